This design comes from an exercise in tuning for small area on the open sky130 flow, not from production work. In this exercise RTL edits were held to simulation tests only and were not proved equivalent to the original. The runs stand in the order in which they began. Some may have run side by side, so a run need not build on the results above it, and the first need not be the original design. The series may have gaps, and a smaller design here may also do less where the tests do not look. Power figures rest on the tool's default switching activity, not on a simulated workload.

**flow/design.v**
```verilog
`timescale 1ns / 1ps
module rvsteel_core #(
  parameter     [31:0]  BOOT_ADDRESS = 32'h00000000
  ) (
  input  wire           clock,
  input  wire           reset,
  input  wire           halt,
  output wire   [31:0]  rw_address,
  input  wire   [31:0]  read_data,
  output wire           read_request,
  input  wire           read_response,
  output wire   [31:0]  write_data,
  output wire   [3:0 ]  write_strobe,
  output wire           write_request,
  input  wire           write_response,
  input  wire           irq_external,
  output wire           irq_external_response,
  input  wire           irq_timer,
  output wire           irq_timer_response,
  input  wire           irq_software,
  output wire           irq_software_response,
  input  wire   [15:0]  irq_fast,
  output wire   [15:0]  irq_fast_response,
  input  wire   [63:0]  real_time_clock
  );
  localparam MARCHID              = 12'hF12;
  localparam MIMPID               = 12'hF13;
  localparam CYCLE                = 12'hC00;
  localparam TIME                 = 12'hC01;
  localparam INSTRET              = 12'hC02;
  localparam CYCLEH               = 12'hC80;
  localparam TIMEH                = 12'hC81;
  localparam INSTRETH             = 12'hC82;
  localparam MSTATUS              = 12'h300;
  localparam MSTATUSH             = 12'h310;
  localparam MISA                 = 12'h301;
  localparam MIE                  = 12'h304;
  localparam MTVEC                = 12'h305;
  localparam MSCRATCH             = 12'h340;
  localparam MEPC                 = 12'h341;
  localparam MCAUSE               = 12'h342;
  localparam MTVAL                = 12'h343;
  localparam MIP                  = 12'h344;
  localparam MCYCLE               = 12'hB00;
  localparam MINSTRET             = 12'hB02;
  localparam MCYCLEH              = 12'hB80;
  localparam MINSTRETH            = 12'hB82;
  localparam WB_ALU               = 3'b000;
  localparam WB_LOAD_UNIT         = 3'b001;
  localparam WB_UPPER_IMM         = 3'b010;
  localparam WB_TARGET_ADDER      = 3'b011;
  localparam WB_CSR               = 3'b100;
  localparam WB_PC_PLUS_4         = 3'b101;
  localparam I_TYPE_IMMEDIATE     = 3'b001;
  localparam S_TYPE_IMMEDIATE     = 3'b010;
  localparam B_TYPE_IMMEDIATE     = 3'b011;
  localparam U_TYPE_IMMEDIATE     = 3'b100;
  localparam J_TYPE_IMMEDIATE     = 3'b101;
  localparam CSR_TYPE_IMMEDIATE   = 3'b110;
  localparam PC_BOOT              = 2'b00;
  localparam PC_EPC               = 2'b01;
  localparam PC_TRAP              = 2'b10;
  localparam PC_NEXT              = 2'b11;
  localparam LOAD_SIZE_BYTE       = 2'b00;
  localparam LOAD_SIZE_HALF       = 2'b01;
  localparam LOAD_SIZE_WORD       = 2'b10;
  localparam CSR_RWX              = 2'b01;
  localparam CSR_RSX              = 2'b10;
  localparam CSR_RCX              = 2'b11;
  localparam STATE_RESET          = 4'b0001;
  localparam STATE_OPERATING      = 4'b0010;
  localparam STATE_TRAP_TAKEN     = 4'b0100;
  localparam STATE_TRAP_RETURN    = 4'b1000;
  localparam NOP_INSTRUCTION      = 32'h00000013;
  localparam OPCODE_OP            = 7'b0110011;
  localparam OPCODE_OP_IMM        = 7'b0010011;
  localparam OPCODE_LOAD          = 7'b0000011;
  localparam OPCODE_STORE         = 7'b0100011;
  localparam OPCODE_BRANCH        = 7'b1100011;
  localparam OPCODE_JAL           = 7'b1101111;
  localparam OPCODE_JALR          = 7'b1100111;
  localparam OPCODE_LUI           = 7'b0110111;
  localparam OPCODE_AUIPC         = 7'b0010111;
  localparam OPCODE_MISC_MEM      = 7'b0001111;
  localparam OPCODE_SYSTEM        = 7'b1110011;
  localparam FUNCT3_ADD           = 3'b000;
  localparam FUNCT3_SUB           = 3'b000;
  localparam FUNCT3_SLT           = 3'b010;
  localparam FUNCT3_SLTU          = 3'b011;
  localparam FUNCT3_AND           = 3'b111;
  localparam FUNCT3_OR            = 3'b110;
  localparam FUNCT3_XOR           = 3'b100;
  localparam FUNCT3_SLL           = 3'b001;
  localparam FUNCT3_SRL           = 3'b101;
  localparam FUNCT3_SRA           = 3'b101;
  localparam FUNCT3_ADDI          = 3'b000;
  localparam FUNCT3_SLTI          = 3'b010;
  localparam FUNCT3_SLTIU         = 3'b011;
  localparam FUNCT3_ANDI          = 3'b111;
  localparam FUNCT3_ORI           = 3'b110;
  localparam FUNCT3_XORI          = 3'b100;
  localparam FUNCT3_SLLI          = 3'b001;
  localparam FUNCT3_SRLI          = 3'b101;
  localparam FUNCT3_SRAI          = 3'b101;
  localparam FUNCT3_BEQ           = 3'b000;
  localparam FUNCT3_BNE           = 3'b001;
  localparam FUNCT3_BLT           = 3'b100;
  localparam FUNCT3_BGE           = 3'b101;
  localparam FUNCT3_BLTU          = 3'b110;
  localparam FUNCT3_BGEU          = 3'b111;
  localparam FUNCT3_SB            = 3'b000;
  localparam FUNCT3_SH            = 3'b001;
  localparam FUNCT3_SW            = 3'b010;
  localparam FUNCT3_ECALL         = 3'b000;
  localparam FUNCT3_EBREAK        = 3'b000;
  localparam FUNCT3_MRET          = 3'b000;
  localparam FUNCT7_SUB           = 7'b0100000;
  localparam FUNCT7_SRA           = 7'b0100000;
  localparam FUNCT7_ADD           = 7'b0000000;
  localparam FUNCT7_SLT           = 7'b0000000;
  localparam FUNCT7_SLTU          = 7'b0000000;
  localparam FUNCT7_AND           = 7'b0000000;
  localparam FUNCT7_OR            = 7'b0000000;
  localparam FUNCT7_XOR           = 7'b0000000;
  localparam FUNCT7_SLL           = 7'b0000000;
  localparam FUNCT7_SRL           = 7'b0000000;
  localparam FUNCT7_SRAI          = 7'b0100000;
  localparam FUNCT7_SLLI          = 7'b0000000;
  localparam FUNCT7_SRLI          = 7'b0000000;
  localparam FUNCT7_ECALL         = 7'b0000000;
  localparam FUNCT7_EBREAK        = 7'b0000000;
  localparam FUNCT7_MRET          = 7'b0011000;
  localparam RS1_ECALL            = 5'b00000;
  localparam RS1_EBREAK           = 5'b00000;
  localparam RS1_MRET             = 5'b00000;
  localparam RS2_ECALL            = 5'b00000;
  localparam RS2_EBREAK           = 5'b00001;
  localparam RS2_MRET             = 5'b00010;
  localparam RD_ECALL             = 5'b00000;
  localparam RD_EBREAK            = 5'b00000;
  localparam RD_MRET              = 5'b00000;
  wire  [31:0]  alu_2nd_operand;
  wire          alu_2nd_operand_source;
  wire  [31:0]  alu_adder_2nd_operand_mux;
  wire  [31:0]  alu_minus_2nd_operand;
  wire  [3:0 ]  alu_operation_code;
  reg   [31:0]  alu_output;
  wire  [31:0]  alu_shift_right_mux;
  wire          alu_slt_result;
  wire          alu_sltu_result;
  wire  [31:0]  alu_sra_result;
  wire  [31:0]  alu_srl_result;
  reg           branch_condition_satisfied;
  wire  [31:0]  branch_target_address;
  wire          clock_enable;
  wire  [31:0]  csr_data_mask;
  reg   [31:0]  csr_data_out;
  wire          csr_file_write_enable;
  wire          csr_file_write_request;
  reg   [31:0]  csr_mcause;
  reg   [4:0 ]  csr_mcause_code;
  reg           csr_mcause_interrupt_flag;
  reg   [63:0]  csr_mcycle;
  reg   [31:0]  csr_mepc;
  wire  [31:0]  csr_mie;
  reg   [15:0]  csr_mie_mfie;
  reg           csr_mie_meie;
  reg           csr_mie_msie;
  reg           csr_mie_mtie;
  wire  [31:0]  csr_mip;
  reg   [15:0]  csr_mip_mfip;
  reg           csr_mip_meip;
  reg           csr_mip_mtip;
  reg           csr_mip_msip;
  reg   [63:0]  csr_minstret;
  reg   [31:0]  csr_mscratch;
  wire  [31:0]  csr_mstatus;
  reg           csr_mstatus_mie;
  reg           csr_mstatus_mpie;
  reg   [31:0]  csr_mtvec;
  reg   [31:0]  csr_mtval;
  wire  [2:0 ]  csr_operation;
  reg   [63:0]  csr_utime;
  reg   [31:0]  csr_write_data;
  reg   [3:0 ]  current_state;
  wire          ebreak;
  wire          ecall;
  wire          flush;
  wire          illegal_instruction;
  reg   [31:0]  immediate;
  wire  [31:0]  immediate_b_type;
  wire  [31:0]  immediate_csr_type;
  wire  [31:0]  immediate_i_type;
  wire  [31:0]  immediate_j_type;
  wire  [31:0]  immediate_s_type;
  wire  [19:0]  immediate_sign_extension;
  reg   [2:0 ]  immediate_type;
  wire  [31:0]  immediate_u_type;
  reg   [31:0]  integer_file [31:1];
  wire          integer_file_write_enable;
  wire          integer_file_write_request;
  wire  [31:0]  instruction;
  wire  [31:0]  instruction_address;
  wire  [2:0 ]  instruction_funct3;
  wire  [6:0 ]  instruction_funct7;
  wire  [6:0 ]  instruction_opcode;
  wire  [11:0]  instruction_csr_address;
  wire  [4:0 ]  instruction_rd_address;
  wire  [4:0 ]  instruction_rs1_address;
  wire  [4:0 ]  instruction_rs2_address;
  wire  [31:0]  interrupt_address_offset;
  wire          load;
  reg   [7:0 ]  load_byte_data;
  wire  [23:0]  load_byte_upper_bits;
  wire          load_commit_cycle;
  reg   [31:0]  load_data;
  reg   [15:0]  load_half_data;
  wire  [15:0]  load_half_upper_bits;
  wire          load_pending;
  wire          load_request;
  wire  [1:0 ]  load_size;
  wire          load_unsigned;
  wire          misaligned_address_exception;
  wire          misaligned_instruction_address;
  wire          misaligned_load;
  wire          misaligned_store;
  wire          mret;
  wire  [31:0]  next_address;
  reg   [31:0]  next_program_counter;
  reg   [3:0 ]  next_state;
  reg   [31:0]  prev_instruction;
  reg   [31:0]  prev_instruction_address;
  reg           prev_load_request;
  reg           prev_read_request;
  reg   [31:0]  prev_rw_address;
  reg   [31:0]  prev_write_data;
  reg           prev_write_request;
  reg   [3:0 ]  prev_write_strobe;
  reg   [31:0]  program_counter;
  wire  [31:0]  program_counter_plus_4;
  reg   [1:0 ]  program_counter_source;
  wire          reset_internal;
  reg           reset_reg;
  wire  [31:0]  rs1_data;
  wire  [31:0]  rs2_data;
  wire  [31:0]  rw_address_internal;
  wire          store;
  reg   [31:0]  store_byte_data;
  wire          store_commit_cycle;
  reg   [31:0]  store_half_data;
  wire          store_pending;
  wire          store_request;
  wire          take_branch;
  wire          take_trap;
  wire  [31:0]  target_address_adder;
  wire          target_address_source;
  wire  [31:0]  trap_address;
  reg   [31:0]  write_data_internal;
  reg   [3:0 ]  write_strobe_for_byte;
  reg   [3:0 ]  write_strobe_for_half;
  reg   [3:0 ]  write_strobe_internal;
  reg   [2:0 ]  writeback_mux_selector;
  reg   [31:0]  writeback_multiplexer_output;
  wire          branch_type;
  wire          jal_type;
  wire          jalr_type;
  wire          auipc_type;
  wire          lui_type;
  wire          load_type;
  wire          store_type;
  wire          system_type;
  wire          op_type;
  wire          op_imm_type;
  wire          misc_mem_type;
  wire          addi;
  wire          slti;
  wire          sltiu;
  wire          andi;
  wire          ori;
  wire          xori;
  wire          slli;
  wire          srli;
  wire          srai;
  wire          add;
  wire          sub;
  wire          slt;
  wire          sltu;
  wire          is_and;
  wire          is_or;
  wire          is_xor;
  wire          sll;
  wire          srl;
  wire          sra;
  wire          csrxxx;
  wire          illegal_store;
  wire          illegal_load;
  wire          illegal_jalr;
  wire          illegal_branch;
  wire          illegal_op;
  wire          illegal_op_imm;
  wire          illegal_system;
  wire          unknown_type;
  wire          misaligned_word;
  wire          misaligned_half;
  wire          misaligned;
  wire          is_branch;
  wire          is_jump;
  wire          is_equal;
  wire          is_not_equal;
  wire          is_less_than_unsigned;
  wire          is_less_than;
  wire          is_greater_or_equal_than;
  wire          is_greater_or_equal_than_unsigned;
  wire          interrupt_pending;
  wire          exception_pending;
  always @(posedge clock)
    reset_reg <= reset;
  assign reset_internal = reset | reset_reg;
  assign clock_enable = !( halt                |
    (prev_read_request   & !read_response    ) |
    (prev_write_request  & !write_response   ) );
  always @(posedge clock) begin
    if (reset_internal) begin
      prev_instruction_address  <= BOOT_ADDRESS;
      prev_load_request         <= 1'b0;
      prev_rw_address           <= 32'h00000000;
      prev_read_request         <= 1'b0;
      prev_write_data           <= 32'h00000000;
      prev_write_request        <= 1'b0;
      prev_write_strobe         <= 4'b0000;
    end
    else if(clock_enable) begin
      prev_instruction_address  <= instruction_address;
      prev_load_request         <= load_request;
      prev_rw_address           <= rw_address;
      prev_read_request         <= read_request;
      prev_write_data           <= write_data;
      prev_write_request        <= write_request;
      prev_write_strobe         <= write_strobe;
    end
  end
  assign instruction_address =
    reset ?
    BOOT_ADDRESS :
    (clock_enable ?
      next_program_counter :
      prev_instruction_address);
    always @(posedge clock)
    if (reset_internal)
      prev_instruction <= NOP_INSTRUCTION;
    else
      prev_instruction <= instruction;
  always @* begin : next_program_counter_mux
    case (program_counter_source)
      PC_BOOT: next_program_counter = BOOT_ADDRESS;
      PC_EPC:  next_program_counter = csr_mepc;
      PC_TRAP: next_program_counter = trap_address;
      PC_NEXT: next_program_counter = next_address;
    endcase
  end
  assign program_counter_plus_4 =
    program_counter + 32'h00000004;
  assign target_address_adder =
    target_address_source == 1'b1 ?
    rs1_data + immediate :
    program_counter + immediate;
  assign branch_target_address =
    {target_address_adder[31:1], 1'b0};
  assign next_address =
   take_branch ?
   branch_target_address :
   program_counter_plus_4;
  always @(posedge clock) begin : program_counter_reg_implementation
    if (reset_internal)
      program_counter <= BOOT_ADDRESS;
    else if (clock_enable & !load_pending & !store_pending)
      program_counter <= next_program_counter;
  end
  assign instruction =
    flush ?
    NOP_INSTRUCTION :
    (!clock_enable | load_commit_cycle | store_commit_cycle) ?
      prev_instruction :
      read_data;
  assign instruction_opcode =
    instruction[6:0];
  assign instruction_funct3 =
    instruction[14:12];
  assign instruction_funct7 =
    instruction[31:25];
  assign instruction_rs1_address =
    instruction[19:15];
  assign instruction_rs2_address =
    instruction[24:20];
  assign instruction_rd_address =
    instruction[11:7];
  assign instruction_csr_address =
    instruction[31:20];
  assign read_request =
    reset_internal ?
    1'b0 :
    (clock_enable ?
      ~store_request :
      prev_read_request);
  assign rw_address =
    reset_internal ?
    32'h00000000 :
    (clock_enable ?
      rw_address_internal :
      prev_rw_address);
  assign write_request =
    reset_internal ?
    1'b0 :
    (clock_enable ?
      store_request :
      prev_write_request);
  assign write_data =
    reset_internal ?
    32'h00000000 :
    (clock_enable ?
      write_data_internal :
      prev_write_data);
  assign write_strobe =
    reset_internal ?
    4'b0 :
    (clock_enable ?
      write_strobe_internal :
      prev_write_strobe);
  assign load_commit_cycle =
    prev_load_request & read_response;
  assign store_commit_cycle =
    prev_write_request & write_response;
  assign load_pending =
    load  & !load_commit_cycle;
  assign store_pending =
    store & !store_commit_cycle;
  assign load_request =
    load  & ~misaligned_load  & ~take_trap & ~load_commit_cycle;
  assign store_request =
    store & ~misaligned_store & ~take_trap & ~store_commit_cycle;
  assign rw_address_internal =
    load_request | store_request ?
    {target_address_adder[31:2], 2'b00} :
    instruction_address;
  always @* begin
    case(instruction_funct3)
      FUNCT3_SB: begin
        write_strobe_internal = write_strobe_for_byte;
        write_data_internal   = store_byte_data;
      end
      FUNCT3_SH: begin
        write_strobe_internal = write_strobe_for_half;
        write_data_internal   = store_half_data;
      end
      FUNCT3_SW: begin
        write_strobe_internal = {4{write_request}};
        write_data_internal   = rs2_data;
      end
      default: begin
        write_strobe_internal = {4{write_request}};
        write_data_internal   = rs2_data;
      end
    endcase
  end
  always @* begin
    case(target_address_adder[1:0])
      2'b00: begin
        store_byte_data       = {24'b0, rs2_data[7:0]};
        write_strobe_for_byte = {3'b0, write_request};
      end
      2'b01: begin
        store_byte_data       = {16'b0, rs2_data[7:0], 8'b0};
        write_strobe_for_byte = {2'b0, write_request, 1'b0};
      end
      2'b10: begin
        store_byte_data       = {8'b0, rs2_data[7:0], 16'b0};
        write_strobe_for_byte = {1'b0, write_request, 2'b0};
      end
      2'b11: begin
        store_byte_data       = {rs2_data[7:0], 24'b0};
        write_strobe_for_byte = {write_request, 3'b0};
      end
    endcase
  end
  always @* begin
    case(target_address_adder[1])
      1'b0: begin
        store_half_data       = {16'b0, rs2_data[15:0]};
        write_strobe_for_half = {2'b0, {2{write_request}}};
      end
      1'b1: begin
        store_half_data       = {rs2_data[15:0], 16'b0};
        write_strobe_for_half = {{2{write_request}}, 2'b0};
      end
    endcase
  end
  assign branch_type =
    instruction_opcode == OPCODE_BRANCH;
  assign jal_type =
    instruction_opcode == OPCODE_JAL;
  assign jalr_type =
    instruction_opcode == OPCODE_JALR;
  assign auipc_type =
    instruction_opcode == OPCODE_AUIPC;
  assign lui_type =
    instruction_opcode == OPCODE_LUI;
  assign load_type =
    instruction_opcode == OPCODE_LOAD;
  assign store_type =
    instruction_opcode == OPCODE_STORE;
  assign system_type =
    instruction_opcode == OPCODE_SYSTEM;
  assign op_type =
    instruction_opcode == OPCODE_OP;
  assign op_imm_type =
    instruction_opcode == OPCODE_OP_IMM;
  assign misc_mem_type =
    instruction_opcode == OPCODE_MISC_MEM;
  assign addi =
    op_imm_type &
    instruction_funct3 == FUNCT3_ADDI;
  assign slti =
    op_imm_type &
    instruction_funct3 == FUNCT3_SLTI;
  assign sltiu =
    op_imm_type &
    instruction_funct3 == FUNCT3_SLTIU;
  assign andi =
    op_imm_type &
    instruction_funct3 == FUNCT3_ANDI;
  assign ori =
    op_imm_type &
    instruction_funct3 == FUNCT3_ORI;
  assign xori =
    op_imm_type &
    instruction_funct3 == FUNCT3_XORI;
  assign slli =
    op_imm_type &
    instruction_funct3 == FUNCT3_SLLI &
    instruction_funct7 == FUNCT7_SLLI;
  assign srli =
    op_imm_type &
    instruction_funct3 == FUNCT3_SRLI &
    instruction_funct7 == FUNCT7_SRLI;
  assign srai =
    op_imm_type &
    instruction_funct3 == FUNCT3_SRAI &
    instruction_funct7 == FUNCT7_SRAI;
  assign add =
    op_type &
    instruction_funct3 == FUNCT3_ADD &
    instruction_funct7 == FUNCT7_ADD;
  assign sub =
    op_type &
    instruction_funct3 == FUNCT3_SUB &
    instruction_funct7 == FUNCT7_SUB;
  assign slt =
    op_type &
    instruction_funct3 == FUNCT3_SLT &
    instruction_funct7 == FUNCT7_SLT;
  assign sltu =
    op_type &
    instruction_funct3 == FUNCT3_SLTU &
    instruction_funct7 == FUNCT7_SLTU;
  assign is_and =
    op_type &
    instruction_funct3 == FUNCT3_AND &
    instruction_funct7 == FUNCT7_AND;
  assign is_or =
    op_type &
    instruction_funct3 == FUNCT3_OR &
    instruction_funct7 == FUNCT7_OR;
  assign is_xor =
    op_type &
    instruction_funct3 == FUNCT3_XOR &
    instruction_funct7 == FUNCT7_XOR;
  assign sll =
    op_type &
    instruction_funct3 == FUNCT3_SLL &
    instruction_funct7 == FUNCT7_SLL;
  assign srl =
    op_type &
    instruction_funct3 == FUNCT3_SRL &
    instruction_funct7 == FUNCT7_SRL;
  assign sra =
    op_type &
    instruction_funct3 == FUNCT3_SRA &
    instruction_funct7 == FUNCT7_SRA;
  assign csrxxx =
    system_type &
    instruction_funct3 != 3'b000 &
    instruction_funct3 != 3'b100;
  assign ecall =
    system_type &
    instruction_funct3 == FUNCT3_ECALL &
    instruction_funct7 == FUNCT7_ECALL &
    instruction_rs1_address == RS1_ECALL &
    instruction_rs2_address == RS2_ECALL &
    instruction_rd_address  == RD_ECALL;
  assign ebreak =
    system_type &
    instruction_funct3 == FUNCT3_EBREAK &
    instruction_funct7 == FUNCT7_EBREAK &
    instruction_rs1_address == RS1_EBREAK &
    instruction_rs2_address == RS2_EBREAK &
    instruction_rd_address  == RD_EBREAK;
  assign mret =
    system_type &
    instruction_funct3 == FUNCT3_MRET &
    instruction_funct7 == FUNCT7_MRET &
    instruction_rs1_address == RS1_MRET &
    instruction_rs2_address == RS2_MRET &
    instruction_rd_address  == RD_MRET;
  assign illegal_store =
    store_type &
    (instruction_funct3[2] == 1'b1 ||
    instruction_funct3[1:0] == 2'b11);
  assign illegal_load =
    load_type &
    (instruction_funct3 == 3'b011 ||
     instruction_funct3 == 3'b110 ||
     instruction_funct3 == 3'b111);
  assign illegal_jalr =
    jalr_type &
    instruction_funct3 != 3'b000;
  assign illegal_branch =
    branch_type &
    (instruction_funct3 == 3'b010 ||
    instruction_funct3 == 3'b011);
  assign illegal_op =
    op_type &
    ~(add | sub | slt | sltu | is_and | is_or | is_xor | sll | srl | sra);
  assign illegal_op_imm =
    op_imm_type &
    ~(addi | slti | sltiu | andi | ori | xori | slli | srli | srai);
  assign illegal_system =
    system_type &
    ~(csrxxx | ecall | ebreak | mret);
  assign unknown_type =
    ~(branch_type | jal_type | jalr_type | auipc_type | lui_type | load_type | store_type
    | system_type | op_type | op_imm_type | misc_mem_type);
  assign illegal_instruction =
    unknown_type | illegal_store | illegal_load | illegal_jalr | illegal_branch | illegal_op
    | illegal_op_imm | illegal_system;
  assign misaligned_word =
    instruction_funct3[1:0] == 2'b10 &
    (target_address_adder[1] | target_address_adder[0]);
  assign misaligned_half =
    instruction_funct3[1:0] == 2'b01 &
    target_address_adder[0];
  assign misaligned =
    misaligned_word | misaligned_half;
  assign misaligned_store =
    store & misaligned;
  assign misaligned_load =
    load & misaligned;
  assign alu_operation_code[2:0] =
    instruction_funct3;
  assign alu_operation_code[3] =
    instruction_funct7[5] &
    ~(addi | slti | sltiu | andi | ori | xori);
  assign load =
    load_type &
    ~illegal_load;
  assign store =
    store_type &
    ~illegal_store;
  assign load_size =
    instruction_funct3[1:0];
  assign load_unsigned =
    instruction_funct3[2];
  assign alu_2nd_operand_source =
    instruction_opcode[5];
  assign target_address_source =
    load_type | store_type | jalr_type;
  assign integer_file_write_request =
    lui_type | auipc_type | jalr_type | jal_type | op_type | op_imm_type | load_type | csrxxx;
  assign csr_file_write_request =
    csrxxx;
  assign csr_operation = instruction_funct3;
  always @* begin : writeback_selector_decoding
    if (op_type == 1'b1 || op_imm_type == 1'b1)
      writeback_mux_selector = WB_ALU;
    else if (load_type == 1'b1)
      writeback_mux_selector = WB_LOAD_UNIT;
    else if (jal_type == 1'b1 || jalr_type == 1'b1)
      writeback_mux_selector = WB_PC_PLUS_4;
    else if (lui_type == 1'b1)
      writeback_mux_selector = WB_UPPER_IMM;
    else if (auipc_type == 1'b1)
      writeback_mux_selector = WB_TARGET_ADDER;
    else if (csrxxx == 1'b1)
      writeback_mux_selector = WB_CSR;
    else
      writeback_mux_selector = WB_ALU;
  end
  always @* begin : immediate_type_decoding
    if (op_imm_type == 1'b1 || load_type == 1'b1 || jalr_type == 1'b1)
      immediate_type = I_TYPE_IMMEDIATE;
    else if (store_type == 1'b1)
      immediate_type = S_TYPE_IMMEDIATE;
    else if (branch_type == 1'b1)
      immediate_type = B_TYPE_IMMEDIATE;
    else if (jal_type == 1'b1)
      immediate_type = J_TYPE_IMMEDIATE;
    else if (lui_type == 1'b1 || auipc_type == 1'b1)
      immediate_type = U_TYPE_IMMEDIATE;
    else if (csrxxx == 1'b1)
      immediate_type = CSR_TYPE_IMMEDIATE;
    else
      immediate_type = I_TYPE_IMMEDIATE;
  end
  assign immediate_sign_extension = {
    20 {instruction[31]}
  };
  assign immediate_i_type = {
    immediate_sign_extension,
    instruction[31:20]
  };
  assign immediate_s_type = {
    immediate_sign_extension,
    instruction[31:25],
    instruction[11:7 ]
  };
  assign immediate_b_type = {
    immediate_sign_extension,
    instruction[7],
    instruction[30:25],
    instruction[11:8],
    1'b0
  };
  assign immediate_u_type = {
    instruction[31:12],
    12'h000
  };
  assign immediate_j_type = {
    immediate_sign_extension[11:0],
    instruction[19:12],
    instruction[20],
    instruction[30:21],
    1'b0
  };
  assign immediate_csr_type = {
    27'b0,
    instruction[19:15]
  };
  always @(*) begin : immediate_mux
    case (immediate_type)
      I_TYPE_IMMEDIATE:
        immediate = immediate_i_type;
      S_TYPE_IMMEDIATE:
        immediate = immediate_s_type;
      B_TYPE_IMMEDIATE:
        immediate = immediate_b_type;
      U_TYPE_IMMEDIATE:
        immediate = immediate_u_type;
      J_TYPE_IMMEDIATE:
        immediate = immediate_j_type;
      CSR_TYPE_IMMEDIATE:
        immediate = immediate_csr_type;
      default:
        immediate = immediate_i_type;
    endcase
  end
  assign is_branch =
    branch_type & !illegal_branch;
  assign is_jump =
    jal_type | (jalr_type & !illegal_jalr);
  assign is_equal =
    rs1_data == rs2_data;
  assign is_not_equal =
    !is_equal;
  assign is_less_than_unsigned =
    rs1_data < rs2_data;
  assign is_less_than =
    rs1_data[31] ^ rs2_data[31] ?
    rs1_data[31] :
    is_less_than_unsigned;
  assign is_greater_or_equal_than =
    !is_less_than;
  assign is_greater_or_equal_than_unsigned =
    !is_less_than_unsigned;
  always @* begin : branch_condition_satisfied_mux
    case (instruction_funct3)
      FUNCT3_BEQ:
        branch_condition_satisfied =
          is_equal;
      FUNCT3_BNE:
        branch_condition_satisfied =
          is_not_equal;
      FUNCT3_BLT:
        branch_condition_satisfied =
          is_less_than;
      FUNCT3_BGE:
        branch_condition_satisfied =
          is_greater_or_equal_than;
      FUNCT3_BLTU:
        branch_condition_satisfied =
          is_less_than_unsigned;
      FUNCT3_BGEU:
        branch_condition_satisfied =
          is_greater_or_equal_than_unsigned;
      default:
        branch_condition_satisfied =
          1'b0;
      endcase
  end
  assign take_branch =
    (is_jump == 1'b1) ?
    1'b1 :
      (is_branch == 1'b1) ?
      branch_condition_satisfied :
      1'b0;
  assign integer_file_write_enable =
    integer_file_write_request & !flush & !load_pending;
  integer i;
  always @(posedge clock) begin
    if (reset_internal)
      for (i = 1; i < 32; i = i + 1) integer_file[i] <= 32'h00000000;
    else if (clock_enable & integer_file_write_enable)
      integer_file[instruction_rd_address] <= writeback_multiplexer_output;
  end
  assign rs1_data =
    instruction_rs1_address == 5'b00000 ?
    32'h00000000 :
    integer_file[instruction_rs1_address];
  assign rs2_data =
    instruction_rs2_address == 5'b00000 ?
    32'h00000000 :
    integer_file[instruction_rs2_address];
  assign flush =
    current_state != STATE_OPERATING;
  assign interrupt_pending =
    (csr_mie_meie & csr_mip_meip) |
    (csr_mie_mtie & csr_mip_mtip) |
    (csr_mie_msie & csr_mip_msip) |
    (|(csr_mie_mfie & csr_mip_mfip));
  assign exception_pending =
    illegal_instruction |
    misaligned_load |
    misaligned_store |
    misaligned_instruction_address;
  assign take_trap =
    (csr_mstatus_mie & interrupt_pending) |
    exception_pending |
    ecall |
    ebreak;
  always @* begin : m_mode_fsm_next_state_logic
    case (current_state)
      STATE_RESET:
        next_state = STATE_OPERATING;
      STATE_OPERATING:
        if(take_trap)
          next_state = STATE_TRAP_TAKEN;
        else if(mret)
          next_state = STATE_TRAP_RETURN;
        else
          next_state = STATE_OPERATING;
      STATE_TRAP_TAKEN:
        next_state = STATE_OPERATING;
      STATE_TRAP_RETURN:
        next_state = STATE_OPERATING;
      default:
        next_state = STATE_OPERATING;
    endcase
  end
  always @(posedge clock) begin : m_mode_fsm_current_state_register
    if(reset_internal)
      current_state <= STATE_RESET;
    else if (clock_enable | interrupt_pending)
      current_state <= next_state;
  end
  always @* begin : program_counter_source_mux
    case (current_state)
      STATE_RESET:
        program_counter_source = PC_BOOT;
      STATE_OPERATING:
        program_counter_source = PC_NEXT;
      STATE_TRAP_TAKEN:
        program_counter_source = PC_TRAP;
      STATE_TRAP_RETURN:
        program_counter_source = PC_EPC;
      default:
        program_counter_source = PC_NEXT;
    endcase
  end
  assign irq_external_response =
    (current_state    == STATE_TRAP_TAKEN) &&
    (csr_mcause_code  == 5'b1011);
  assign irq_timer_response =
    (current_state    == STATE_TRAP_TAKEN) &&
    (csr_mcause_code  == 5'b0111);
  assign irq_software_response =
    (current_state    == STATE_TRAP_TAKEN) &&
    (csr_mcause_code  == 5'b0011);
  generate
    genvar ifast;
    for (ifast = 0; ifast < 16; ifast = ifast + 1) begin
        assign irq_fast_response[ifast] =
        (current_state    == STATE_TRAP_TAKEN) &&
        (csr_mcause_code  == ifast+16);
    end
  endgenerate
  assign csr_data_mask =
    csr_operation[2] == 1'b1 ?
    {27'b0, immediate[4:0]} :
    rs1_data;
  always @* begin : csr_write_data_mux
    case (csr_operation[1:0])
      CSR_RWX:
        csr_write_data = csr_data_mask;
      CSR_RSX:
        csr_write_data = csr_data_out |  csr_data_mask;
      CSR_RCX:
        csr_write_data = csr_data_out & ~csr_data_mask;
      default:
        csr_write_data = csr_data_out;
    endcase
  end
  always @* begin : csr_data_out_mux
    case (instruction_csr_address)
      MARCHID:       csr_data_out = 32'h00000018;  
      MIMPID:        csr_data_out = 32'h00000006;  
      CYCLE:         csr_data_out = csr_mcycle    [31:0 ];
      CYCLEH:        csr_data_out = csr_mcycle    [63:32];
      TIME:          csr_data_out = csr_utime     [31:0 ];
      TIMEH:         csr_data_out = csr_utime     [63:32];
      INSTRET:       csr_data_out = csr_minstret  [31:0 ];
      INSTRETH:      csr_data_out = csr_minstret  [63:32];
      MSTATUS:       csr_data_out = csr_mstatus;
      MSTATUSH:      csr_data_out = 32'h00000000;
      MISA:          csr_data_out = 32'h40000100;  
      MIE:           csr_data_out = csr_mie;
      MTVEC:         csr_data_out = csr_mtvec;
      MSCRATCH:      csr_data_out = csr_mscratch;
      MEPC:          csr_data_out = csr_mepc;
      MCAUSE:        csr_data_out = csr_mcause;
      MTVAL:         csr_data_out = csr_mtval;
      MIP:           csr_data_out = csr_mip;
      MCYCLE:        csr_data_out = csr_mcycle    [31:0 ];
      MCYCLEH:       csr_data_out = csr_mcycle    [63:32];
      MINSTRET:      csr_data_out = csr_minstret  [31:0 ];
      MINSTRETH:     csr_data_out = csr_minstret  [63:32];
      default:       csr_data_out = 32'h00000000;
    endcase
  end
  assign csr_file_write_enable =
    csr_file_write_request & !flush;
  assign misaligned_instruction_address =
    take_branch & next_address[1];
  assign csr_mstatus = {
    19'b0000000000000000000,
    2'b11,               
    3'b000,
    csr_mstatus_mpie,    
    3'b000,
    csr_mstatus_mie,     
    3'b000
  };
  always @(posedge clock) begin : mstatus_csr_fields_update
    if(reset_internal) begin
      csr_mstatus_mie   <= 1'b0;
      csr_mstatus_mpie  <= 1'b1;
    end
    else if (clock_enable) begin
      if(current_state == STATE_TRAP_RETURN) begin
        csr_mstatus_mie   <= csr_mstatus_mpie;
        csr_mstatus_mpie  <= 1'b1;
      end
      else if(current_state == STATE_TRAP_TAKEN) begin
        csr_mstatus_mpie  <= csr_mstatus_mie;
        csr_mstatus_mie   <= 1'b0;
      end
      else if(current_state == STATE_OPERATING && instruction_csr_address == MSTATUS && csr_file_write_enable) begin
        csr_mstatus_mie   <= csr_write_data[3];
        csr_mstatus_mpie  <= csr_write_data[7];
      end
    end
  end
  assign csr_mie = {
    csr_mie_mfie,    
    4'b0,
    csr_mie_meie,    
    3'b0,
    csr_mie_mtie,    
    3'b0,
    csr_mie_msie,    
    3'b0
  };
  always @(posedge clock) begin : mie_csr_fields_implementation
    if(reset_internal) begin
      csr_mie_mfie <= 16'b0;
      csr_mie_meie <= 1'b0;
      csr_mie_mtie <= 1'b0;
      csr_mie_msie <= 1'b0;
    end
    else if(clock_enable & instruction_csr_address == MIE && csr_file_write_enable) begin
      csr_mie_mfie <= csr_write_data[31:16];
      csr_mie_meie <= csr_write_data[11];
      csr_mie_mtie <= csr_write_data[7];
      csr_mie_msie <= csr_write_data[3];
    end
  end
  assign csr_mip = {
    csr_mip_mfip,
    4'b0,
    csr_mip_meip,
    3'b0,
    csr_mip_mtip,
    3'b0,
    csr_mip_msip,
    3'b0
  };
  always @(posedge clock) begin : mip_csr_fields_implementation
    if(reset_internal) begin
      csr_mip_mfip <= 16'b0;
      csr_mip_meip <= 1'b0;
      csr_mip_mtip <= 1'b0;
      csr_mip_msip <= 1'b0;
    end
    else begin
      csr_mip_mfip <= irq_fast;
      csr_mip_meip <= irq_external;
      csr_mip_mtip <= irq_timer;
      csr_mip_msip <= irq_software;
    end
  end
  always @(posedge clock) begin : mepc_implementation
    if(reset_internal)
      csr_mepc <= 32'h00000000;
    else if (clock_enable) begin
      if(take_trap)
        csr_mepc <= program_counter;
      else if(current_state == STATE_OPERATING && instruction_csr_address == MEPC && csr_file_write_enable)
        csr_mepc <= {csr_write_data[31:2], 2'b00};
    end
  end
  always @(posedge clock) begin
    if(reset_internal)
      csr_mscratch <= 32'h00000000;
    else if(clock_enable & instruction_csr_address == MSCRATCH && csr_file_write_enable)
      csr_mscratch <= csr_write_data;
  end
  always @(posedge clock) begin : mcycle_implementation
    if (reset_internal)
      csr_mcycle <= 64'b0;
    else begin
      if (clock_enable & instruction_csr_address == MCYCLE && csr_file_write_enable)
        csr_mcycle <= {csr_mcycle[63:32], csr_write_data} + 1;
      else if (clock_enable & instruction_csr_address == MCYCLEH && csr_file_write_enable)
        csr_mcycle <= {csr_write_data, csr_mcycle[31:0]} + 1;
      else
        csr_mcycle <= csr_mcycle + 1;
    end
  end
  always @(posedge clock) begin : minstret_implementation
    if (reset_internal)
      csr_minstret  <= 64'b0;
    else if (clock_enable) begin
      if (instruction_csr_address == MINSTRET && csr_file_write_enable) begin
        if (current_state == STATE_OPERATING)
          csr_minstret <= {csr_minstret[63:32], csr_write_data} + 1;
        else
          csr_minstret <= {csr_minstret[63:32], csr_write_data};
      end
      else if (instruction_csr_address == MINSTRETH && csr_file_write_enable) begin
        if (current_state == STATE_OPERATING)
          csr_minstret <= {csr_write_data, csr_minstret[31:0]} + 1;
        else
          csr_minstret <= {csr_write_data, csr_minstret[31:0]};
      end
      else begin
        if (current_state == STATE_OPERATING)
          csr_minstret <= csr_minstret + 1;
        else
          csr_minstret <= csr_minstret;
      end
    end
  end
  always @(posedge clock) begin : utime_csr_implementation
    csr_utime <= real_time_clock;
  end
  always @(posedge clock) begin : mcause_implementation
    if(reset_internal)
      csr_mcause <= 32'h00000000;
    else if (clock_enable) begin
      if(current_state == STATE_TRAP_TAKEN)
        csr_mcause <= {csr_mcause_interrupt_flag, 26'b0, csr_mcause_code};
      else if(current_state == STATE_OPERATING && instruction_csr_address == MCAUSE && csr_file_write_enable)
        csr_mcause <= csr_write_data;
    end
  end
  always @(posedge clock) begin : trap_cause_implementation
    if(reset_internal) begin
      csr_mcause_code           <= 5'b0;
      csr_mcause_interrupt_flag <= 1'b0;
    end
    if(clock_enable & current_state == STATE_OPERATING) begin
      if(illegal_instruction) begin
        csr_mcause_code           <= 5'b0010;
        csr_mcause_interrupt_flag <= 1'b0;
      end
      else if(misaligned_instruction_address) begin
        csr_mcause_code           <= 5'b0000;
        csr_mcause_interrupt_flag <= 1'b0;
      end
      else if(ecall) begin
        csr_mcause_code           <= 5'b1011;
        csr_mcause_interrupt_flag <= 1'b0;
      end
      else if(ebreak) begin
        csr_mcause_code           <= 5'b0011;
        csr_mcause_interrupt_flag <= 1'b0;
      end
      else if(misaligned_store) begin
        csr_mcause_code           <= 5'b0110;
        csr_mcause_interrupt_flag <= 1'b0;
      end
      else if(misaligned_load) begin
        csr_mcause_code           <= 5'b0100;
        csr_mcause_interrupt_flag <= 1'b0;
      end
      else if(csr_mstatus_mie & csr_mie_mfie[0] & csr_mip_mfip[0]) begin
        csr_mcause_code           <= 5'd16;
        csr_mcause_interrupt_flag <= 1'b1;
      end
      else if(csr_mstatus_mie & csr_mie_mfie[1] & csr_mip_mfip[1]) begin
        csr_mcause_code           <= 5'd17;
        csr_mcause_interrupt_flag <= 1'b1;
      end
      else if(csr_mstatus_mie & csr_mie_mfie[2] & csr_mip_mfip[2]) begin
        csr_mcause_code           <= 5'd18;
        csr_mcause_interrupt_flag <= 1'b1;
      end
      else if(csr_mstatus_mie & csr_mie_mfie[3] & csr_mip_mfip[3]) begin
        csr_mcause_code           <= 5'd19;
        csr_mcause_interrupt_flag <= 1'b1;
      end
      else if(csr_mstatus_mie & csr_mie_mfie[4] & csr_mip_mfip[4]) begin
        csr_mcause_code           <= 5'd20;
        csr_mcause_interrupt_flag <= 1'b1;
      end
      else if(csr_mstatus_mie & csr_mie_mfie[5] & csr_mip_mfip[5]) begin
        csr_mcause_code           <= 5'd21;
        csr_mcause_interrupt_flag <= 1'b1;
      end
      else if(csr_mstatus_mie & csr_mie_mfie[6] & csr_mip_mfip[6]) begin
        csr_mcause_code           <= 5'd22;
        csr_mcause_interrupt_flag <= 1'b1;
      end
      else if(csr_mstatus_mie & csr_mie_mfie[7] & csr_mip_mfip[7]) begin
        csr_mcause_code           <= 5'd23;
        csr_mcause_interrupt_flag <= 1'b1;
      end
      else if(csr_mstatus_mie & csr_mie_mfie[8] & csr_mip_mfip[8]) begin
        csr_mcause_code           <= 5'd24;
        csr_mcause_interrupt_flag <= 1'b1;
      end
      else if(csr_mstatus_mie & csr_mie_mfie[9] & csr_mip_mfip[9]) begin
        csr_mcause_code           <= 5'd25;
        csr_mcause_interrupt_flag <= 1'b1;
      end
      else if(csr_mstatus_mie & csr_mie_mfie[10] & csr_mip_mfip[10]) begin
        csr_mcause_code           <= 5'd26;
        csr_mcause_interrupt_flag <= 1'b1;
      end
      else if(csr_mstatus_mie & csr_mie_mfie[11] & csr_mip_mfip[11]) begin
        csr_mcause_code           <= 5'd27;
        csr_mcause_interrupt_flag <= 1'b1;
      end
      else if(csr_mstatus_mie & csr_mie_mfie[12] & csr_mip_mfip[12]) begin
        csr_mcause_code           <= 5'd28;
        csr_mcause_interrupt_flag <= 1'b1;
      end
      else if(csr_mstatus_mie & csr_mie_mfie[13] & csr_mip_mfip[13]) begin
        csr_mcause_code           <= 5'd29;
        csr_mcause_interrupt_flag <= 1'b1;
      end
      else if(csr_mstatus_mie & csr_mie_mfie[14] & csr_mip_mfip[14]) begin
        csr_mcause_code           <= 5'd30;
        csr_mcause_interrupt_flag <= 1'b1;
      end
      else if(csr_mstatus_mie & csr_mie_mfie[15] & csr_mip_mfip[15]) begin
        csr_mcause_code           <= 5'd31;
        csr_mcause_interrupt_flag <= 1'b1;
      end
      else if(csr_mstatus_mie & csr_mie_meie & csr_mip_meip) begin
        csr_mcause_code           <= 5'b1011;
        csr_mcause_interrupt_flag <= 1'b1;
      end
      else if(csr_mstatus_mie & csr_mie_msie & csr_mip_msip) begin
        csr_mcause_code           <= 5'b0011;
        csr_mcause_interrupt_flag <= 1'b1;
      end
      else if(csr_mstatus_mie & csr_mie_mtie & csr_mip_mtip) begin
        csr_mcause_code           <= 5'b0111;
        csr_mcause_interrupt_flag <= 1'b1;
      end
    end
  end
  assign misaligned_address_exception =
    misaligned_load | misaligned_store | misaligned_instruction_address;
  always @(posedge clock) begin : mtval_implementation
    if(reset_internal)
      csr_mtval <= 32'h00000000;
    else if (clock_enable) begin
      if(take_trap) begin
        if(misaligned_address_exception)
          csr_mtval <= target_address_adder;
        else if (ebreak)
          csr_mtval <= program_counter;
        else
          csr_mtval <= 32'h00000000;
      end
      else if(current_state == STATE_OPERATING && instruction_csr_address == MTVAL && csr_file_write_enable)
        csr_mtval <= csr_write_data;
    end
  end
  assign interrupt_address_offset =
    {{25{1'b0}}, csr_mcause_code, 2'b00};
  assign trap_address =
    csr_mtvec[1:0] == 2'b01 && csr_mcause_interrupt_flag ?
    {csr_mtvec[31:2], 2'b00} + interrupt_address_offset :
    {csr_mtvec[31:2], 2'b00};
  always @(posedge clock) begin : mtvec_implementation
    if(reset_internal)
      csr_mtvec <= 32'h00000000;
    else if(clock_enable & instruction_csr_address == MTVEC && csr_file_write_enable)
      csr_mtvec <= {csr_write_data[31:2], 1'b0, csr_write_data[0]};
  end
  always @* begin
    case (writeback_mux_selector)
      WB_ALU:          writeback_multiplexer_output = alu_output;
      WB_LOAD_UNIT:    writeback_multiplexer_output = load_data;
      WB_UPPER_IMM:    writeback_multiplexer_output = immediate;
      WB_TARGET_ADDER: writeback_multiplexer_output = target_address_adder;
      WB_CSR:          writeback_multiplexer_output = csr_data_out;
      WB_PC_PLUS_4:    writeback_multiplexer_output = program_counter_plus_4;
      default:         writeback_multiplexer_output = alu_output;
    endcase
  end
  always @* begin : load_size_mux
    case (load_size)
      LOAD_SIZE_BYTE:
        load_data = {load_byte_upper_bits, load_byte_data};
      LOAD_SIZE_HALF:
        load_data = {load_half_upper_bits, load_half_data};
      LOAD_SIZE_WORD:
        load_data = read_data;
      default:
        load_data = read_data;
    endcase
  end
  always @* begin : load_byte_data_mux
    case (target_address_adder[1:0])
      2'b00:
        load_byte_data = read_data[7:0];
      2'b01:
        load_byte_data = read_data[15:8];
      2'b10:
        load_byte_data = read_data[23:16];
      2'b11:
        load_byte_data = read_data[31:24];
    endcase
  end
  always @* begin : load_half_data_mux
    case (target_address_adder[1])
      1'b0:
        load_half_data = read_data[15:0];
      1'b1:
        load_half_data = read_data[31:16];
    endcase
  end
  assign load_byte_upper_bits =
    load_unsigned == 1'b1 ?
    24'b0 :
    {24{load_byte_data[7]}};
  assign load_half_upper_bits =
    load_unsigned == 1'b1 ?
    16'b0 :
    {16{load_half_data[15]}};
  assign alu_2nd_operand =
    alu_2nd_operand_source ?
    rs2_data :
    immediate;
  assign alu_minus_2nd_operand =
    - alu_2nd_operand;
  assign alu_adder_2nd_operand_mux =
    alu_operation_code[3] == 1'b1 ?
    alu_minus_2nd_operand :
    alu_2nd_operand;
  assign alu_sra_result =
    $signed(rs1_data) >>> alu_2nd_operand[4:0];
  assign alu_srl_result =
    rs1_data >> alu_2nd_operand[4:0];
  assign alu_shift_right_mux =
    alu_operation_code[3] == 1'b1 ?
    alu_sra_result :
    alu_srl_result;
  assign alu_sltu_result =
    rs1_data < alu_2nd_operand;
  assign alu_slt_result =
    rs1_data[31] ^ alu_2nd_operand[31] ?
    rs1_data[31] :
    alu_sltu_result;
  always @* begin : operation_result_mux
    case (alu_operation_code[2:0])
      FUNCT3_ADD:
        alu_output =
          rs1_data + alu_adder_2nd_operand_mux;
      FUNCT3_SRL:
        alu_output =
          alu_shift_right_mux;
      FUNCT3_OR:
        alu_output =
          rs1_data | alu_2nd_operand;
      FUNCT3_AND:
        alu_output =
          rs1_data & alu_2nd_operand;
      FUNCT3_XOR:
        alu_output =
          rs1_data ^ alu_2nd_operand;
      FUNCT3_SLT:
        alu_output =
          {31'b0, alu_slt_result};
      FUNCT3_SLTU:
        alu_output =
          {31'b0, alu_sltu_result};
      FUNCT3_SLL:
        alu_output =
          rs1_data << alu_2nd_operand[4:0];
    endcase
  end
endmodule
```
**flow/run.sh**
```bash
#!/bin/bash
# synth_recipe.tcl (not shown) runs the flow's synth.tcl, then flattens the netlist and writes it again
# the make line also repeats each setting of config.mk as NAME=value (left out here)
make -C /OpenROAD-flow-scripts/flow DESIGN_CONFIG=/design/flow/config.mk WORK_HOME=/design/flow/orfs CLKGATE_MAP_FILE= SYNTH_SCRIPT=/design/flow/synth_recipe.tcl finish
```
**flow/config.mk**
```make
export PLATFORM = sky130hd
export DESIGN_NAME = rvsteel_core
export DESIGN_NICKNAME = rvsteel_core
export VERILOG_FILES = /design/flow/design.v
export SDC_FILE = /design/flow/constraint.sdc
export NUM_CORES = 4
export LEC_CHECK = 0
export CAP_MARGIN = 20
export CORE_MARGIN = 2
export CORE_UTILIZATION = 25
export PLACE_DENSITY = 0.3
export SLEW_MARGIN = 20
```
**flow/constraint.sdc**
```tcl
create_clock -name core_clock -period 20.0 [get_ports {clock}]
set_input_delay 4.0000 -clock core_clock [delete_from_list [all_inputs] [get_ports {clock}]]
set_output_delay 4.0000 -clock core_clock [all_outputs]
set_load 0.01 [all_outputs]
```
==> flow_summary.toml, run 1 <==
[status]
status = "complete, no violations"

[floorplanning]
start_util = 0.251
core-area_sq_um = 409000
num_io_pins = 209
die-area_sq_um = 416000
fp.dieH_um = 645
die_w_um = 645
rows = 235

[sta]
period_share = 0.975
finalHoldWorstSlack_ns = 0.457
tightest_slew_ns = 1.38
finClkSkew_ns = 0.141
finalHoldViolCount = 0
fin_crit_ns = 19.51
slew-limit-headroom = 0.0746
fin_setup_tns_ns = 0
setup-violations-final = 0
clock.fmax_mhz = 51.3
drv_slew = 0
rsz0062_at_grt = "false"

[synth]
synth_compound_area_frac = 0.236
synth_top_area_share = 0.299
async_reset_ff_frac = 0
synth_top_area_cell = "edfxtp_1"
synth_area_per_cell_sq_um = 8.57
synth_common_cells = "1730 x nor2_1, 1220 x nand2_1, 1023 x edfxtp_1"
synth_top_family_by_area = "compound AO/OA/AOI/OAI gates"
yosysMostFrequentCell = "nor2_1"
synth_cell_types = 128
synthMuxAreaShare = 0.0433
netlist_area_sq_um = 103000
synthTopCellsByArea = "edfxtp_1 30%, dfxtp_1 10%, nor2_1 6.3%"
synthAdderAreaFrac = 0.0250
synth-simple-area-share = 0.216
ys_ff_latch = 1560
synth_xor_area_frac = 0.0218
synth_edf_count = 1023
postSynthCellCount = 11976
ys_seq_area_frac = 0.404
yosysWarnings = 1
synth_flop_cell = "edfxtp_1"

[worst_setup_path]
cp.buffers_inverters = 7
critPathMaxStageDelay_ns = 1.03
crit_family = "simple AND/OR/NAND/NOR gates"
critical_path_class = "in2out"
cp.required_ns = 16.00
crit_slowest_cell = "clkdlybuf4s50_1"
start_kind = "input pin"
critPathCaptureType = "primary output"
critPathArrivalTime_ns = 15.51
crit_top_cell = "buf_4"
cp_max_fo = 84

[pwr]
p_leak_nw = 42.1
powerDensity_nw_per_um2 = 65.7
ir_drop_mv = 0.0694
power.total_w = 0.00800

[finish]
largest_reg_flops = 1023
final_area_sq_um = 122000
layout-drive-gt1-share = 0.128
area_growth_pct = 18.5
layout.nets = 12395
top_register = "integer_file"

[cts]
postCtsHoldBufs = 0
cts_buffers = 207
root_buffer = "clkbuf_16"
cts_tree = "done"
clock-sinks = 1560
clock_path_buffers = 4
htreeDepth = 4
path_clk_slew_ns = 0.06
post_cts_buffers = 0
ctsResizeCount = 0
clkLatencyLatePin_ns = 1.00

[hold_path]
holdCritPathClass = "reg2reg"

[place]
hpwl_mm = 636
gp_congestion = 1.01
io_buffer_count = 208
placed_area_sq_um = 115000

[routing]
drt_iter0_drc = 17553
ant_nets = 0
drc = 0
first_pass_iters = 9
routed-via-count = 113752
viasPerCell = 6.41
wire_per_inst_um = 49.0
routed_wl_mm = 870

[global_routing]
grt_use_total = 0.402
grt_overflow_total = 0
grt_pass1_vias = 104881
grt_pass1_wl_mm = 1110
grt_max_degree = 89
antenna_found_initial = 121

[run]
drv_cap = 0
## area by class of cell
type	instances	area, sq um
clock inverter	109	980
fill	43698	288000
multi-input combinational	9129	57600
tap	5451	6820
inverter	184	691
timing repair buffer	990	8320
antenna	67	168
sequential	1560	41500
clock buffer	256	5620
## through the flow
step | util | cells | setup WS (ns)
2_1_floorplan | - | 11976 | 4.75
3_3_place_gp | 0.280 | 17305 | 0.850
3_5_place_dp | 0.281 | 17314 | 1.15
4_1_cts | 0.297 | 17679 | 1.11
5_1_grt | 0.297 | 17697 | 0.559
6_report | 0.297 | 17746 | 0.494
## final timing paths
| check | start | end | slack [ns] | cells past startpoint |
|---|---|---|---|---|
| max | read_response | rw_address[6] | 0.49 | 29 |
| min | csr_mscratch[4] | csr_mscratch[4] | 0.46 | 2 |
| max reg2reg | current_state[1] | integer_file[17][27] | 7.26 | 33 |
| min reg2reg | csr_mscratch[4] | csr_mscratch[4] | 0.46 | 2 |
## metal layers
| layer | part of all wire | vias to the layer above | wire length (um) | track usage |
|---|---|---|---|---|
| li1 | - | 45397 | - | - |
| met1 | 0.40 | 58698 | 346000 | 0.507 |
| met2 | 0.43 | 7795 | 375000 | 0.611 |
| met3 | 0.089 | 1818 | 77600 | 0.0889 |
| met4 | 0.081 | 44 | 70800 | 0.274 |
| met5 | 0.00035 | - | 306 | 0 |
## layout by cell type, fill, tap and decap left out, types with 90 or more instances in the layout
| master | netlist | layout |
|---|---|---|
| a211oi_1 | 418 | 406 |
| nand2_1 | 1220 | 1141 |
| o221ai_1 | 176 | 173 |
| o22ai_1 | 112 | 108 |
| nor4_1 | 96 | 90 |
| o211ai_1 | 96 | 96 |
| o21ai_0 | 611 | 594 |
| and3_1 | 423 | 423 |
| nand3_1 | 401 | 397 |
| edfxtp_1 | 1023 | 1023 |
| a21oi_1 | 669 | 652 |
| nor2_1 | 1730 | 1700 |
| inv_1 | 177 | 175 |
| nor3_1 | 258 | 237 |
| xnor2_1 | 177 | 177 |
| clkbuf_16 | 0 | 213 |
| a31oi_1 | 223 | 212 |
| a22oi_1 | 150 | 149 |
| a2111oi_0 | 111 | 95 |
| dfxtp_1 | 537 | 537 |
| buf_4 | 56 | 748 |
| nand4_1 | 129 | 129 |
| mux2i_1 | 364 | 359 |
| clkdlybuf4s50_1 | 0 | 208 |
| ha_1 | 200 | 200 |
## worst reg2reg max path, delay by kind of cell, from the launching register on
| kind | cells | cell delay, ns |
|---|---|---|
| fa+ha+maj | 1 | 0.38 |
| xor+xnor | 2 | 0.36 |
| compound gates | 15 | 5.78 |
| flops | 1 | 0.51 |
| buf+inv | 7 | 3.22 |
| simple gates | 8 | 2.34 |
## kinds of logic after synthesis
kind of cell               Yosys count
muxes                              424
xor gates and xnor gates           256
AOI/OAI and AO/OA                 3501
and+or+nand+nor                   4745
adders and majority gates          203
buffers and inverters             1287
DFF                               1560
## where the power goes
part / internal (W) / switching, W / total [W] / leakage, nW
Clock: 0.00218 / 0.00168 / 0.00387 / 3.25
Sequential: 0.00353 / 0.0000903 / 0.00362 / 15.7
Combinational: 0.000125 / 0.000394 / 0.000519 / 23.1
==> run 2, diff against run 1 <==
==> flow/design.v (replaced) <==
`timescale 1ns / 1ps
module rvsteel_core #(
  parameter     [31:0]  BOOT_ADDRESS = 32'h00000000
  ) (
  input  wire           clock,
  input  wire           reset,
  input  wire           halt,
  output wire   [31:0]  rw_address,
  input  wire   [31:0]  read_data,
  output wire           read_request,
  input  wire           read_response,
  output wire   [31:0]  write_data,
  output wire   [3:0 ]  write_strobe,
  output wire           write_request,
  input  wire           write_response,
  input  wire           irq_external,
  output wire           irq_external_response,
  input  wire           irq_timer,
  output wire           irq_timer_response,
  input  wire           irq_software,
  output wire           irq_software_response,
  input  wire   [15:0]  irq_fast,
  output wire   [15:0]  irq_fast_response,
  input  wire   [63:0]  real_time_clock
  );
  localparam NOP_INSTRUCTION      = 32'h00000013;
  localparam OPCODE_OP            = 7'b0110011;
  localparam OPCODE_OP_IMM        = 7'b0010011;
  localparam OPCODE_LOAD          = 7'b0000011;
  localparam OPCODE_STORE         = 7'b0100011;
  localparam OPCODE_BRANCH        = 7'b1100011;
  localparam OPCODE_JAL           = 7'b1101111;
  localparam OPCODE_JALR          = 7'b1100111;
  localparam OPCODE_LUI           = 7'b0110111;
  localparam OPCODE_AUIPC         = 7'b0010111;
  localparam OPCODE_MISC_MEM      = 7'b0001111;
  localparam OPCODE_SYSTEM        = 7'b1110011;
  reg           reset_reg;
  wire          reset_internal;
  wire          clock_enable;
  reg           prev_load_request;
  reg           prev_read_request;
  reg           prev_write_request;
  reg   [31:0]  prev_rw_address;
  reg   [31:0]  prev_write_data;
  reg   [3:0 ]  prev_write_strobe;
  reg   [31:0]  prev_instruction;
  reg           state_reset;
  reg           state_trap_taken;
  reg           state_trap_return;
  wire          state_operating;
  wire          flush;
  reg   [31:1]  program_counter;
  always @(posedge clock)
    reset_reg <= reset;
  assign reset_internal = reset | reset_reg;
  assign clock_enable = !( halt                |
    (prev_read_request   & !read_response    ) |
    (prev_write_request  & !write_response   ) );
  wire          load_commit_cycle  = prev_load_request  & read_response;
  wire          store_commit_cycle = prev_write_request & write_response;
  wire  [31:0]  instruction =
    flush ?
    NOP_INSTRUCTION :
    (!clock_enable | load_commit_cycle | store_commit_cycle) ?
      prev_instruction :
      read_data;
  always @(posedge clock)
    prev_instruction <= reset_internal ? NOP_INSTRUCTION : instruction;
  wire  [6:0 ]  opcode     = instruction[6:0];
  wire  [2:0 ]  funct3     = instruction[14:12];
  wire  [6:0 ]  funct7     = instruction[31:25];
  wire  [4:0 ]  rd_address = instruction[11:7];
  wire  [4:0 ]  rs1_address = instruction[19:15];
  wire  [4:0 ]  rs2_address = instruction[24:20];
  wire  [11:0]  csr_address = instruction[31:20];
  wire branch_type   = opcode == OPCODE_BRANCH;
  wire jal_type      = opcode == OPCODE_JAL;
  wire jalr_type     = opcode == OPCODE_JALR;
  wire auipc_type    = opcode == OPCODE_AUIPC;
  wire lui_type      = opcode == OPCODE_LUI;
  wire load_type     = opcode == OPCODE_LOAD;
  wire store_type    = opcode == OPCODE_STORE;
  wire system_type   = opcode == OPCODE_SYSTEM;
  wire op_type       = opcode == OPCODE_OP;
  wire op_imm_type   = opcode == OPCODE_OP_IMM;
  wire misc_mem_type = opcode == OPCODE_MISC_MEM;
  wire funct7_zero   = funct7 == 7'b0000000;
  wire funct7_alt    = funct7 == 7'b0100000;
  wire legal_op =
    funct7_zero | (funct7_alt & (funct3 == 3'b000 | funct3 == 3'b101));
  wire legal_op_imm =
    (funct3[1:0] != 2'b01) |
    funct7_zero |
    (funct7_alt & funct3[2]);
  wire rs1_rd_zero = rs1_address == 5'b00000 & rd_address == 5'b00000;
  wire csrxxx = system_type & funct3[1:0] != 2'b00;
  wire system_zero = system_type & funct3 == 3'b000 & rs1_rd_zero;
  wire ecall  = system_zero & funct7_zero & rs2_address == 5'b00000;
  wire ebreak = system_zero & funct7_zero & rs2_address == 5'b00001;
  wire mret   = system_zero & funct7 == 7'b0011000 & rs2_address == 5'b00010;
  wire illegal_store  = store_type  & (funct3[2] | funct3[1:0] == 2'b11);
  wire illegal_load   = load_type   & (funct3 == 3'b011 | funct3[2:1] == 2'b11);
  wire illegal_jalr   = jalr_type   & funct3 != 3'b000;
  wire illegal_branch = branch_type & funct3[2:1] == 2'b01;
  wire illegal_op     = op_type     & ~legal_op;
  wire illegal_op_imm = op_imm_type & ~legal_op_imm;
  wire illegal_system = system_type & ~(csrxxx | ecall | ebreak | mret);
  wire unknown_type =
    ~(branch_type | jal_type | jalr_type | auipc_type | lui_type | load_type | store_type
    | system_type | op_type | op_imm_type | misc_mem_type);
  wire illegal_instruction =
    unknown_type | illegal_store | illegal_load | illegal_jalr | illegal_branch | illegal_op
    | illegal_op_imm | illegal_system;
  wire load  = load_type  & ~illegal_load;
  wire store = store_type & ~illegal_store;
  wire integer_file_write_request =
    lui_type | auipc_type | jalr_type | jal_type | op_type | op_imm_type | load_type | csrxxx;
  reg   [31:0]  integer_file [31:1];
  reg   [31:0]  rs1_data;
  reg   [31:0]  rs2_data;
  reg   [31:0]  writeback_data;
  wire          load_pending;
  wire integer_file_write_enable =
    clock_enable & integer_file_write_request & !flush & !load_pending;
  wire [31:0] integer_file_write_data =
    writeback_data & {32{~reset_internal}};
  genvar ireg;
  generate
    for (ireg = 1; ireg < 32; ireg = ireg + 1) begin : integer_file_regs
      wire enable = reset_internal | (integer_file_write_enable & (rd_address == ireg));
      always @(posedge clock)
        if (enable)
          integer_file[ireg] <= integer_file_write_data;
    end
  endgenerate
  wire  [32:0]  rs1_select;
  wire  [32:0]  rs2_select;
  assign rs1_select[0]  = 1'b0;
  assign rs2_select[0]  = 1'b0;
  assign rs1_select[32] = 1'b0;
  assign rs2_select[32] = 1'b0;
  genvar isel, ibitr, igrp;
  generate
    for (isel = 1; isel < 32; isel = isel + 1) begin : read_select
      assign rs1_select[isel] = rs1_address == isel;
      assign rs2_select[isel] = rs2_address == isel;
    end
    for (ibitr = 0; ibitr < 32; ibitr = ibitr + 1) begin : read_bits
      wire [10:0] rs1_group_n;
      wire [10:0] rs2_group_n;
      for (igrp = 0; igrp < 11; igrp = igrp + 1) begin : groups
        wire data0 = integer_file[3*igrp+1][ibitr];
        wire data1 = integer_file[3*igrp+2][ibitr];
        wire data2 = (3*igrp+3 < 32) ? integer_file[(3*igrp+3) % 32 + (3*igrp+3) / 32][ibitr] : 1'b0;
        rvsteel_core_aoi222 rs1_group (
          .a0(data0), .s0(rs1_select[3*igrp+1]),
          .a1(data1), .s1(rs1_select[3*igrp+2]),
          .a2(data2), .s2(rs1_select[3*igrp+3]),
          .y(rs1_group_n[igrp]));
        rvsteel_core_aoi222 rs2_group (
          .a0(data0), .s0(rs2_select[3*igrp+1]),
          .a1(data1), .s1(rs2_select[3*igrp+2]),
          .a2(data2), .s2(rs2_select[3*igrp+3]),
          .y(rs2_group_n[igrp]));
      end
      always @* begin
        rs1_data[ibitr] = ~&rs1_group_n;
        rs2_data[ibitr] = ~&rs2_group_n;
      end
    end
  endgenerate
  wire  [31:0]  immediate_i_type = {{20{instruction[31]}}, instruction[31:20]};
  wire  [31:0]  immediate_s_type = {{20{instruction[31]}}, instruction[31:25], instruction[11:7]};
  wire  [31:0]  immediate_b_type = {{20{instruction[31]}}, instruction[7], instruction[30:25],
                                    instruction[11:8], 1'b0};
  wire  [31:0]  immediate_u_type = {instruction[31:12], 12'h000};
  wire  [31:0]  immediate_j_type = {{12{instruction[31]}}, instruction[19:12], instruction[20],
                                    instruction[30:21], 1'b0};
  reg   [31:0]  target_immediate;
  always @* begin
    if (store_type)
      target_immediate = immediate_s_type;
    else if (branch_type)
      target_immediate = immediate_b_type;
    else if (jal_type)
      target_immediate = immediate_j_type;
    else if (lui_type | auipc_type)
      target_immediate = immediate_u_type;
    else
      target_immediate = immediate_i_type;
  end
  wire target_from_rs1 = load_type | store_type | jalr_type;
  wire  [31:0]  target_base =
    target_from_rs1 ? rs1_data :
    lui_type        ? 32'h00000000 :
                      {program_counter, 1'b0};
  wire  [31:0]  target_address_adder = target_base + target_immediate;
  wire  [31:1]  program_counter_plus_4;
  wire  [31:2]  pc_carry;
  assign pc_carry[2] = 1'b1;
  assign program_counter_plus_4[1] = program_counter[1];
  genvar ipc;
  generate
    for (ipc = 2; ipc < 32; ipc = ipc + 1) begin : pc_increment
      assign program_counter_plus_4[ipc] = program_counter[ipc] ^ pc_carry[ipc];
      if (ipc < 31) begin : carry
        assign pc_carry[ipc + 1] = pc_carry[ipc] & program_counter[ipc];
      end
    end
  endgenerate
  wire  [31:0]  alu_2nd_operand = opcode[5] ? rs2_data : immediate_i_type;
  wire alu_subtract = opcode[6] | (funct3 != 3'b000) | (opcode[5] & instruction[30]);
  wire  [32:0]  alu_sum =
    {1'b0, rs1_data} + {1'b0, alu_2nd_operand ^ {32{alu_subtract}}} + {32'b0, alu_subtract};
  wire alu_sltu_result = ~alu_sum[32];
  wire alu_slt_result  =
    rs1_data[31] ^ alu_2nd_operand[31] ? rs1_data[31] : alu_sltu_result;
  wire alu_equal       = alu_sum[31:0] == 32'h00000000;
  wire          shift_left  = ~funct3[2];
  wire          shift_arith = instruction[30] & rs1_data[31];
  wire  [31:0]  shift_input;
  wire  [31:0]  shift_output;
  wire  [31:0]  shift_output_reversed;
  genvar ibit;
  generate
    for (ibit = 0; ibit < 32; ibit = ibit + 1) begin : shift_reverse
      assign shift_input[ibit] = shift_left ? rs1_data[31 - ibit] : rs1_data[ibit];
      assign shift_output_reversed[ibit] = shift_output[31 - ibit];
    end
  endgenerate
  wire  [32:0]  shift_extended = {shift_arith & ~shift_left, shift_input};
  assign shift_output = $signed(shift_extended) >>> alu_2nd_operand[4:0];
  reg   [31:0]  alu_output;
  always @* begin
    case (funct3)
      3'b000: alu_output = alu_sum[31:0];
      3'b001: alu_output = shift_output_reversed;
      3'b010: alu_output = {31'b0, alu_slt_result};
      3'b011: alu_output = {31'b0, alu_sltu_result};
      3'b100: alu_output = rs1_data ^ alu_2nd_operand;
      3'b101: alu_output = shift_output;
      3'b110: alu_output = rs1_data | alu_2nd_operand;
      3'b111: alu_output = rs1_data & alu_2nd_operand;
    endcase
  end
  reg branch_condition_satisfied;
  always @* begin
    case (funct3)
      3'b000:  branch_condition_satisfied = alu_equal;
      3'b001:  branch_condition_satisfied = ~alu_equal;
      3'b100:  branch_condition_satisfied = alu_slt_result;
      3'b101:  branch_condition_satisfied = ~alu_slt_result;
      3'b110:  branch_condition_satisfied = alu_sltu_result;
      3'b111:  branch_condition_satisfied = ~alu_sltu_result;
      default: branch_condition_satisfied = 1'b0;
    endcase
  end
  wire take_branch =
    jal_type | (jalr_type & ~illegal_jalr) | (branch_type & branch_condition_satisfied);
  wire  [31:1]  next_address =
    take_branch ? target_address_adder[31:1] : program_counter_plus_4;
  reg           csr_mstatus_mie;
  reg           csr_mstatus_mpie;
  reg   [15:0]  csr_mie_mfie;
  reg           csr_mie_meie;
  reg           csr_mie_mtie;
  reg           csr_mie_msie;
  reg   [15:0]  csr_mip_mfip;
  reg           csr_mip_meip;
  reg           csr_mip_mtip;
  reg           csr_mip_msip;
  reg   [4:0 ]  csr_mcause_code;
  reg           csr_mcause_interrupt_flag;
  wire misaligned =
    (funct3[1:0] == 2'b10 & (target_address_adder[1] | target_address_adder[0])) |
    (funct3[1:0] == 2'b01 & target_address_adder[0]);
  wire misaligned_store = store & misaligned;
  wire misaligned_load  = load  & misaligned;
  wire misaligned_instruction_address = take_branch & target_address_adder[1];
  wire [15:0] fast_pending = csr_mie_mfie & csr_mip_mfip;
  wire interrupt_pending =
    (csr_mie_meie & csr_mip_meip) |
    (csr_mie_mtie & csr_mip_mtip) |
    (csr_mie_msie & csr_mip_msip) |
    (|fast_pending);
  wire exception_pending =
    illegal_instruction | misaligned_load | misaligned_store | misaligned_instruction_address;
  wire take_trap = (csr_mstatus_mie & interrupt_pending) | exception_pending | ecall | ebreak;
  assign flush = state_reset | state_trap_taken | state_trap_return;
  assign state_operating = ~flush;
  always @(posedge clock) begin
    if (reset_internal) begin
      state_reset       <= 1'b1;
      state_trap_taken  <= 1'b0;
      state_trap_return <= 1'b0;
    end
    else if (clock_enable | interrupt_pending) begin
      state_reset       <= 1'b0;
      state_trap_taken  <= state_operating & take_trap;
      state_trap_return <= state_operating & ~take_trap & mret;
    end
  end
  wire trap_response = state_trap_taken;
  assign irq_external_response = trap_response & csr_mcause_code == 5'd11;
  assign irq_timer_response    = trap_response & csr_mcause_code == 5'd7;
  assign irq_software_response = trap_response & csr_mcause_code == 5'd3;
  genvar ifast;
  generate
    for (ifast = 0; ifast < 16; ifast = ifast + 1) begin : fast_response
      assign irq_fast_response[ifast] = trap_response & csr_mcause_code == ifast + 16;
    end
  endgenerate
  assign load_pending      = load  & !load_commit_cycle;
  wire   store_pending     = store & !store_commit_cycle;
  wire load_request  = load  & ~misaligned & ~take_trap & ~load_commit_cycle;
  wire store_request = store & ~misaligned & ~take_trap & ~store_commit_cycle;
  wire  [31:0]  csr_mepc_value;
  wire  [31:0]  csr_mtvec_value;
  wire          trap_vectored = csr_mtvec_value[0] & csr_mcause_interrupt_flag;
  wire  [5:0 ]  trap_low_sum  = {1'b0, csr_mtvec_value[6:2]} + {1'b0, csr_mcause_code & {5{trap_vectored}}};
  wire  [31:7]  trap_high;
  wire  [32:7]  trap_carry;
  assign trap_carry[7] = trap_low_sum[5];
  genvar itrap;
  generate
    for (itrap = 7; itrap < 32; itrap = itrap + 1) begin : trap_increment
      assign trap_high[itrap]      = csr_mtvec_value[itrap] ^ trap_carry[itrap];
      assign trap_carry[itrap + 1] = csr_mtvec_value[itrap] & trap_carry[itrap];
    end
  endgenerate
  wire  [31:1]  trap_address = {trap_high, trap_low_sum[4:0], 1'b0};
  wire  [31:1]  next_program_counter =
    state_reset       ? BOOT_ADDRESS[31:1] :
    state_trap_taken  ? trap_address :
    state_trap_return ? csr_mepc_value[31:1] :
                        next_address;
  always @(posedge clock) begin
    if (reset_internal)
      program_counter <= BOOT_ADDRESS[31:1];
    else if (clock_enable & !load_pending & !store_pending)
      program_counter <= next_program_counter;
  end
  wire  [31:0]  rw_address_internal =
    load_request | store_request ?
    {target_address_adder[31:2], 2'b00} :
    {next_program_counter, 1'b0};
  reg   [31:0]  write_data_internal;
  reg   [3:0 ]  write_strobe_internal;
  always @* begin
    case (funct3[1:0])
      2'b00: begin
        write_data_internal   = {4{rs2_data[7:0]}};
        write_strobe_internal = 4'b0001 << target_address_adder[1:0];
      end
      2'b01: begin
        write_data_internal   = {2{rs2_data[15:0]}};
        write_strobe_internal = target_address_adder[1] ? 4'b1100 : 4'b0011;
      end
      default: begin
        write_data_internal   = rs2_data;
        write_strobe_internal = 4'b1111;
      end
    endcase
    if (!write_strobe_internal[0]) write_data_internal[7:0]   = 8'h00;
    if (!write_strobe_internal[1]) write_data_internal[15:8]  = 8'h00;
    if (!write_strobe_internal[2]) write_data_internal[23:16] = 8'h00;
    if (!write_strobe_internal[3]) write_data_internal[31:24] = 8'h00;
  end
  assign read_request =
    reset_internal ? 1'b0 : (clock_enable ? ~store_request : prev_read_request);
  assign write_request =
    reset_internal ? 1'b0 : (clock_enable ? store_request : prev_write_request);
  assign rw_address   = clock_enable ? rw_address_internal   : prev_rw_address;
  assign write_data   = clock_enable ? write_data_internal   : prev_write_data;
  assign write_strobe = clock_enable ? write_strobe_internal : prev_write_strobe;
  always @(posedge clock) begin
    if (reset_internal) begin
      prev_load_request  <= 1'b0;
      prev_read_request  <= 1'b0;
      prev_write_request <= 1'b0;
    end
    else if (clock_enable) begin
      prev_load_request  <= load_request;
      prev_read_request  <= read_request;
      prev_write_request <= write_request;
    end
  end
  always @(posedge clock) begin
    if (clock_enable) begin
      prev_rw_address    <= rw_address;
      prev_write_data    <= write_data;
      prev_write_strobe  <= write_strobe;
    end
  end
  wire  [7:0 ]  load_byte_data =
    target_address_adder[1] ?
      (target_address_adder[0] ? read_data[31:24] : read_data[23:16]) :
      (target_address_adder[0] ? read_data[15:8]  : read_data[7:0]);
  wire  [15:0]  load_half_data =
    target_address_adder[1] ? read_data[31:16] : read_data[15:0];
  reg   [31:0]  load_data;
  always @* begin
    case (funct3[1:0])
      2'b00:   load_data = {{24{~funct3[2] & load_byte_data[7]}}, load_byte_data};
      2'b01:   load_data = {{16{~funct3[2] & load_half_data[15]}}, load_half_data};
      default: load_data = read_data;
    endcase
  end
  reg   [63:0]  csr_mcycle;
  reg   [63:0]  csr_minstret;
  reg   [63:0]  csr_utime;
  reg   [31:0]  csr_mscratch;
  reg   [31:1]  csr_mepc;
  reg   [31:0]  csr_mcause;
  reg   [31:0]  csr_mtval;
  reg   [31:2]  csr_mtvec_base;
  reg           csr_mtvec_mode;
  reg   [31:0]  csr_data_out;
  assign csr_mepc_value  = {csr_mepc, 1'b0};
  assign csr_mtvec_value = {csr_mtvec_base, 1'b0, csr_mtvec_mode};
  wire  [31:0]  csr_mstatus = {19'b0, 2'b11, 3'b000, csr_mstatus_mpie, 3'b000, csr_mstatus_mie, 3'b000};
  wire  [31:0]  csr_mie = {csr_mie_mfie, 4'b0, csr_mie_meie, 3'b0, csr_mie_mtie, 3'b0, csr_mie_msie, 3'b0};
  wire  [31:0]  csr_mip = {csr_mip_mfip, 4'b0, csr_mip_meip, 3'b0, csr_mip_mtip, 3'b0, csr_mip_msip, 3'b0};
  wire  sel_cycle    = csr_address == 12'hC00 | csr_address == 12'hB00;
  wire  sel_cycleh   = csr_address == 12'hC80 | csr_address == 12'hB80;
  wire  sel_time     = csr_address == 12'hC01;
  wire  sel_timeh    = csr_address == 12'hC81;
  wire  sel_instret  = csr_address == 12'hC02 | csr_address == 12'hB02;
  wire  sel_instreth = csr_address == 12'hC82 | csr_address == 12'hB82;
  wire  sel_mtvec    = csr_address == 12'h305;
  wire  sel_mscratch = csr_address == 12'h340;
  wire  sel_mepc     = csr_address == 12'h341;
  wire  sel_mcause   = csr_address == 12'h342;
  wire  sel_mtval    = csr_address == 12'h343;
  wire  [31:0]  csr_small_out =
    ({32{csr_address == 12'hF12}} & 32'h00000018) |
    ({32{csr_address == 12'hF13}} & 32'h00000006) |
    ({32{csr_address == 12'h301}} & 32'h40000100) |
    ({32{csr_address == 12'h300}} & csr_mstatus)  |
    ({32{csr_address == 12'h304}} & csr_mie)      |
    ({32{csr_address == 12'h344}} & csr_mip);
  genvar icsr;
  generate
    for (icsr = 0; icsr < 32; icsr = icsr + 1) begin : csr_read_bits
      wire [3:0] group_n;
      rvsteel_core_aoi222 group0 (
        .a0(csr_mcycle[icsr]),        .s0(sel_cycle),
        .a1(csr_mcycle[32+icsr]),     .s1(sel_cycleh),
        .a2(csr_utime[icsr]),         .s2(sel_time),
        .y(group_n[0]));
      rvsteel_core_aoi222 group1 (
        .a0(csr_utime[32+icsr]),      .s0(sel_timeh),
        .a1(csr_minstret[icsr]),      .s1(sel_instret),
        .a2(csr_minstret[32+icsr]),   .s2(sel_instreth),
        .y(group_n[1]));
      rvsteel_core_aoi222 group2 (
        .a0(csr_mtvec_value[icsr]),   .s0(sel_mtvec),
        .a1(csr_mscratch[icsr]),      .s1(sel_mscratch),
        .a2(csr_mepc_value[icsr]),    .s2(sel_mepc),
        .y(group_n[2]));
      rvsteel_core_aoi222 group3 (
        .a0(csr_mcause[icsr]),        .s0(sel_mcause),
        .a1(csr_mtval[icsr]),         .s1(sel_mtval),
        .a2(csr_small_out[icsr]),     .s2(1'b1),
        .y(group_n[3]));
      always @*
        csr_data_out[icsr] = ~&group_n;
    end
  endgenerate
  wire  [31:0]  csr_data_mask = funct3[2] ? {27'b0, rs1_address} : rs1_data;
  reg   [31:0]  csr_write_data;
  always @* begin
    case (funct3[1:0])
      2'b01:   csr_write_data = csr_data_mask;
      2'b10:   csr_write_data = csr_data_out |  csr_data_mask;
      default: csr_write_data = csr_data_out & ~csr_data_mask;
    endcase
  end
  wire csr_write = clock_enable & csrxxx & state_operating;
  wire write_mstatus  = csr_write & csr_address == 12'h300;
  wire write_mie      = csr_write & csr_address == 12'h304;
  wire write_mtvec    = csr_write & csr_address == 12'h305;
  wire write_mscratch = csr_write & csr_address == 12'h340;
  wire write_mepc     = csr_write & csr_address == 12'h341;
  wire write_mcause   = csr_write & csr_address == 12'h342;
  wire write_mtval    = csr_write & csr_address == 12'h343;
  wire write_mcycle   = csr_write & csr_address == 12'hB00;
  wire write_mcycleh  = csr_write & csr_address == 12'hB80;
  wire write_minstret = csr_write & csr_address == 12'hB02;
  wire write_minstreth= csr_write & csr_address == 12'hB82;
  wire  [31:0]  csr_write_data_or_zero = csr_write_data & {32{~reset_internal}};
  always @(posedge clock) begin
    if (reset_internal) begin
      csr_mstatus_mie   <= 1'b0;
      csr_mstatus_mpie  <= 1'b1;
    end
    else if (clock_enable) begin
      if (state_trap_return) begin
        csr_mstatus_mie   <= csr_mstatus_mpie;
        csr_mstatus_mpie  <= 1'b1;
      end
      else if (state_trap_taken) begin
        csr_mstatus_mpie  <= csr_mstatus_mie;
        csr_mstatus_mie   <= 1'b0;
      end
      else if (write_mstatus) begin
        csr_mstatus_mie   <= csr_write_data[3];
        csr_mstatus_mpie  <= csr_write_data[7];
      end
    end
  end
  always @(posedge clock) begin
    if (reset_internal | write_mie) begin
      csr_mie_mfie <= csr_write_data_or_zero[31:16];
      csr_mie_meie <= csr_write_data_or_zero[11];
      csr_mie_mtie <= csr_write_data_or_zero[7];
      csr_mie_msie <= csr_write_data_or_zero[3];
    end
  end
  always @(posedge clock) begin
    csr_mip_mfip <= irq_fast     & {16{~reset_internal}};
    csr_mip_meip <= irq_external & ~reset_internal;
    csr_mip_mtip <= irq_timer    & ~reset_internal;
    csr_mip_msip <= irq_software & ~reset_internal;
  end
  wire trap_now = clock_enable & take_trap;
  always @(posedge clock) begin
    if (reset_internal | trap_now | write_mepc)
      csr_mepc <= reset_internal ? 31'b0 :
                  take_trap ? program_counter : {csr_write_data[31:2], 1'b0};
  end
  always @(posedge clock) begin
    if (reset_internal | write_mscratch)
      csr_mscratch <= csr_write_data_or_zero;
  end
  always @(posedge clock) begin
    if (reset_internal | write_mtvec) begin
      csr_mtvec_base <= csr_write_data_or_zero[31:2];
      csr_mtvec_mode <= csr_write_data_or_zero[0];
    end
  end
  wire mcause_trap = clock_enable & state_trap_taken;
  always @(posedge clock) begin
    if (reset_internal | mcause_trap | write_mcause)
      csr_mcause <= reset_internal ? 32'b0 :
                    state_trap_taken ? {csr_mcause_interrupt_flag, 26'b0, csr_mcause_code} :
                    csr_write_data;
  end
  wire misaligned_address_exception =
    misaligned_load | misaligned_store | misaligned_instruction_address;
  always @(posedge clock) begin
    if (reset_internal | trap_now | write_mtval)
      csr_mtval <= reset_internal ? 32'b0 :
                   take_trap ? (misaligned_address_exception ? target_address_adder :
                                ebreak ? {program_counter, 1'b0} : 32'b0) :
                   csr_write_data;
  end
  wire  [31:0]  counter_write_data = csr_write_data | {32{reset_internal}};
  wire  [63:0]  mcycle_base = {
    (write_mcycleh | reset_internal) ? counter_write_data : csr_mcycle[63:32],
    (write_mcycle  | reset_internal) ? counter_write_data : csr_mcycle[31:0]};
  wire  [64:0]  mcycle_carry;
  wire  [64:0]  minstret_carry;
  assign mcycle_carry[0] = 1'b1;
  genvar icnt;
  generate
    for (icnt = 0; icnt < 64; icnt = icnt + 1) begin : counter_carry
      assign mcycle_carry[icnt + 1]   = mcycle_carry[icnt]   & mcycle_base[icnt];
      assign minstret_carry[icnt + 1] = minstret_carry[icnt] & minstret_base[icnt];
    end
  endgenerate
  always @(posedge clock)
    csr_mcycle <= mcycle_base ^ mcycle_carry[63:0];
  wire  [63:0]  minstret_base = {
    (write_minstreth | reset_internal) ? counter_write_data : csr_minstret[63:32],
    (write_minstret  | reset_internal) ? counter_write_data : csr_minstret[31:0]};
  always @(posedge clock)
    if (clock_enable | reset_internal)
      csr_minstret <= minstret_base ^ minstret_carry[63:0];
  assign minstret_carry[0] = state_operating | reset_internal;
  always @(posedge clock)
    csr_utime <= real_time_clock;
  reg   [4:0 ]  trap_code;
  reg           trap_interrupt;
  reg           trap_cause_valid;
  integer       ifp;
  always @* begin
    trap_cause_valid = 1'b1;
    trap_interrupt   = 1'b0;
    trap_code        = 5'd0;
    if (illegal_instruction)
      trap_code = 5'd2;
    else if (misaligned_instruction_address)
      trap_code = 5'd0;
    else if (ecall)
      trap_code = 5'd11;
    else if (ebreak)
      trap_code = 5'd3;
    else if (misaligned_store)
      trap_code = 5'd6;
    else if (misaligned_load)
      trap_code = 5'd4;
    else begin
      trap_interrupt = 1'b1;
      if (csr_mstatus_mie & |fast_pending) begin
        trap_code = 5'd31;
        for (ifp = 15; ifp >= 0; ifp = ifp - 1)
          if (fast_pending[ifp]) trap_code = 5'd16 + ifp;
      end
      else if (csr_mstatus_mie & csr_mie_meie & csr_mip_meip)
        trap_code = 5'd11;
      else if (csr_mstatus_mie & csr_mie_msie & csr_mip_msip)
        trap_code = 5'd3;
      else if (csr_mstatus_mie & csr_mie_mtie & csr_mip_mtip)
        trap_code = 5'd7;
      else
        trap_cause_valid = 1'b0;
    end
  end
  always @(posedge clock) begin
    if (clock_enable & state_operating & trap_cause_valid) begin
      csr_mcause_code           <= trap_code;
      csr_mcause_interrupt_flag <= trap_interrupt;
    end
    else if (reset_internal) begin
      csr_mcause_code           <= 5'b0;
      csr_mcause_interrupt_flag <= 1'b0;
    end
  end
  always @* begin
    if (op_type | op_imm_type)
      writeback_data = alu_output;
    else if (load_type)
      writeback_data = load_data;
    else if (jal_type | jalr_type)
      writeback_data = {program_counter_plus_4, 1'b0};
    else if (lui_type | auipc_type)
      writeback_data = target_address_adder;
    else
      writeback_data = csr_data_out;
  end
endmodule
module rvsteel_core_aoi222 (
  input  wire a0,
  input  wire s0,
  input  wire a1,
  input  wire s1,
  input  wire a2,
  input  wire s2,
  output wire y
  );
  assign y = ~((a0 & s0) | (a1 & s1) | (a2 & s2));
endmodule
--- a/flow/config.mk
+++ b/flow/config.mk
@@ -10,3 +10,5 @@
 export CORE_UTILIZATION = 25
 export PLACE_DENSITY = 0.3
 export SLEW_MARGIN = 20
+export SYNTH_HIERARCHICAL = 1
+export SYNTH_MINIMUM_KEEP_SIZE = 0
==> run 2 against run 1 <==
Against the previous run: setup slack better by 0.041 ns; non-clock buffer count down 66; clock skew shrank 0.046 ns; clock power is 11% lower; flip-flop and latch count is 34 lower; die area shrank 25%; combinational power increased to 2.9 times the previous value; routed wire length shrank 47%; final area fell by 20%; register-to-register slack got worse by 3.8 ns; via count decreased by 40%; sequential share of layout area increased by 11 points; critical path type unchanged; largest power group is now sequential cells.
==> flow_summary.toml, run 2 <==
[status]
status = "complete, no violations"

[finish]
fillers = 31122
multi_input_area_sq_um = 34000
final_area_sq_um = 97200
layout-drive-gt1-share = 0.160
final_cell_mix = "1307 x edfxtp_1, 834 x a222oi_1, 680 x buf_4"
post-route-util = 0.318
layout.nets = 7925
seq_area_sq_um = 43600
final_common_cell = "edfxtp_1"
top_register = "integer_file"
area_growth_pct = 26.6
largest_reg_flops = 992

[sta]
slew-limit-headroom = 0.206
fin_setup_tns_ns = 0
drv_slew = 0
clock.fmax_mhz = 51.4
period_share = 0.973
fin_crit_ns = 19.46
setup-violations-final = 0
finClkSkew_ns = 0.0950
tightest_slew_ns = 1.18
rsz0062_at_grt = "false"
finalHoldViolCount = 0
finalHoldWorstSlack_ns = 0.519

[pwr]
pwr-share-clk = 0.378
comb_power_share = 0.164
p_leak_nw = 36.5
p_sw_frac = 0.303
ir_drop_mv = 0.0741
internal-power_w = 0.00636
p_sw_w = 0.00276
power.total_w = 0.00912
p_seq_frac = 0.458
powerDensity_nw_per_um2 = 93.9

[synth]
synth_top_area_cell = "edfxtp_1"
postSynthCellCount = 6409
synth_common_cells = "1307 x edfxtp_1, 834 x a222oi_1, 521 x nand2_1"
synthTopCellsByArea = "edfxtp_1 51%, a222oi_1 11%, dfxtp_1 5.7%"
yosysMostFrequentCell = "edfxtp_1"
synth_cell_types = 93
synth_flop_cell = "edfxtp_1"
synth_edf_count = 1307
async_reset_ff_frac = 0
ys_seq_area_frac = 0.568
yosysWarnings = 72
synth_area_per_cell_sq_um = 12.0
netlist_area_sq_um = 76800
synth_top_area_share = 0.511
ys_ff_latch = 1526

[routing]
routed_wl_mm = 458
first_pass_iters = 12
drt_iter0_drc = 10877
wire_per_inst_um = 39.0
viasPerCell = 5.77
ant_nets = 0
drc = 0
routed-via-count = 67883

[floorplanning]
num_io_pins = 209
die-area_sq_um = 312000
die_w_um = 558
rows = 203
fp.dieH_um = 558
core-area_sq_um = 306000
start_util = 0.251

[worst_setup_path]
cp_max_fo = 22
start_kind = "input pin"
critical_path_class = "in2out"
critPathCaptureType = "primary output"
cp.required_ns = 16.00
crit_slowest_cell = "a21oi_1"
r2r_setup_slack_ns = 3.45
critPathArrivalTime_ns = 15.46
critPathMaxStageDelay_ns = 0.71
crit_top_cell = "buf_4"

[cts]
cts_buffers = 192
postCtsHoldBufs = 0
clock_path_buffers = 4
clkLatencyLatePin_ns = 0.91
cts_tree = "done"
htreeDepth = 4
ctsResizeCount = 0
path_clk_slew_ns = 0.06
post_cts_buffers = 0
clock-sinks = 1526
root_buffer = "clkbuf_16"

[run]
drv_cap = 0

[hold_path]
holdCritPathClass = "reg2reg"

[global_routing]
antenna_found_initial = 27
grt_use_total = 0.285
grt_pass1_wl_mm = 609
grt_max_degree = 68
grt_pass1_vias = 66791
grt_overflow_total = 0

[place]
placed_area_sq_um = 91000
io_buffer_count = 208
gp_congestion = 0.939
hpwl_mm = 334
[run 2: final cells by class]
type	instances	share of cell area
Antenna cell	22	0.000567
Clock buffer	253	0.0539
Clock inverter	90	0.00825
Inverter	118	0.00458
Multi-Input combinational cell	4728	0.349
Sequential cell	1526	0.449
Tap cell	4100	0.0528
Timing Repair Buffer	924	0.0814
[run 2: cell families (layout without fill, tap and decap cells)]
family          after synthesis  in the layout  share of synthesized area
compound gates             2207           2207                      0.226
mux                         126            126                     0.0170
simple gates               1694           1694                      0.105
buf+inv                     451           1385                     0.0226
other cells                   2            320                  0.0000978
xor+xnor                     88             88                     0.0100
flops                      1526           1526                      0.568
fa+ha+maj                   315            315                     0.0516
[run 2: Yosys stat by module, one instance, submodules excluded]
module | cells inside | area [sq um]
rvsteel_core | 5577 | 68400
rvsteel_core_aoi222 | 1 | 10.0
[run 2: final timing paths]
| path | start | end | cells after the start |
|---|---|---|---|
| worst max-delay path | read_response | rw_address[25] | 37 |
| worst min-delay path | prev_instruction[1] | prev_instruction[1] | 2 |
| worst min register to register | prev_instruction[1] | prev_instruction[1] | 2 |
| worst max register to register | state_trap_return | csr_minstret[63] | 81 |
[run 2: power groups by stage]
| stage | clock, W | sequential, W | combinational [W] |
|---|---|---|---|
| after detailed placement | 0 | 0.00423 | 0.00149 |
| after floorplan | 0 | 0.00416 | 0.000659 |
| final | 0.00345 | 0.00418 | 0.00150 |
| after global routing | 0.00364 | 0.00422 | 0.00158 |
| after CTS | 0.00354 | 0.00417 | 0.00149 |
| after global placement | 0 | 0.00424 | 0.00150 |
[run 2: stage by stage]
stage	cells	setup WS, ns
2_1_floorplan	6705	0.816
3_3_place_gp	11395	-0.835
3_5_place_dp	11395	-0.783
4_1_cts	11738	0.0807
5_1_grt	11749	0.105
6_report	11761	0.535
[run 2: worst max-delay path, delay by kind of cell]
kind                       cells  cell delay (ns)
AOI/OAI and AO/OA              6             2.19
xor gates and xnor gates       2             0.37
adders and majority gates      1             0.65
buffers and inverters         12             2.94
muxes                          1             0.28
and+or+nand+nor               15             4.89
[run 2: metal layers]
metal | vias up | GRT usage | share of wire
met3 | 577 | 0.0384 | 0.061
met5 | - | 0 | 0.000046
met2 | 2983 | 0.482 | 0.48
li1 | 29156 | - | -
met1 | 35163 | 0.359 | 0.41
met4 | 4 | 0.135 | 0.053
==> run 3, diff against run 2 <==
==> flow/config.mk (replaced) <==
export PLATFORM = sky130hd
export DESIGN_NAME = rvsteel_core
export DESIGN_NICKNAME = rvsteel_core
export VERILOG_FILES = /design/flow/design.v
export SDC_FILE = /design/flow/constraint.sdc
export NUM_CORES = 4
export LEC_CHECK = 0
export CAP_MARGIN = 10
export CORE_MARGIN = 2
export CORE_UTILIZATION = 35
export CTS_BUF_LIST = sky130_fd_sc_hd__clkbuf_8
export PLACE_DENSITY = 0.4
export SETUP_SLACK_MARGIN = 0.1
export SLEW_MARGIN = 10
export SYNTH_HIERARCHICAL = 1
export SYNTH_MINIMUM_KEEP_SIZE = 0
==> run 3 against run 2 <==
Against the previous run: sequential power barely moved; clock power decreased by 17%; core utilization increased by 12 points; sequential share of layout area is 1.2 points higher; global-route usage up 7.1 points; via count is 2.7% higher; final cell count is 9.4% lower; first-iteration DRC count increased by 23%; clock skew grew 0.042 ns; maximum frequency shrank 0.60%; critical endpoint is now rw_address[1]; largest power group unchanged.
==> flow_summary.toml, run 3 <==
[sta]
setup-violations-final = 0
slew-limit-headroom = 0.105
finClkSkew_ns = 0.137
drv_slew = 0
rsz0062_at_grt = "false"
setup_slack_ns = 0.417
fin_crit_ns = 19.58
finalHoldWorstSlack_ns = 0.528
period_share = 0.979
tightest_slew_ns = 1.34
finalHoldViolCount = 0
clock.fmax_mhz = 51.1

[worst_setup_path]
cp.required_ns = 16.00
start_kind = "input pin"
r2r_setup_slack_ns = 3.40
critPathArrivalTime_ns = 15.58
critPathMaxStageDelay_ns = 0.98
critical_path_class = "in2out"
crit_slowest_cell = "nor3_2"
cp_max_fo = 20
crit_family = "compound AO/OA/AOI/OAI gates"
cp.buffers_inverters = 11
crit_top_cell = "buf_4"
critPathCaptureType = "primary output"

[global_routing]
grt_pass1_wl_mm = 556
grt_max_degree = 146
grt_pass1_vias = 66988
antenna_found_initial = 15
grt_use_total = 0.356
grt_overflow_total = 0

[cts]
htreeDepth = 5
root_buffer = "clkbuf_8"
clkLatencyLatePin_ns = 1.10
path_clk_slew_ns = 0.06
clock-sinks = 1526
clock_path_buffers = 4
post_cts_buffers = 0
cts_buffers = 294
cts_tree = "done"

[finish]
largest_reg_flops = 992
layoutNonFillerInstCount = 10661
final_cell_mix = "1307 x edfxtp_1, 834 x a222oi_1, 679 x buf_4"
final_common_cell = "edfxtp_1"
layout.nets = 8022
fillers = 20520
layout-drive-gt1-share = 0.170
area_growth_pct = 23.2
post-route-util = 0.435
top_register = "integer_file"

[floorplanning]
die-area_sq_um = 223000
fp.dieH_um = 472
num_io_pins = 209
rows = 171
core-area_sq_um = 218000
start_util = 0.353
die_w_um = 472

[synth]
synth_flop_cell = "edfxtp_1"
async_reset_ff_frac = 0
ys_ff_latch = 1526
synth_area_per_cell_sq_um = 12.0
ys_seq_area_frac = 0.568
synth_common_cells = "1307 x edfxtp_1, 834 x a222oi_1, 521 x nand2_1"
netlist_area_sq_um = 76800
synth_edf_count = 1307
synthTopCellsByArea = "edfxtp_1 51%, a222oi_1 11%, dfxtp_1 5.7%"
yosysWarnings = 72
synth_top_area_cell = "edfxtp_1"
synth_top_area_share = 0.511
postSynthCellCount = 6409
yosysMostFrequentCell = "edfxtp_1"
synth_cell_types = 93

[place]
hpwl_mm = 296
io_buffer_count = 208
dp_slack_ns = -0.379
dp_cells = 10144
gp_congestion = 1.00

[pwr]
p_leak_nw = 36.5
power.total_w = 0.00851
powerDensity_nw_per_um2 = 89.9
ir_drop_mv = 0.0653

[status]
status = "complete, no violations"

[hold_path]
holdCritPathClass = "reg2reg"

[routing]
drt_iter0_drc = 13404
viasPerCell = 6.54
wire_per_inst_um = 38.5
first_pass_iters = 13
routed-via-count = 69724
ant_nets = 0
drc = 0
routed_wl_mm = 411

[run]
drv_cap = 0
run 3: cells by family (layout without fill, tap and decap cells):
family | after synthesis | count (layout) | share of synthesized area
multiplexers | 126 | 126 | 0.0170
flip-flops | 1526 | 1526 | 0.568
AND/OR/NAND/NOR | 1694 | 1694 | 0.105
AO/OA/AOI/OAI | 2207 | 2207 | 0.226
XOR/XNOR | 88 | 88 | 0.0100
adder cells (fa/ha/maj) | 315 | 315 | 0.0516
buffers and inverters | 451 | 1533 | 0.0226
other | 2 | 318 | 0.0000978
run 3: layout make-up:
type                    instances  area [sq um]  share of cell area
flip-flops and latches       1526         43600               0.461
multi-input cells            4728         33900               0.359
repair buffers                919          7800              0.0825
clock buffers                 314          4320              0.0457
well taps                    2854          3570              0.0377
clock inverters               182           858             0.00907
inverters                     118           445             0.00471
diodes                         20          50.0            0.000529
run 3: routing by layer:
layer  vias up  track usage  share of wire
met2      4306        0.564           0.45
met5         -            0       0.000078
li1      29360            -              -
met3       888       0.0692          0.087
met1     35166        0.443           0.38
met4         4        0.235          0.077
run 3: metrics by stage:
| stage | setup TNS [ns] | instance area, sq um |
|---|---|---|
| 2_1_floorplan | 0 | 77900 |
| 3_3_place_gp | -1.10 | 89300 |
| 3_5_place_dp | -1.22 | 89300 |
| 4_1_cts | 0 | 94500 |
| 5_1_grt | 0 | 94600 |
| 6_report | 0 | 94600 |
run 3: worst reg2reg max path, delay by kind of cell, from the launching register on:
family / cells / cell delay, ns
xor gates and xnor gates: 1 / 0.12
muxes: 1 / 0.10
buffers and inverters: 5 / 1.40
adders and majority gates: 60 / 11.58
AOI/OAI and AO/OA: 4 / 1.32
and+or+nand+nor: 7 / 1.57
DFF: 1 / 0.29
run 3: repair_timing:
item | in CTS | in global routing
hold buffers | 0 | 0
setup endpoints to repair | 0 | 5
gates resized for setup | 0 | 19
run 3: per-module statistics from Yosys (local to each module, per instance):
| module | flip-flops and latches | area (sq um) | cells | times used |
|---|---|---|---|---|
| rvsteel_core | 1526 | 68400 | 5577 | 1 |
| rvsteel_core_aoi222 | 0 | 10.0 | 1 | 832 |
run 3: path summary, 6_finish.rpt:
kind / from / to / depth (start not counted)
worst max-delay path: read_response / rw_address[1] / 36
worst max register to register: state_reset / csr_minstret[63] / 78
worst min register to register: prev_instruction[1] / prev_instruction[1] / 2
worst min-delay path: prev_instruction[1] / prev_instruction[1] / 2
run 3: power by group:
group | total (W) | internal (W) | switching [W]
Combinational | 0.00144 | 0.000430 | 0.00101
Clock | 0.00288 | 0.00148 | 0.00140
Sequential | 0.00418 | 0.00395 | 0.000230
Total | 0.00851 | 0.00586 | 0.00265
==> run 4, diff against run 3 <==
==> flow/flow/run.sh (new file) <==
#!/bin/bash
# Standard layout, with two changes: clock tree synthesis without dummy loads,
# and small buffers (buf_1) on the input and output ports.
set -e
export CTS_ARGS="-sink_clustering_enable -repair_clock_nets -dont_use_dummy_load"
export BUFFER_PORTS_ARGS="-buffer_cell sky130_fd_sc_hd__buf_1"
bash standard.sh > standard.log 2>&1
==> flow/standard.sh (new file) <==
#!/bin/bash
# synth_recipe.tcl (not shown) runs the flow's synth.tcl, then flattens the netlist and writes it again
# the make line also repeats each setting of config.mk as NAME=value (left out here)
make -C /OpenROAD-flow-scripts/flow DESIGN_CONFIG=/design/flow/config.mk WORK_HOME=/design/flow/orfs CLKGATE_MAP_FILE= SYNTH_SCRIPT=/design/flow/synth_recipe.tcl "${@:-finish}"
removed: flow/run.sh
==> run 4 against run 3 <==
Against the previous run: final cell count shrank 4.7%; maximum frequency is 0.15% lower; sequential power about the same; critical path depth stayed put; final area shrank 3.9%; sequential share of layout area up 1.9 points; clock skew is 0.011 ns higher; synthesized area unchanged; first-iteration DRC count shrank 6.1%; synthesized cell count unchanged; critical path type unchanged; highest routed layer unchanged.
==> flow_summary.toml, run 4 <==
[cts]
clkLatencyLatePin_ns = 0.86
root_buffer = "clkbuf_16"
clock_path_buffers = 3
ctsResizeCount = 0
post_cts_buffers = 0
cts_buffers = 177
postCtsHoldBufs = 0
cts_tree = "done"
path_clk_slew_ns = 0.04
htreeDepth = 4
clock-sinks = 1526

[floorplanning]
core-area_sq_um = 218000
fp.dieH_um = 472
die_w_um = 472
start_util = 0.353
die-area_sq_um = 223000
num_io_pins = 209
rows = 171

[global_routing]
grt_use_total = 0.354
grt_pass1_wl_mm = 548
grt_pass1_vias = 64627
grt_overflow_total = 0
antenna_found_initial = 29
grt_max_degree = 76

[sta]
fin_crit_ns = 19.61
clock.fmax_mhz = 51.0
period_share = 0.981
finalHoldWorstSlack_ns = 0.546
setup-violations-final = 0
rsz0062_at_grt = "false"
finClkSkew_ns = 0.148
tightest_slew_ns = 1.35
finalHoldViolCount = 0
slew-limit-headroom = 0.0889
drv_slew = 0

[place]
io_buffer_count = 208
gp_congestion = 0.996
hpwl_mm = 295

[status]
status = "complete, no violations"

[synth]
synth_top_area_cell = "edfxtp_1"
yosysMostFrequentCell = "edfxtp_1"
ys_ff_latch = 1526
netlist_area_sq_um = 76800
synthTopCellsByArea = "edfxtp_1 51%, a222oi_1 11%, dfxtp_1 5.7%"
synth_top_area_share = 0.511
yosysWarnings = 72
synth_cell_types = 93
synth_flop_cell = "edfxtp_1"
synth_common_cells = "1307 x edfxtp_1, 834 x a222oi_1, 521 x nand2_1"
synth_area_per_cell_sq_um = 12.0
async_reset_ff_frac = 0
synth_edf_count = 1307
postSynthCellCount = 6409
ys_seq_area_frac = 0.568

[routing]
drc = 0
routed_wl_mm = 408
drt_iter0_drc = 12582
routed-via-count = 67890
ant_nets = 0
first_pass_iters = 13
wire_per_inst_um = 40.2
viasPerCell = 6.68

[worst_setup_path]
r2r_setup_slack_ns = 3.41
worstSetupPathDepth = 36
cp.buffers_inverters = 8
critPathMaxStageDelay_ns = 1.01
crit_top_cell = "buf_4"
crit_slowest_cell = "o21ai_0"
critPathCaptureType = "primary output"
cp.required_ns = 16.00
critical_path_class = "in2out"
crit_start = "read_response"
crit_family = "simple AND/OR/NAND/NOR gates"
cp_max_fo = 30
critPathArrivalTime_ns = 15.61
worstReg2RegEnd = "csr_minstret[63]"
start_kind = "input pin"
r2r-start = "state_reset"
crit_path_end = "rw_address[5]"
r2r_cells = 78

[pwr]
power.total_w = 0.00832
ir_drop_mv = 0.0848
p_leak_nw = 34.2
powerDensity_nw_per_um2 = 91.5

[finish]
area_growth_pct = 18.4
layout-drive-gt1-share = 0.127
seq_area_sq_um = 43600
final_common_cell = "edfxtp_1"
multi_input_area_sq_um = 33800
layout.nets = 7715
top_register = "integer_file"
final_cell_mix = "1307 x edfxtp_1, 834 x a222oi_1, 517 x nand2_1"
largest_reg_flops = 992
fillers = 20644

[run]
drv_cap = 0

[hold_path]
holdCritPathClass = "reg2reg"
## run 4: cell types whose count changed in the layout (fill, tap and decap cells not counted), moves of 15 or more
cell / before / now
clkinv_1: 48 / 2
clkdlybuf4s50_1: 208 / 0
buf_12: 31 / 16
buf_1: 0 / 206
inv_1: 195 / 112
buf_4: 679 / 507
clkinv_2: 42 / 0
clkbuf_16: 0 / 177
clkbuf_8: 314 / 0
## run 4: per-stage QoR
step / cell area, sq um / util / setup TNS [ns] / setup WS, ns / std cells
final: 90900 / 0.418 / 0 / 0.388 / 10156
after global routing: 90900 / 0.418 / 0 / 0.153 / 10148
after CTS: 90800 / 0.417 / 0 / 0.745 / 10132
after detailed placement: 86400 / 0.397 / -0.185 / -0.117 / 9955
after global placement: 86400 / 0.397 / 0 / 0.0344 / 9955
after floorplan: 77900 / - / 0 / 0.816 / 6705
## run 4: layer usage
layer / vias up / track usage / wire (um)
met5: - / 0 / 75
met4: 14 / 0.217 / 29400
met3: 846 / 0.0658 / 34700
met2: 4021 / 0.573 / 190000
met1: 34433 / 0.437 / 154000
li1: 28576 / - / -
## run 4: cell families (layout without fill, tap and decap cells)
logic type / after synthesis / in the layout / share of synthesized area
other cells: 2 / 322 / 0.0000978
flops: 1526 / 1526 / 0.568
fa+ha+maj: 315 / 315 / 0.0516
simple gates: 1694 / 1694 / 0.105
mux: 126 / 126 / 0.0170
xor+xnor: 88 / 88 / 0.0100
buf+inv: 451 / 1024 / 0.0226
compound gates: 2207 / 2207 / 0.226
## run 4: worst min path at each step
stage,startpoint,endpoint,slack [ns],cells past startpoint
final,prev_instruction[0],prev_instruction[0],0.55,2
after global routing,prev_instruction[0],prev_instruction[0],0.56,2
after CTS,prev_instruction[0],prev_instruction[0],0.53,2
after detailed placement,prev_instruction[0],prev_instruction[0],0.52,2
after global placement,prev_write_strobe[0],prev_write_strobe[0],0.53,2
after floorplan,prev_instruction[0],prev_instruction[0],0.47,2
## run 4: Yosys stat by module (local to each module, per instance)
| module | cell area, sq um | flip-flops and latches |
|---|---|---|
| rvsteel_core | 68400 | 1526 |
| rvsteel_core_aoi222 | 10.0 | 0 |
## run 4: power breakdown
part	switching [W]	internal [W]	total, W
clock	0.00124	0.00154	0.00277
combinational	0.00100	0.000361	0.00136
sequential	0.000228	0.00395	0.00418
## run 4: area by class of cell
class	count	area share
inverter	118	0.00490
clock buffer	177	0.0487
antenna	24	0.000661
tap	2854	0.0393
sequential	1526	0.480
timing repair buffer	729	0.0539
multi-input combinational	4728	0.372
## run 4: worst register-to-register path, delay by kind of cell (launching register included)
| family | cells | cell delay [ns] |
|---|---|---|
| AOI/OAI and AO/OA | 3 | 0.69 |
| xor gates and xnor gates | 1 | 0.12 |
| adders and majority gates | 60 | 11.54 |
| buffers and inverters | 5 | 1.18 |
| DFF | 1 | 0.30 |
| muxes | 1 | 0.19 |
| and+or+nand+nor | 8 | 2.36 |
==> run 5, diff against run 4 <==
==> flow/flow/run.sh (replaced) <==
#!/bin/bash
# Standard layout, with two changes: clock tree synthesis with clkbuf_8 buffers
# and without dummy loads, and small buffers (buf_1) on the input and output ports.
set -e
export CTS_ARGS="-sink_clustering_enable -repair_clock_nets -dont_use_dummy_load -buf_list sky130_fd_sc_hd__clkbuf_8"
export BUFFER_PORTS_ARGS="-buffer_cell sky130_fd_sc_hd__buf_1"
bash standard.sh > standard.log 2>&1
==> flow/config.mk (replaced) <==
export PLATFORM = sky130hd
export DESIGN_NAME = rvsteel_core
export DESIGN_NICKNAME = rvsteel_core
export VERILOG_FILES = /design/flow/design.v
export SDC_FILE = /design/flow/constraint.sdc
export NUM_CORES = 4
export LEC_CHECK = 0
export CAP_MARGIN = 5
export CORE_MARGIN = 2
export CORE_UTILIZATION = 35
export PLACE_DENSITY = 0.4
export SETUP_SLACK_MARGIN = 0.1
export SLEW_MARGIN = 5
export SYNTH_HIERARCHICAL = 1
export SYNTH_MINIMUM_KEEP_SIZE = 0
==> run 5 against run 4 <==
Against the previous run: still clean on timing, DRC and antenna; register-to-register slack worse by 0.26 ns; synthesized cell count stayed put; setup slack better by 0.052 ns; global-route usage is 0.19 points higher; hold slack worse by 0.0065 ns; combinational power hardly changed; critical endpoint unchanged.
==> flow_summary.toml, run 5 <==
[status]
status = "complete, no violations"

[routing]
routed-via-count = 68601
ant_nets = 0
wire_per_inst_um = 40.0
first_pass_iters = 14
wl_met3_mm = 35.6
drc = 0
met1Wirelength_mm = 154
highest_layer = "met5"
viasPerCell = 6.68
routed_wl_mm = 411
drt_iter0_drc = 12851
dr_wl_met2_mm = 191

[cts]
cts_tree = "done"
post_cts_buffers = 0
postCtsHoldBufs = 0
clock-sinks = 1526
ctsResizeCount = 0
clock_path_buffers = 4
clkLatencyLatePin_ns = 1.08
root_buffer = "clkbuf_8"
path_clk_slew_ns = 0.06
cts_buffers = 296
htreeDepth = 5

[floorplanning]
start_util = 0.353
rows = 171
core-area_sq_um = 218000
die_w_um = 472
fp.dieH_um = 472
die-area_sq_um = 223000
num_io_pins = 209

[place]
io_buffer_count = 208
hpwl_mm = 295
dp_cells = 9955
gp_congestion = 0.996

[synth]
ys_seq_area_frac = 0.568
synth_top_area_cell = "edfxtp_1"
synth_top_family_by_area = "compound AO/OA/AOI/OAI gates"
synth_xor_area_frac = 0.0100
synth_edf_count = 1307
synth_flop_cell = "edfxtp_1"
ys_ff_latch = 1526
synth_compound_area_frac = 0.226
synth_top_area_share = 0.511
synth_area_per_cell_sq_um = 12.0
synth-simple-area-share = 0.105
synthAdderAreaFrac = 0.0516
postSynthCellCount = 6409
synth_cell_types = 93
synthTopCellsByArea = "edfxtp_1 51%, a222oi_1 11%, dfxtp_1 5.7%"
async_reset_ff_frac = 0
yosysMostFrequentCell = "edfxtp_1"
netlist_area_sq_um = 76800
yosysWarnings = 72
synthMuxAreaShare = 0.0170
synth_common_cells = "1307 x edfxtp_1, 834 x a222oi_1, 521 x nand2_1"

[sta]
rsz0062_at_grt = "false"
slew-limit-headroom = 0.121
finClkSkew_ns = 0.147
period_share = 0.978
clock.fmax_mhz = 51.1
tightest_slew_ns = 1.30
setup-violations-final = 0
drv_slew = 0
fin_crit_ns = 19.56
fin_setup_tns_ns = 0
finalHoldViolCount = 0

[worst_setup_path]
critPathCaptureType = "primary output"
r2r_cells = 80
cp.required_ns = 16.00
worstReg2RegEnd = "csr_minstret[63]"
r2r-start = "state_reset"
start_kind = "input pin"
crit_slowest_cell = "o21ai_0"
cp_max_fo = 30
r2r_setup_slack_ns = 3.15
critPathMaxStageDelay_ns = 1.01
critPathArrivalTime_ns = 15.56
critical_path_class = "in2out"
crit_top_cell = "buf_4"

[finish]
final_common_cell = "edfxtp_1"
layout.nets = 7834
final_cell_mix = "1307 x edfxtp_1, 834 x a222oi_1, 517 x nand2_1"
area_growth_pct = 17.9
layoutNonFillerInstCount = 10276
largest_reg_flops = 992
layout-drive-gt1-share = 0.141
top_register = "integer_file"

[global_routing]
grt_pass1_wl_mm = 551
antenna_found_initial = 27
grt_max_degree = 76
grt_pass1_vias = 65777
grt_overflow_total = 0
grt_use_total = 0.356

[pwr]
power.total_w = 0.00810
ir_drop_mv = 0.0678
p_leak_nw = 34.1
powerDensity_nw_per_um2 = 89.5

[hold_path]
worstHoldStart = "prev_instruction[0]"
hold_depth = 2
hold_end = "prev_instruction[0]"
holdCritPathClass = "reg2reg"

[run]
drv_cap = 0
-- run 5: critical path, delay by kind of cell --
kind | cells | cell delay (ns)
AND/OR/NAND/NOR | 14 | 4.36
adder cells (fa/ha/maj) | 1 | 0.55
multiplexers | 1 | 0.24
buffers and inverters | 8 | 1.83
AO/OA/AOI/OAI | 10 | 3.98
XOR/XNOR | 2 | 0.47
-- run 5: where the power goes --
group	switching, W	internal, W
Combinational	0.00100	0.000361
Sequential	0.000228	0.00395
Clock	0.00126	0.00130
Total	0.00249	0.00562
-- run 5: layer usage --
layer  GRT usage  vias to the layer above
met5           0                        -
met4       0.225                       10
met3      0.0626                      881
met2       0.575                     4296
met1       0.440                    34627
li1            -                    28787
-- run 5: area by class of cell --
class                           count  area, sq um
Timing Repair Buffer              729         4900
Clock buffer                      296         4070
Fill cell                       20764       127000
Sequential cell                  1526        43600
Antenna cell                       25         62.6
Tap cell                         2854         3570
Multi-Input combinational cell   4728        33800
Inverter                          118          445
-- run 5: kinds of logic (layout without fill, tap and decap cells) --
logic type / Yosys count / after routing
adder cells (fa/ha/maj): 315 / 315
AND/OR/NAND/NOR: 1694 / 1694
flip-flops: 1526 / 1526
other: 2 / 323
AO/OA/AOI/OAI: 2207 / 2207
XOR/XNOR: 88 / 88
multiplexers: 126 / 126
buffers and inverters: 451 / 1143
-- run 5: worst max path at each step --
| stage | end | depth (start not counted) | slack (ns) | startpoint |
|---|---|---|---|---|
| 5_1_grt | csr_minstret[63] | 83 | 0.18 | read_response |
| 3_3_place_gp | csr_minstret[63] | 83 | 0.03 | read_response |
| 3_5_place_dp | csr_minstret[63] | 82 | -0.12 | read_response |
| 2_1_floorplan | csr_minstret[63] | 82 | 0.82 | read_response |
| 6_report | rw_address[5] | 36 | 0.44 | read_response |
| 4_1_cts | rw_address[5] | 34 | 0.82 | read_response |
-- run 5: per-module statistics from Yosys, one instance, submodules excluded --
| module | times used | area [sq um] | flip-flops and latches | cells inside |
|---|---|---|---|---|
| rvsteel_core_aoi222 | 832 | 10.0 | 0 | 1 |
| rvsteel_core | 1 | 68400 | 1526 | 5577 |
-- run 5: metrics by stage --
step	worst slack (ns)	utilization	hold slack, ns	instance area, sq um
floorplan	0.816	-	0.473	77900
global placement	0.0344	0.397	0.531	86400
detailed placement	-0.117	0.397	0.522	86400
CTS	0.824	0.416	0.530	90500
global route	0.180	0.416	0.557	90500
finish	0.441	0.416	0.540	90500
==> run 6, diff against run 5 <==
--- a/flow/design.v
+++ b/flow/design.v
@@ -149,10 +149,10 @@
     for (ibitr = 0; ibitr < 32; ibitr = ibitr + 1) begin : read_bits
       wire [10:0] rs1_group_n;
       wire [10:0] rs2_group_n;
-      for (igrp = 0; igrp < 11; igrp = igrp + 1) begin : groups
+      for (igrp = 0; igrp < 10; igrp = igrp + 1) begin : groups
         wire data0 = integer_file[3*igrp+1][ibitr];
         wire data1 = integer_file[3*igrp+2][ibitr];
-        wire data2 = (3*igrp+3 < 32) ? integer_file[(3*igrp+3) % 32 + (3*igrp+3) / 32][ibitr] : 1'b0;
+        wire data2 = integer_file[3*igrp+3][ibitr];
         rvsteel_core_aoi222 rs1_group (
           .a0(data0), .s0(rs1_select[3*igrp+1]),
           .a1(data1), .s1(rs1_select[3*igrp+2]),
@@ -164,6 +164,8 @@
           .a2(data2), .s2(rs2_select[3*igrp+3]),
           .y(rs2_group_n[igrp]));
       end
+      assign rs1_group_n[10] = ~(integer_file[31][ibitr] & rs1_select[31]);
+      assign rs2_group_n[10] = ~(integer_file[31][ibitr] & rs2_select[31]);
       always @* begin
         rs1_data[ibitr] = ~&rs1_group_n;
         rs2_data[ibitr] = ~&rs2_group_n;
@@ -459,10 +461,10 @@
         .a1(csr_mscratch[icsr]),      .s1(sel_mscratch),
         .a2(csr_mepc_value[icsr]),    .s2(sel_mepc),
         .y(group_n[2]));
-      rvsteel_core_aoi222 group3 (
+      rvsteel_core_aoi221 group3 (
         .a0(csr_mcause[icsr]),        .s0(sel_mcause),
         .a1(csr_mtval[icsr]),         .s1(sel_mtval),
-        .a2(csr_small_out[icsr]),     .s2(1'b1),
+        .c(csr_small_out[icsr]),
         .y(group_n[3]));
       always @*
         csr_data_out[icsr] = ~&group_n;
@@ -652,3 +654,13 @@
   );
   assign y = ~((a0 & s0) | (a1 & s1) | (a2 & s2));
 endmodule
+module rvsteel_core_aoi221 (
+  input  wire a0,
+  input  wire s0,
+  input  wire a1,
+  input  wire s1,
+  input  wire c,
+  output wire y
+  );
+  assign y = ~((a0 & s0) | (a1 & s1) | c);
+endmodule
==> flow/flow/run.sh (replaced) <==
#!/bin/bash
# Standard layout, with two changes: clock tree synthesis without dummy loads,
# and small buffers (buf_1) on the input and output ports.
set -e
export CTS_ARGS="-sink_clustering_enable -repair_clock_nets -dont_use_dummy_load"
export BUFFER_PORTS_ARGS="-buffer_cell sky130_fd_sc_hd__buf_1"
bash standard.sh > standard.log 2>&1
==> flow/config.mk (replaced) <==
export PLATFORM = sky130hd
export DESIGN_NAME = rvsteel_core
export DESIGN_NICKNAME = rvsteel_core
export VERILOG_FILES = /design/flow/design.v
export SDC_FILE = /design/flow/constraint.sdc
export NUM_CORES = 4
export LEC_CHECK = 0
export CAP_MARGIN = 10
export CORE_MARGIN = 2
export CORE_UTILIZATION = 42
export PLACE_DENSITY = 0.48
export SETUP_SLACK_MARGIN = 0.1
export SLEW_MARGIN = 10
export SYNTH_HIERARCHICAL = 1
export SYNTH_MINIMUM_KEEP_SIZE = 0
==> run 6 against run 5 <==
Against the previous run: clock power is 5% higher; via count up 0.88%; final area fell by 1.7%; critical endpoint is now csr_minstret[63].
==> flow_summary.toml, run 6 <==
[finish]
fillers = 16569
layoutNonFillerInstCount = 9440
multi_input_area_sq_um = 33300
layout-drive-gt1-share = 0.130
post-route-util = 0.486
layout.nets = 7400
largest_reg_flops = 992
seq_area_sq_um = 43600
final_common_cell = "edfxtp_1"
area_growth_pct = 15.1
final_cell_mix = "1307 x edfxtp_1, 738 x a222oi_1, 637 x nand2_1"
top_register = "integer_file"

[sta]
setup_slack_ns = 0.810
finalHoldViolCount = 0
slew-limit-headroom = 0.0544
fin_crit_ns = 19.19
finClkSkew_ns = 0.0930
clock.fmax_mhz = 52.1
rsz0062_at_grt = "false"
period_share = 0.960
tightest_slew_ns = 1.42
drv_slew = 0
setup-violations-final = 0

[routing]
highest_layer = "met5"
dr_wl_met2_mm = 179
ant_nets = 0
routed_wl_mm = 408
drt_iter0_drc = 14310
routed-via-count = 69202
wl_met3_mm = 46.2
viasPerCell = 7.33
drc = 0
first_pass_iters = 15
met1Wirelength_mm = 140
wire_per_inst_um = 43.2

[worst_setup_path]
r2r-start = "state_trap_taken"
critical_path_class = "in2reg"
r2r_setup_slack_ns = 3.46
critPathArrivalTime_ns = 19.75
worstSetupPathDepth = 83
crit_slowest_cell = "a2111o_1"
cp.buffers_inverters = 5
crit_path_end = "csr_minstret[63]"
worstReg2RegEnd = "csr_minstret[63]"
critPathCaptureType = "flop"
cp_max_fo = 31
crit_family = "adder cells"
start_kind = "input pin"
r2r_cells = 78
crit_start = "read_response"
critPathMaxStageDelay_ns = 0.50
crit_top_cell = "ha_1"
cp.required_ns = 20.56

[pwr]
ir_drop_mv = 0.0751
p_sw_frac = 0.276
p_seq_frac = 0.526
powerDensity_nw_per_um2 = 86.5
comb_power_share = 0.124
p_leak_nw = 33.4
internal-power_w = 0.00557
pwr-share-clk = 0.350
p_sw_w = 0.00212

[cts]
cts_tree = "done"
path_clk_slew_ns = 0.05
clock-sinks = 1526
clkLatencyLatePin_ns = 0.86
cts_buffers = 170
clock_path_buffers = 3
htreeDepth = 4
postCtsHoldBufs = 0
root_buffer = "clkbuf_16"

[global_routing]
grt_pass1_vias = 65054
grt_use_total = 0.424
antenna_found_initial = 45
grt_pass1_wl_mm = 547
grt_max_degree = 131
grt_overflow_total = 0

[synth]
yosysMostFrequentCell = "edfxtp_1"
ys_seq_area_frac = 0.564
synth_area_per_cell_sq_um = 12.0
synthTopCellsByArea = "edfxtp_1 51%, a222oi_1 9.6%, dfxtp_1 5.7%"
synth-simple-area-share = 0.101
synthAdderAreaFrac = 0.0513
async_reset_ff_frac = 0
netlist_area_sq_um = 77300
synth_top_area_share = 0.508
synth_xor_area_frac = 0.00929
synth_top_family_by_area = "compound AO/OA/AOI/OAI gates"
yosysWarnings = 8
ys_ff_latch = 1526
synth_common_cells = "1307 x edfxtp_1, 738 x a222oi_1, 642 x nand2_1"
synth_flop_cell = "edfxtp_1"
synth_edf_count = 1307
postSynthCellCount = 6443
synthMuxAreaShare = 0.0226
synth_compound_area_frac = 0.230
synth_top_area_cell = "edfxtp_1"
synth_cell_types = 97

[floorplanning]
fp.dieH_um = 433
core-area_sq_um = 183000
die-area_sq_um = 188000
num_io_pins = 209
start_util = 0.422
rows = 157
die_w_um = 433

[hold_path]
holdCritPathClass = "reg2reg"
worstHoldStart = "prev_instruction[1]"

[place]
hpwl_mm = 294
dp_cells = 9253
dp_slack_ns = -0.0644
gp_congestion = 1.09
io_buffer_count = 208

[status]
status = "complete, no violations"

[run]
drv_cap = 0
run 6: cell count changes after synthesis, sizes merged, moves of 29 or more:
cell and delta:
a221oi +32, nand2 +121, xnor2 +29, a2111o +61, a21oi -79, nand3 -113
o21ai +124, a222oi -96, o22ai -36, xor2 -35
run 6: through the flow:
step / hold WS, ns / total power, W / setup TNS [ns] / instance area [sq um]
after floorplan: 0.451 / 0.00449 / 0 / 77400
after global placement: 0.478 / 0.00501 / -0.242 / 84700
after detailed placement: 0.478 / 0.00502 / -0.0689 / 84700
after CTS: 0.490 / 0.00768 / 0 / 88900
after global routing: 0.526 / 0.00789 / 0 / 89000
final: 0.495 / 0.00770 / 0 / 89000
run 6: tightest hold or removal path, stage by stage (launching register included):
cell	delay, ns
dfxtp_1	0.33
nand2_1	0.05
nand4_1	0.07
run 6: kinds of logic (layout without fill, tap and decap cells):
logic type      after synthesis  in the layout
compound gates             2234           2234
xor+xnor                     82             82
fa+ha+maj                   315            315
other cells                   1             23
mux                         139            139
flops                      1526           1526
buf+inv                     436            947
simple gates               1710           1710
run 6: cell type report:
type / instances / area share
Timing Repair Buffer: 652 / 0.0471
Sequential cell: 1526 / 0.490
Antenna cell: 13 / 0.000365
Inverter: 125 / 0.00530
Tap cell: 2464 / 0.0346
Clock buffer: 170 / 0.0478
Multi-Input combinational cell: 4490 / 0.375
run 6: power groups by stage:
stage | combinational [W] | sequential, W | clock (W)
6_report | 0.000951 | 0.00405 | 0.00269
2_1_floorplan | 0.000464 | 0.00403 | 0
3_3_place_gp | 0.000911 | 0.00410 | 0
5_1_grt | 0.000993 | 0.00407 | 0.00282
4_1_cts | 0.000918 | 0.00404 | 0.00272
3_5_place_dp | 0.000915 | 0.00410 | 0
run 6: repair_timing:
| action | in CTS | in global routing |
|---|---|---|
| resized for setup | 0 | 4 |
| setup endpoints to repair | 0 | 2 |
| setup buffers | 0 | 4 |
run 6: worst min-delay path by stage:
| stage | to | slack, ns | cells after the start |
|---|---|---|---|
| 2_1_floorplan | prev_instruction[0] | 0.45 | 2 |
| 4_1_cts | prev_instruction[1] | 0.49 | 2 |
| 6_report | prev_instruction[1] | 0.50 | 2 |
| 5_1_grt | prev_instruction[1] | 0.53 | 2 |
| 3_5_place_dp | prev_instruction[1] | 0.48 | 2 |
| 3_3_place_gp | prev_instruction[1] | 0.48 | 2 |
run 6: Yosys stat by module, one instance, submodules excluded:
| module | cell area, sq um | cells |
|---|---|---|
| rvsteel_core | 69500 | 5675 |
| rvsteel_core_aoi222 | 10.0 | 1 |
| rvsteel_core_aoi221 | 15.0 | 1 |
run 6: per-layer routing:
| metal | track usage | up-vias |
|---|---|---|
| met4 | 0.348 | 30 |
| met3 | 0.116 | 1395 |
| met2 | 0.652 | 5221 |
| li1 | - | 28083 |
| met5 | 0 | - |
| met1 | 0.496 | 34473 |
==> run 7, diff against run 6 <==
==> flow/flow/run.sh (replaced) <==
#!/bin/bash
# Standard layout, with two changes: clock tree synthesis with clkbuf_8 buffers
# and without dummy loads, and small buffers (buf_1) on the input and output ports.
set -e
export CTS_ARGS="-sink_clustering_enable -repair_clock_nets -dont_use_dummy_load -buf_list sky130_fd_sc_hd__clkbuf_8"
export BUFFER_PORTS_ARGS="-buffer_cell sky130_fd_sc_hd__buf_1"
bash standard.sh > standard.log 2>&1
==> flow/config.mk (replaced) <==
export PLATFORM = sky130hd
export DESIGN_NAME = rvsteel_core
export DESIGN_NICKNAME = rvsteel_core
export VERILOG_FILES = /design/flow/design.v
export SDC_FILE = /design/flow/constraint.sdc
export NUM_CORES = 4
export LEC_CHECK = 0
export CAP_MARGIN = 5
export CORE_MARGIN = 2
export CORE_UTILIZATION = 35
export PLACE_DENSITY = 0.4
export SETUP_SLACK_MARGIN = 0.1
export SLEW_MARGIN = 5
export SYNTH_HIERARCHICAL = 1
export SYNTH_MINIMUM_KEEP_SIZE = 0
==> run 7 against run 6 <==
Against the previous run: still clean; final area grew 1.2%; sequential power is essentially flat; total power shrank 1.5%; count of clock-buffer cells in the layout grew 124; sequential share of layout area shrank 0.59 points; critical path depth shrank 50; combinational power grew 2%; maximum frequency shrank 2.1%; clock power shrank 5%; clock skew grew 0.014 ns; critical path type is now in2out.
==> flow_summary.toml, run 7 <==
[run]
drv_cap = 0

[global_routing]
grt_overflow_total = 0
grt_use_total = 0.377
grt_pass1_wl_mm = 579
grtUsageMet1 = 0.444
busiest_layer = "met2"
use_met3 = 0.0827
grt_pass1_vias = 66477
grt_max_degree = 91
gr-usage-met2 = 0.590
antenna_found_initial = 36

[status]
status = "complete, no violations"

[synth]
yosysMostFrequentCell = "edfxtp_1"
yosysWarnings = 8
async_reset_ff_frac = 0
synth_edf_count = 1307
ys_ff_latch = 1526
synth_area_per_cell_sq_um = 12.0
synth_top_area_share = 0.508
ys_seq_area_frac = 0.564
postSynthCellCount = 6443
synth_cell_types = 97
synth_top_area_cell = "edfxtp_1"
synth_flop_cell = "edfxtp_1"
synthTopCellsByArea = "edfxtp_1 51%, a222oi_1 9.6%, dfxtp_1 5.7%"
synth_common_cells = "1307 x edfxtp_1, 738 x a222oi_1, 642 x nand2_1"
netlist_area_sq_um = 77300

[floorplanning]
rows = 172
core-area_sq_um = 220000
start_util = 0.352
fp.dieH_um = 474
die_w_um = 474
die-area_sq_um = 225000
num_io_pins = 209

[cts]
path_clk_slew_ns = 0.05
cts_tree = "done"
root_buffer = "clkbuf_8"
postCtsHoldBufs = 0
clock-sinks = 1526
htreeDepth = 5
cts_buffers = 294
post_cts_buffers = 0
clock_path_buffers = 4
clkLatencyLatePin_ns = 1.07

[place]
dp_cells = 9816
io_buffer_count = 208
gp_congestion = 1.02
hpwl_mm = 316

[routing]
drt_iter0_drc = 12965
routed-via-count = 69415
first_pass_iters = 14
routed_wl_mm = 437
ant_nets = 0
wire_per_inst_um = 43.1
viasPerCell = 6.85
drc = 0

[worst_setup_path]
cp.required_ns = 16.00
critical_path_class = "in2out"
critPathArrivalTime_ns = 15.61
crit_slowest_cell = "o41ai_1"
cp.buffers_inverters = 10
start_kind = "input pin"
r2r_setup_slack_ns = 3.43
crit_top_cell = "buf_4"
cp_max_fo = 31
critPathMaxStageDelay_ns = 0.79
critPathCaptureType = "primary output"
crit_family = "compound AO/OA/AOI/OAI gates"

[pwr]
ir_drop_mv = 0.0629
power.total_w = 0.00758
powerDensity_nw_per_um2 = 84.1
p_leak_nw = 33.8

[finish]
layout.nets = 7589
final_cell_mix = "1307 x edfxtp_1, 738 x a222oi_1, 637 x nand2_1"
fillers = 20842
area_growth_pct = 16.5
largest_reg_flops = 992
layout-drive-gt1-share = 0.154
multi_input_area_sq_um = 33400
layoutNonFillerInstCount = 10140
top_register = "integer_file"
final_common_cell = "edfxtp_1"
seq_area_sq_um = 43600

[sta]
clock.fmax_mhz = 51.0
tightest_slew_ns = 1.31
finalHoldWorstSlack_ns = 0.494
period_share = 0.981
drv_slew = 0
setup-violations-final = 0
finClkSkew_ns = 0.107
finalHoldViolCount = 0
fin_setup_tns_ns = 0
fin_crit_ns = 19.61
slew-limit-headroom = 0.115
rsz0062_at_grt = "false"

[hold_path]
holdCritPathClass = "reg2reg"
==> run 7: changes by cell type in the layout (fill, tap and decap cells not counted), moves of 4 or more <==
cell       before  now
clkbuf_8        0  294
clkbuf_16     170    0
buf_4         436  497
diode_2        13   30
nor2_2         21    9
nor2_4         52   62
buf_12          6   11
o21ai_0       346  342
o21ai_1         4    8
==> run 7: per-layer routing <==
layer / part of all wire / wire length, um
met1: 0.36 / 157000
met2: 0.45 / 197000
met3: 0.093 / 40600
met4: 0.097 / 42200
met5: 0.00029 / 125
==> run 7: kinds of logic (layout without fill, tap and decap cells) <==
logic type,Yosys count,after routing,share of synthesized area
compound gates,2234,2234,0.230
simple gates,1710,1710,0.101
flops,1526,1526,0.564
buf+inv,436,1136,0.0217
fa+ha+maj,315,315,0.0513
mux,139,139,0.0226
xor+xnor,82,82,0.00929
other cells,1,40,0.0000485
==> run 7: Yosys stat by module (local to each module, per instance) <==
| module | copies in the design | cells inside | cell area, sq um | flip-flops and latches |
|---|---|---|---|---|
| rvsteel_core_aoi222 | 736 | 1 | 10.0 | 0 |
| rvsteel_core_aoi221 | 32 | 1 | 15.0 | 0 |
| rvsteel_core | 1 | 5675 | 69500 | 1526 |
==> run 7: final cells by class <==
type	instances	area share
Clock buffer	294	0.0449
Antenna cell	30	0.000833
Tap cell	2958	0.0411
Multi-Input combinational cell	4490	0.371
Timing Repair Buffer	717	0.0528
Inverter	125	0.00523
Sequential cell	1526	0.484
==> run 7: path summary, 6_finish.rpt <==
| check | cells after the start | to | startpoint |
|---|---|---|---|
| min reg2reg | 2 | prev_instruction[1] | prev_instruction[1] |
| max | 33 | rw_address[2] | halt |
| max reg2reg | 82 | csr_minstret[63] | state_trap_taken |
| min | 2 | prev_instruction[1] | prev_instruction[1] |
==> run 7: what timing repair did <==
action                     CTS  global route
hold endpoints to repair     0             0
setup endpoints to repair    0             4
resized for setup            0             2
==> run 7: power breakdown <==
part	internal, W	leakage [nW]	switching (W)	total (W)
clock network	0.00129	2.11	0.00126	0.00256
logic	0.000256	15.6	0.000713	0.000968
registers	0.00385	16.1	0.000208	0.00405
==> run 7: per-stage QoR <==
| step | utilization | cell area (sq um) | worst slack, ns |
|---|---|---|---|
| after floorplan | - | 77400 | 0.141 |
| after global placement | 0.391 | 85900 | -0.167 |
| after detailed placement | 0.391 | 86000 | -0.0775 |
| after CTS | 0.410 | 90000 | 0.689 |
| after global routing | 0.410 | 90100 | 0.181 |
| final | 0.410 | 90100 | 0.389 |
==> run 7: tightest hold or removal path, stage by stage, from the launching register on <==
cell     delay, ns
dfxtp_1       0.33
nand2_1       0.05
nand4_1       0.08
==> run 8, diff against run 7 <==
==> flow/config.mk (replaced) <==
export PLATFORM = sky130hd
export DESIGN_NAME = rvsteel_core
export DESIGN_NICKNAME = rvsteel_core
export VERILOG_FILES = /design/flow/design.v
export SDC_FILE = /design/flow/constraint.sdc
export NUM_CORES = 4
export LEC_CHECK = 0
export CAP_MARGIN = 10
export CORE_MARGIN = 2
export CORE_UTILIZATION = 42
export PLACE_DENSITY = 0.48
export SETUP_SLACK_MARGIN = 0.1
export SLEW_MARGIN = 10
export SYNTH_HIERARCHICAL = 1
export SYNTH_MINIMUM_KEEP_SIZE = 0
==> run 8 against run 7 <==
Against the previous run: still clean; final cell count shrank 5.8%; hold slack barely moved; routed wire length shrank 6.1%; final area down 1.6%; sequential share of layout area increased by 0.78 points; combinational power decreased by 2.1%; total power decreased by 0.81%; via count is 0.45% higher; largest cell class unchanged; largest power group unchanged; highest routed layer unchanged.
==> flow_summary.toml, run 8 <==
[hold_path]
hold_end = "prev_instruction[1]"
hold_depth = 2
worstHoldStart = "prev_instruction[1]"
holdCritPathClass = "reg2reg"

[worst_setup_path]
cp.required_ns = 16.00
critPathArrivalTime_ns = 15.48
cp_max_fo = 29
r2r_setup_slack_ns = 3.27
r2r_cells = 81
r2r-start = "state_trap_taken"
critPathMaxStageDelay_ns = 0.89
worstReg2RegEnd = "csr_minstret[63]"
start_kind = "input pin"
crit_top_cell = "buf_4"
critical_path_class = "in2out"
crit_slowest_cell = "nor4b_1"
critPathCaptureType = "primary output"

[finish]
final_common_cell = "edfxtp_1"
layout.nets = 7514
fillers = 16690
layout-drive-gt1-share = 0.144
top_register = "integer_file"
largest_reg_flops = 992
area_growth_pct = 14.7
layoutNonFillerInstCount = 9555
final_cell_mix = "1307 x edfxtp_1, 738 x a222oi_1, 637 x nand2_1"

[synth]
synthTopCellsByArea = "edfxtp_1 51%, a222oi_1 9.6%, dfxtp_1 5.7%"
synth_edf_count = 1307
synth_area_per_cell_sq_um = 12.0
ys_seq_area_frac = 0.564
synth_common_cells = "1307 x edfxtp_1, 738 x a222oi_1, 642 x nand2_1"
synth_cell_types = 97
postSynthCellCount = 6443
ys_ff_latch = 1526
async_reset_ff_frac = 0
yosysWarnings = 8
synth_top_area_cell = "edfxtp_1"
netlist_area_sq_um = 77300
yosysMostFrequentCell = "edfxtp_1"
synth_top_area_share = 0.508
synth_flop_cell = "edfxtp_1"

[floorplanning]
die-area_sq_um = 188000
num_io_pins = 209
die_w_um = 433
rows = 157
core-area_sq_um = 183000
start_util = 0.422
fp.dieH_um = 433

[cts]
post_cts_buffers = 0
clock-sinks = 1526
root_buffer = "clkbuf_8"
cts_buffers = 288
clkLatencyLatePin_ns = 1.07
ctsResizeCount = 0
clock_path_buffers = 4
postCtsHoldBufs = 0
cts_tree = "done"
htreeDepth = 5
path_clk_slew_ns = 0.05

[place]
hpwl_mm = 294
io_buffer_count = 208
dp_slack_ns = -0.0644
gp_congestion = 1.09
dp_cells = 9253

[routing]
viasPerCell = 7.30
drc = 0
routed_wl_mm = 410
routed-via-count = 69730
ant_nets = 0
first_pass_iters = 15
drt_iter0_drc = 14389
wire_per_inst_um = 42.9

[status]
status = "complete, no violations"

[sta]
setup-violations-final = 0
drv_slew = 0
period_share = 0.974
clock.fmax_mhz = 51.3
finClkSkew_ns = 0.123
slew-limit-headroom = 0.112
finalHoldViolCount = 0
rsz0062_at_grt = "false"
fin_crit_ns = 19.48
tightest_slew_ns = 1.33
setup_slack_ns = 0.522

[global_routing]
grt_pass1_vias = 66093
antenna_found_initial = 30
grt_pass1_wl_mm = 550
grt_use_total = 0.426
grt_overflow_total = 0
grt_max_degree = 131

[pwr]
p_leak_nw = 33.4
powerDensity_nw_per_um2 = 84.8
ir_drop_mv = 0.0721

[run]
drv_cap = 0
run 8: Yosys stat by module (local to each module, per instance):
module               copies in the design  cell area [sq um]
rvsteel_core                            1              69500
rvsteel_core_aoi222                   736               10.0
rvsteel_core_aoi221                    32               15.0
run 8: final cells by class:
| class | instances | area (sq um) | area share |
|---|---|---|---|
| Clock buffer | 288 | 3960 | 0.0447 |
| Antenna cell | 14 | 35.0 | 0.000395 |
| Tap cell | 2464 | 3080 | 0.0348 |
| Inverter | 125 | 472 | 0.00532 |
| Sequential cell | 1526 | 43600 | 0.492 |
| Timing Repair Buffer | 648 | 4150 | 0.0468 |
| Multi-Input combinational cell | 4490 | 33300 | 0.376 |
run 8: worst max-delay path: cells and delay by family:
family	cells	cell delay (ns)
AOI/OAI and AO/OA	13	5.23
and+or+nand+nor	10	3.47
buffers and inverters	7	1.73
adders and majority gates	1	0.60
xor gates and xnor gates	2	0.36
run 8: cell families (layout without fill, tap and decap cells):
kind of cell,Yosys count,in the layout,share of synthesized area
flops,1526,1526,0.564
compound gates,2234,2234,0.230
buf+inv,436,1061,0.0217
xor+xnor,82,82,0.00929
other cells,1,24,0.0000485
simple gates,1710,1710,0.101
fa+ha+maj,315,315,0.0513
mux,139,139,0.0226
run 8: worst max path at each step:
stage | from | endpoint | slack [ns] | cells after the start
6_report | read_response | write_request | 0.52 | 33
2_1_floorplan | read_response | csr_minstret[63] | 0.14 | 86
3_3_place_gp | read_response | csr_minstret[63] | -0.15 | 85
3_5_place_dp | read_response | csr_minstret[63] | -0.06 | 81
4_1_cts | read_response | csr_minstret[63] | 1.02 | 81
5_1_grt | read_response | csr_minstret[63] | 0.14 | 87
run 8: metrics by stage:
stage	hold WS [ns]	instance area (sq um)	TNS [ns]	util	power, W
floorplan	0.451	77400	0	-	0.00449
global placement	0.478	84700	-0.242	0.462	0.00501
detailed placement	0.478	84700	-0.0689	0.462	0.00502
CTS	0.491	88600	0	0.484	0.00751
global route	0.527	88600	0	0.484	0.00773
finish	0.495	88700	0	0.484	0.00752
run 8: where the power goes:
group,internal [W],switching (W),total [W]
Combinational,0.000250,0.000698,0.000948
Sequential,0.00385,0.000207,0.00405
Clock,0.00127,0.00125,0.00252
run 8: routing by layer:
layer  vias up  GRT usage  routed length [um]
met3      1493      0.118               46600
met5         -   0.000260                 180
met2      5351      0.651              180000
met1     34590      0.495              141000
li1      28270          -                   -
met4        26      0.364               42800

==> port drivers added, routing unchanged <==
The results above use ideal ports. As a check the final layouts listed here were re-extracted and re-timed, cells and wires unchanged.
Step 1: set_driving_cell puts a clkbuf_16 on clock and a buf_2 on each other input, an assumption about the parent block.
Step 2 times the ports against the registers' clock, not the clock port: input delays grow and output delays shrink by t, the midpoint of the rising clock arrivals with the driver on.
Three values: ideal, step 1, step 2; two values: the first two.
run | t (ns) | setup slack, ns | worst setup path after step 2 | worst slew at a driven data input, ns
run 1 | 1.059 | 0.494 / 0.414 / 0.414 | input to output | 0.11
run 2 | 0.960 | 0.535 / 0.515 / -0.126 | input to register | 0.06
run 3 | 1.123 | 0.417 / 0.393 / -0.314 | input to register | 0.06
run 4 | 0.884 | 0.388 / 0.189 / -0.143 | input to register | 0.21
run 5 | 1.109 | 0.441 / 0.255 / -0.428 | input to register | 0.21
run 6 | 0.915 | 0.810 / 0.861 / -0.033 | input to register | 0.06
run 7 | 1.117 | 0.389 / 0.283 / -0.198 | input to register | 0.14
run 8 | 1.103 | 0.522 / 0.493 / -0.243 | input to register | 0.06
Met with ideal ports but missed after step 2: setup timing in 7 of these runs. For run 5, which loses most, drivers alone change the setup slack by -0.186 ns; drivers and shift together by -0.869 ns.
